Context: an optimization exercise on an open-source flow, tuned for small area, a short achievable clock period and few clock cycles. The choices shown serve that exercise and are no tape-out recipe. In this exercise RTL edits were held to simulation tests only and were not proved equivalent to the original. The runs stand in the order in which they began. Some may have run side by side, so a run need not build on the results above it, and the first need not be the original design. Some runs may be left out. An edit can pass the tests and still lose a function that they never use.

==> design/flow/design.v <==
`timescale 1ns / 1ps
module stack
(
	data_in,  
	data_out,  
	sp,  
	reset,  
	clk,  
	push,  
	pop,  
	full  
);
parameter CPU_BIT_WIDTH = 32;
input[CPU_BIT_WIDTH-1:0] data_in;
output[CPU_BIT_WIDTH-1:0] data_out;
output[CPU_BIT_WIDTH-1:0] sp;
output full;
input reset;
input clk;
input push;
input pop;
reg[CPU_BIT_WIDTH-1:0] data_out;
reg[CPU_BIT_WIDTH-1:0] sp;
reg full;
parameter stack_addr_bits=4;
parameter stack_addr_max=15;
reg[CPU_BIT_WIDTH-1:0] mem[stack_addr_max:0];
always @ (posedge clk) begin
	if(reset == 1) begin
		data_out <= 0;
		sp <= -1;
		full <= 0;
	end
	else if( (pop==1) && (push==1) ) begin
		data_out <= data_in;
	end
	else if( pop==1) begin
		if(sp > stack_addr_max) begin
			sp <= -1;
			data_out <= mem[0];
		end
		else begin
			sp <= sp -1;
			data_out <= mem[sp[stack_addr_bits-1:0]];
		end
		full <= 0;
	end
	else if( push==1) begin
		if(sp==stack_addr_max) begin
			mem[stack_addr_max] <= data_in;
			full <= 1;
		end
		else begin
			sp <= sp +1;
			full <= 0;
			mem[sp[stack_addr_bits-1:0]+1'b1] <= data_in;
		end
	end
end
endmodule
`timescale 1ns / 1ps
module stack_cpu
(
	clk,  
	rst,  
	inst,  
	inst_ready,  
	inst_complete,  
	pc_next,  
	mem_we,  
	mem_addr,  
	mem_wdata,  
	mem_rdata  
);
parameter CPU_BIT_WIDTH = 32;
parameter OP_CODE_BITS = 5;  
parameter CONST_INST_BITS = CPU_BIT_WIDTH - OP_CODE_BITS;  
input clk;
input rst;
input [CPU_BIT_WIDTH-1:0] inst;
input inst_ready;
output reg inst_complete;
output reg [CPU_BIT_WIDTH-1:0] pc_next;
output reg mem_we;
output reg [7:0] mem_addr;
output reg [CPU_BIT_WIDTH-1:0] mem_wdata;
input [CPU_BIT_WIDTH-1:0] mem_rdata;
reg [CPU_BIT_WIDTH-1:0] pc_current;
reg COMPARE;  
reg [CPU_BIT_WIDTH-1:0] next_open_mem;  
reg [CPU_BIT_WIDTH-1:0] current_sframe_addr;
localparam FETCH_STATE = 1'b0;
localparam EXECUTE_STATE = 1'b1;
reg current_state;
reg [OP_CODE_BITS-1:0] current_op_code;
reg [CONST_INST_BITS-1:0] current_constant;
reg [3:0] step;
reg [1:0] sub;
reg [CPU_BIT_WIDTH-1:0] tmp0, tmp1, tmp2, tmp3;
reg [CPU_BIT_WIDTH-1:0] arg_i;
localparam U_END  = 3'd0;  
localparam U_POP  = 3'd1;  
localparam U_PUSH = 3'd2;  
localparam U_RD   = 3'd3;  
localparam U_WR   = 3'd4;  
localparam U_SET  = 3'd5;  
localparam U_LOOP = 3'd6;  
reg [2:0] u_op;
reg [1:0] u_dst;
reg [CPU_BIT_WIDTH-1:0] u_val;
reg [CPU_BIT_WIDTH-1:0] u_addr;
reg [3:0] u_next;
wire [CPU_BIT_WIDTH-1:0] stack_data_out;
wire [CPU_BIT_WIDTH-1:0] stack_sp;
wire stack_full;
wire stack_push = (current_state == EXECUTE_STATE) && (u_op == U_PUSH);
wire stack_pop = (current_state == EXECUTE_STATE) && (u_op == U_POP) && (sub == 2'd0);
stack cpu_stack(
	.data_in(u_val),
	.data_out(stack_data_out),
	.sp(stack_sp),
	.full(stack_full),
	.reset(rst),
	.clk(clk),
	.push(stack_push),
	.pop(stack_pop)
);
always @(*) begin
	u_op = U_END;
	u_dst = 2'd0;
	u_val = 0;
	u_addr = 0;
	u_next = step + 4'd1;
	case (current_op_code)
	5'd1: begin  
		if (step == 0) begin u_op = U_PUSH; u_val = {{OP_CODE_BITS{1'b0}}, current_constant}; end
	end
	5'd2: begin  
		case (step)
		4'd0: begin u_op = U_POP; u_dst = 2'd0; end
		4'd1: begin u_op = U_RD; u_addr = tmp0; u_dst = 2'd1; end
		4'd2: begin u_op = U_PUSH; u_val = tmp1; end
		default: ;
		endcase
	end
	5'd3: begin  
		case (step)
		4'd0: begin u_op = U_POP; u_dst = 2'd0; end
		4'd1: begin u_op = U_POP; u_dst = 2'd1; end
		4'd2: begin u_op = U_WR; u_addr = tmp0; u_val = tmp1; end
		default: ;
		endcase
	end
	5'd4, 5'd5, 5'd15, 5'd16, 5'd17: begin  
		case (step)
		4'd0: begin u_op = U_POP; u_dst = 2'd0; end
		4'd1: begin u_op = U_POP; u_dst = 2'd1; end
		4'd2: begin
			if (current_op_code == 5'd15) begin u_op = U_PUSH; u_val = tmp0 + tmp1; end
			else if (current_op_code == 5'd16) begin u_op = U_PUSH; u_val = tmp0 - tmp1; end
			else if (current_op_code == 5'd17) begin u_op = U_PUSH; u_val = tmp0 * tmp1; end
		end
		default: ;
		endcase
	end
	5'd6, 5'd7, 5'd8, 5'd13: begin  
		if (step == 0) begin u_op = U_POP; u_dst = 2'd0; end
	end
	5'd9: begin  
		case (step)
		4'd0: begin u_op = U_POP; u_dst = 2'd0; end  
		4'd1: begin u_op = U_POP; u_dst = 2'd1; end  
		4'd2: begin u_op = U_SET; end
		4'd3: begin u_op = U_WR; u_addr = tmp2; u_val = pc_current + 1; end
		4'd4: begin u_op = U_WR; u_addr = tmp2 + 1; u_val = tmp1; end
		4'd5: begin u_op = U_LOOP; u_next = (arg_i < tmp1) ? 4'd6 : 4'd8; end
		4'd6: begin u_op = U_POP; u_dst = 2'd3; end
		4'd7: begin u_op = U_WR; u_addr = tmp2 + 2 + arg_i; u_val = tmp3; u_next = 4'd5; end
		4'd8: begin u_op = U_PUSH; u_val = tmp2; end
		default: ;
		endcase
	end
	5'd10: begin  
		case (step)
		4'd0: begin u_op = U_POP; u_dst = 2'd3; end  
		4'd1: begin u_op = U_POP; u_dst = 2'd0; end  
		4'd2: begin u_op = U_RD; u_addr = tmp0; u_dst = 2'd1; end  
		4'd3: begin u_op = U_RD; u_addr = tmp0 + 1; u_dst = 2'd2; end  
		4'd4: begin u_op = U_POP; u_dst = 2'd3; end  
		default: ;
		endcase
	end
	5'd11: begin  
		if (step == 0) begin u_op = U_PUSH; u_val = current_sframe_addr + 2 + {{OP_CODE_BITS{1'b0}}, current_constant}; end
	end
	5'd12: begin  
		if (step == 0) begin u_op = U_PUSH; u_val = 0; end
	end
	default: ;  
	endcase
end
always @(posedge clk) begin
	mem_we <= 1'b0;
	if (rst) begin
		current_state <= FETCH_STATE;
		inst_complete <= 1'b1;
		pc_next <= 0;
		pc_current <= 0;
		next_open_mem <= 0;
		current_sframe_addr <= 0;
		COMPARE <= 1'b0;
		mem_addr <= 8'd0;
		step <= 0;
		sub <= 0;
	end
	else if (current_state == FETCH_STATE) begin
		if (inst_ready) begin
			current_op_code <= inst[CPU_BIT_WIDTH-1:CPU_BIT_WIDTH-OP_CODE_BITS];
			current_constant <= inst[CONST_INST_BITS-1:0];
			pc_current <= pc_next;
			inst_complete <= 1'b0;
			current_state <= EXECUTE_STATE;
			step <= 0;
			sub <= 0;
		end
	end
	else begin
		case (u_op)
		U_POP: begin
			if (sub == 2'd0) sub <= 2'd1;
			else begin
				sub <= 2'd0;
				step <= u_next;
				case (u_dst)
				2'd0: tmp0 <= stack_data_out;
				2'd1: tmp1 <= stack_data_out;
				2'd2: tmp2 <= stack_data_out;
				default: tmp3 <= stack_data_out;
				endcase
			end
		end
		U_PUSH: step <= u_next;
		U_RD: begin
			if (sub == 2'd0) begin
				mem_addr <= u_addr[7:0];
				sub <= 2'd1;
			end
			else if (sub == 2'd1) sub <= 2'd2;
			else begin
				sub <= 2'd0;
				step <= u_next;
				case (u_dst)
				2'd0: tmp0 <= mem_rdata;
				2'd1: tmp1 <= mem_rdata;
				2'd2: tmp2 <= mem_rdata;
				default: tmp3 <= mem_rdata;
				endcase
			end
		end
		U_WR: begin
			mem_we <= 1'b1;
			mem_addr <= u_addr[7:0];
			mem_wdata <= u_val;
			if (u_addr >= next_open_mem) next_open_mem <= u_addr + 1;
			if (current_op_code == 5'd9 && step == 4'd7) arg_i <= arg_i + 1;
			step <= u_next;
		end
		U_SET: begin
			tmp2 <= next_open_mem;
			arg_i <= 0;
			step <= u_next;
		end
		U_LOOP: step <= u_next;
		default: begin  
			current_state <= FETCH_STATE;
			inst_complete <= 1'b1;
			pc_next <= pc_current + 1;
			case (current_op_code)
			5'd4: COMPARE <= (tmp0 == tmp1);
			5'd5: COMPARE <= (tmp0 < tmp1);
			5'd6: pc_next <= tmp0;
			5'd7: if (COMPARE == 1'b0) pc_next <= tmp0;
			5'd8: if (COMPARE != 1'b0) pc_next <= tmp0;
			5'd9: begin
				current_sframe_addr <= tmp2;
				pc_next <= tmp0;
			end
			5'd10: begin
				next_open_mem <= tmp0;
				pc_next <= tmp1;
				current_sframe_addr <= tmp3;
			end
			default: ;
			endcase
		end
		endcase
	end
end
endmodule
==> design/flow/run.sh <==
#!/bin/bash
# synth_recipe.tcl (not shown) runs the flow's synth.tcl, then flattens the netlist and writes it again
# the make line also repeats each setting of config.mk as NAME=value (left out here)
make -C /OpenROAD-flow-scripts/flow DESIGN_CONFIG=/design/flow/config.mk WORK_HOME=/design/flow/orfs CLKGATE_MAP_FILE= SYNTH_SCRIPT=/design/flow/synth_recipe.tcl finish
==> design/flow/config.mk <==
export PLATFORM = sky130hd
export DESIGN_NAME = stack_cpu
export DESIGN_NICKNAME = stack_cpu
export VERILOG_FILES = /design/flow/design.v
export SDC_FILE = /design/flow/constraint.sdc
export NUM_CORES = 4
export LEC_CHECK = 0
export CAP_MARGIN = 20
export CORE_MARGIN = 2
export CORE_UTILIZATION = 40
export PLACE_DENSITY = 0.6
export SLEW_MARGIN = 20
==> design/flow/constraint.sdc <==
create_clock -name core_clock -period 12.0 [get_ports {clk}]
set_input_delay 2.4000 -clock core_clock [delete_from_list [all_inputs] [get_ports {clk}]]
set_output_delay 2.4000 -clock core_clock [all_outputs]
set_load 0.01 [all_outputs]
==> results of run 1 <==
-- routing by layer --
| metal | vias up | share of wire | global-route usage |
|---|---|---|---|
| met5 | - | 0.00050 | 0.00389 |
| met4 | 8 | 0.065 | 0.171 |
| met3 | 607 | 0.093 | 0.0529 |
| met2 | 2981 | 0.44 | 0.469 |
| met1 | 27400 | 0.40 | 0.409 |
| li1 | 23200 | - | - |
-- cells in the mapped netlist, types with 21 or more instances --
cell	count
a211oi_1	66
a21o_1	58
a21oi_1	366
a221o_1	24
a221oi_1	35
a222oi_1	48
a22oi_1	56
a311oi_1	51
a31oi_1	45
and2_1	272
and3_1	42
and4_1	21
buf_1	22
clkbuf_1	349
dfxtp_1	214
edfxtp_1	736
fa_1	412
ha_1	376
inv_1	543
mux2_2	32
mux2i_1	50
mux4_2	160
nand2_1	705
nand2b_1	39
nand3_1	122
nand4_1	57
nor2_1	464
nor2b_1	36
nor3_1	107
nor4_1	23
o211ai_1	38
o21a_1	28
o21ai_0	196
o21bai_1	28
o22ai_1	40
or3_1	33
xnor2_1	160
xor2_1	91
-- worst paths after layout --
path	start	to	slack, ps	cells past startpoint
worst max-delay path	tmp1[3]	cpu_stack.mem[6][28]	2850	26
worst min register to register	inst_complete	inst_complete	470	1
worst min-delay path	inst_complete	inst_complete	470	1
worst max register to register	tmp1[3]	cpu_stack.mem[6][28]	2850	26
-- through the flow --
step / hold slack [ps] / utilization / std cells / area, um2 / setup WS, ps
2_1_floorplan: 443 / - / 6471 / 68000 / 4350
3_3_place_gp: 447 / 0.427 / 8595 / 72200 / 3240
3_5_place_dp: 454 / 0.427 / 8596 / 72200 / 3030
4_1_cts: 469 / 0.447 / 8779 / 75600 / 3020
5_1_grt: 504 / 0.447 / 8781 / 75700 / 2610
6_report: 466 / 0.448 / 8791 / 75700 / 2850
-- worst max-delay path, delay by kind of cell, from the launching register on --
family / cells / cell delay (ps)
flops: 1 / 760
compound gates: 8 / 2570
buf+inv: 6 / 850
mux: 1 / 120
simple gates: 2 / 810
fa+ha+maj: 9 / 3530
-- cells by family after synthesis --
kind of cell,Yosys count,share of synthesized area
DFF,950,0.388
xor gates and xnor gates,251,0.0323
muxes,242,0.0656
adders and majority gates,788,0.190
AOI/OAI and AO/OA,1283,0.128
and+or+nand+nor,2012,0.142
buffers and inverters,945,0.0533
-- sequential cells by signal, indices dropped and copies added, names as in the netlist, 27 cells and up, named ones only --
| signal | flops |
|---|---|
| cpu_stack.data_out | 32 |
| arg_i | 32 |
| tmp2 | 32 |
| tmp3 | 32 |
| tmp1 | 32 |
| current_constant | 27 |
| tmp0 | 32 |
| cpu_stack.sp | 32 |
| mem_wdata | 32 |
| pc_current | 32 |
| current_sframe_addr | 32 |
| pc_next | 32 |
| cpu_stack.mem | 512 |
| next_open_mem | 32 |
-- final cells by class --
class / count / share of cell area
multi-input cells: 4576 / 0.506
flip-flops and latches: 950 / 0.349
well taps: 2218 / 0.0367
repair buffers: 308 / 0.0352
clock buffers: 111 / 0.0342
inverters: 545 / 0.0270
clock inverters: 72 / 0.0114
diodes: 11 / 0.000364
==> results.txt, run 1 <==
Fin Clk Skew: 85.4 ps
DR iter-0 viols: 6838
asr flop ratio synth: 0
Netlist cell types: 115
via count: 54200
final wirelength: 269000 um
DP Wirelength: 194000 um
final net count: 7336
Vias/cell: 6.17
top-area cell type share of the netlist area: 0.325
Slew Viols, Final: 0
Slew headroom: 0.214
CTS Buf Count: 100
GRT Util Overall: 0.305
cell area after synthesis: 68000 um2
CTS root buf: clkbuf_16
remaining antenna violation count after routing: 0
Syn Inst Count: 6471
EDFF count, synth: 736
Initial Util: 0.402
die area: 173000 um2
most common cell after layout, fill and taps aside: edfxtp_1
drt pass-1 iters: 9
most frequent CP cell: fa_1
yosys warns: 2
endpoint class of the critical path: flip-flop
Die W: 416 um
setup TNS: 0 ps
Syn-to-layout area delta: 11.3%
Hold Vio Cnt, Final: 0
Setup violations, final: 0
layout cells sized above 1: 0.0975
commonest non-fill, non-tap cells in the layout: edfxtp_1 (736), nand2_1 (705), inv_1 (543)
worst hold path class: flip-flop to flip-flop
Skew-Pair Late Insertion Delay: 790 ps
area leader, netlist: edfxtp_1
filler cell count: 15800
Core ar.: 169000 um2
FF/Latch Area: 26400 um2
post-layout minimum cycle time: 9150 ps
CTS H-tree depth: 3
max-cap viol count: 0
main flop type after synthesis: edfxtp_1
hold_buf cts: 0
Die H: 416 um
max frequency: 0.109 GHz
CTS tree: done
Seq/Total Area, Yosys: 0.388
IO Port Bufs: 140
Critical Path Max Stage Delay: 760 ps
CP arrival: 9390 ps
GRT Residual Overflow: 0
CP Data Required Time: 12250 ps
Mean Syn Cell Area: 10.5 um2
setup repair bufs after CTS: 0
drc violations: 0
initial antenna violation count: 20
Reg clk slew, reported paths: 70 ps
I/O Pins: 141
number of global-route vias before repair: 52300
ranking of synthesized cells by area: edfxtp_1 (33%), fa_1 (12%), ha_1 (6.9%)
Multi-input gate area: 38300 um2
Wirelength per Cell: 30.6 um
num rows: 151
largest net degree at the start of global routing: 75
post-synthesis net count: 7326
part of the cycle the worst path needs: 0.762
Critical Setup Path Class: flip-flop to flip-flop
post-CTS sizing: 0
slowest cell on the critical path: edfxtp_1
startpoint types: flip-flop
RSZ-0062 raised after global routing: false
Slew @ Worst Pin: 1180 ps
GPL Wtd Cong: 1.04
first-pass GRT wire length: 382000 um
Max clock buf depth: 3
Sink Count: 950
worst-path fanout max: 19
post-synthesis register bit count: 950
outcome: complete, no violations
Testbench counts, summed over its fixed seeds: cycles 93,686.
Power of run 1 is not shown: the default activity estimate is doubtful for this run.
==> inputs of run 2 (changes only) <==
==> design/flow/design.v (replaced) <==
`timescale 1ns / 1ps
module stack
(
	clk,
	we,      
	waddr,
	wdata,
	raddr,
	rdata
);
parameter CPU_BIT_WIDTH = 32;
parameter DEPTH = 14;
input clk;
input we;
input [3:0] waddr;
input [CPU_BIT_WIDTH-1:0] wdata;
input [3:0] raddr;
output [CPU_BIT_WIDTH-1:0] rdata;
reg [CPU_BIT_WIDTH-1:0] mem [0:DEPTH-1];
integer i;
always @(posedge clk) begin
	for (i = 0; i < DEPTH; i = i + 1)
		if (we && waddr == i) mem[i] <= wdata;
end
assign rdata = (raddr < DEPTH) ? mem[raddr] : {CPU_BIT_WIDTH{1'b0}};
endmodule
`timescale 1ns / 1ps
module stack_cpu
(
	clk,  
	rst,  
	inst,  
	inst_ready,  
	inst_complete,  
	pc_next,  
	mem_we,  
	mem_addr,  
	mem_wdata,  
	mem_rdata  
);
input clk;
input rst;
input [31:0] inst;
input inst_ready;
output inst_complete;
output reg [31:0] pc_next;
output mem_we;
output [7:0] mem_addr;
output [31:0] mem_wdata;
input [31:0] mem_rdata;
localparam OP_SC = 5'd1, OP_SL = 5'd2, OP_SS = 5'd3, OP_SCMP = 5'd4,
           OP_SSLT = 5'd5, OP_JMP = 5'd6, OP_JZ = 5'd7, OP_JNZ = 5'd8,
           OP_SCALL = 5'd9, OP_SRTN = 5'd10, OP_SLAA = 5'd11, OP_ALLOC = 5'd12,
           OP_DEALLOC = 5'd13, OP_SADD = 5'd15, OP_SSUB = 5'd16, OP_SMULT = 5'd17;
reg COMPARE;
reg [31:0] next_open_mem;
reg [31:0] sframe;  
reg [4:0] op;
reg [26:0] cst;
reg [1:0] st;  
reg [3:0] argc;  
reg [31:0] T, N;
reg tv, nv;
reg [3:0] top;  
wire arr_empty = (top == 4'd15);
wire [31:0] R;
reg [31:0] P;
wire is_sc = (op == OP_SC);
wire is_sl = (op == OP_SL);
wire is_ss = (op == OP_SS);
wire is_scmp = (op == OP_SCMP);
wire is_sslt = (op == OP_SSLT);
wire is_j = (op == OP_JMP) || (op == OP_JZ) || (op == OP_JNZ) || (op == OP_DEALLOC);
wire is_scall = (op == OP_SCALL);
wire is_srtn = (op == OP_SRTN);
wire is_slaa = (op == OP_SLAA);
wire is_alloc = (op == OP_ALLOC);
wire is_sadd = (op == OP_SADD);
wire is_ssub = (op == OP_SSUB);
wire is_smult = (op == OP_SMULT);
wire needs_n = is_ss || is_scmp || is_sslt || is_sadd || is_ssub || is_smult || (is_srtn && st == 2'd0);
wire use_sub = is_ssub || is_sslt;
wire [32:0] alu = {1'b0, T} + {1'b0, N ^ {32{use_sub}}} + {32'd0, use_sub};
wire t_lt_n = ~alu[32];
wire t_eq_n = (T == N);
wire [31:0] msum = P + (T & {32{N[0]}}) + ({T[30:0], 1'b0} & {32{N[1]}})
                 + ({T[29:0], 2'b0} & {32{N[2]}}) + ({T[28:0], 3'b0} & {32{N[3]}});
wire mlast = (N[31:4] == 28'd0);
reg fin;
always @(*) begin
	fin = 1'b1;
	if (is_sl) fin = (st == 2'd1);
	else if (is_ss || is_scmp || is_sslt || is_sadd || is_ssub) fin = nv;
	else if (is_smult) fin = (st == 2'd1);
	else if (is_scall) fin = (st == 2'd1) ? (T[3:0] == 4'd0) : (st == 2'd2) ? (argc == 4'd0) : 1'b0;
	else if (is_srtn) fin = (st == 2'd2);
end
assign inst_complete = fin;
wire take = fin && inst_ready;
wire wr_ss = is_ss && nv;
assign mem_we = wr_ss || is_scall;
assign mem_addr = is_scall ? next_open_mem[7:0] : (is_srtn && st == 2'd0) ? N[7:0] : T[7:0];
assign mem_wdata = wr_ss ? N : (is_scall && st == 2'd0) ? sframe : T;
reg s_push, s_pop1, s_pop2, s_pop1_keep, s_refill, s_set;
reg [31:0] s_val;
reg mstep;
always @(*) begin
	s_push = 1'b0; s_pop1 = 1'b0; s_pop2 = 1'b0; s_pop1_keep = 1'b0;
	s_refill = 1'b0; s_set = 1'b0; s_val = 32'd0; mstep = 1'b0;
	if (needs_n && !nv) s_refill = 1'b1;
	else case (op)
	OP_SC: begin s_push = 1'b1; s_val = {5'd0, cst}; end
	OP_SLAA: begin s_push = 1'b1; s_val = sframe + 32'd2 + {5'd0, cst}; end
	OP_ALLOC: begin s_push = 1'b1; s_val = 32'd0; end
	OP_SL: begin
		if (st == 2'd1) begin s_set = 1'b1; s_val = mem_rdata; end
	end
	OP_SS, OP_SCMP, OP_SSLT: s_pop2 = 1'b1;
	OP_SADD, OP_SSUB: begin s_pop1_keep = 1'b1; s_val = alu[31:0]; end
	OP_SMULT: begin
		if (st == 2'd0) mstep = 1'b1;
		else begin s_pop1_keep = 1'b1; s_val = P; end
	end
	OP_JMP, OP_JZ, OP_JNZ, OP_DEALLOC: s_pop1 = 1'b1;
	OP_SCALL: begin
		if (st == 2'd0) s_pop1 = 1'b1;
		else if (fin) begin s_set = 1'b1; s_val = sframe; end
		else s_pop1 = 1'b1;
	end
	OP_SRTN: begin
		if (st == 2'd0) s_pop2 = 1'b1;
		else if (st == 2'd1) s_pop1 = 1'b1;
	end
	default: ;
	endcase
end
wire arr_we = s_push && tv && nv && !rst;
wire [3:0] arr_waddr = top + 4'd1;
stack cpu_stack(
	.clk(clk),
	.we(arr_we),
	.waddr(arr_waddr),
	.wdata(N),
	.raddr(top),
	.rdata(R)
);
reg [31:0] t_next;
always @(*) begin
	t_next = T;
	if (s_push || s_set) t_next = s_val;
	else if (s_pop1_keep) t_next = s_val;
	else if (s_pop1) t_next = nv ? N : R;
	else if (s_pop2) t_next = R;
	else if (mstep) t_next = {T[27:0], 4'd0};
end
wire c_next = is_scmp && nv ? t_eq_n : is_sslt && nv ? t_lt_n : COMPARE;
wire [4:0] iop = inst[31:27];
wire jump = (iop == OP_JMP) || (iop == OP_SCALL) || (iop == OP_JZ && !c_next) || (iop == OP_JNZ && c_next);
wire [31:0] pc_inc = pc_next + 32'd1;
always @(posedge clk) begin
	if (rst) begin
		pc_next <= 32'd0;
		op <= 5'd0;
		st <= 2'd0;
		COMPARE <= 1'b0;
		next_open_mem <= 32'd0;
		sframe <= 32'd0;
		tv <= 1'b0;
		nv <= 1'b0;
		top <= 4'd15;
	end
	else begin
		if (take) begin
			op <= iop;
			cst <= inst[26:0];
			pc_next <= jump ? t_next : pc_inc;
			if (iop == OP_SCALL) sframe <= pc_inc;
		end
		else if (fin) op <= 5'd0;
		if (fin) st <= 2'd0;
		else if (!(needs_n && !nv) && !(is_smult && st == 2'd0 && !mlast)) st <= st + ((st == 2'd2) ? 2'd0 : 2'd1);
		COMPARE <= c_next;
		T <= t_next;
		if (s_push) begin
			tv <= 1'b1;
			if (tv) begin
				N <= T;
				nv <= 1'b1;
				if (nv) top <= top + 4'd1;
			end
		end
		else if (s_pop1) begin
			if (nv) begin
				if (!arr_empty) begin N <= R; top <= top - 4'd1; end
				else nv <= 1'b0;
			end
			else if (!arr_empty) top <= top - 4'd1;
			else tv <= 1'b0;
		end
		else if (s_pop1_keep) begin
			if (!arr_empty) begin N <= R; top <= top - 4'd1; end
			else nv <= 1'b0;
		end
		else if (s_pop2) begin
			nv <= 1'b0;
			if (!arr_empty) top <= top - 4'd1;
			else tv <= 1'b0;
		end
		else if (s_refill) begin
			N <= R;
			nv <= 1'b1;
			if (!arr_empty) top <= top - 4'd1;
		end
		else if (mstep && !mlast) N <= {4'd0, N[31:4]};
		if (wr_ss && (T >= next_open_mem)) next_open_mem <= T + 32'd1;
		if (is_scall) begin
			next_open_mem <= next_open_mem + 32'd1;
			if (st == 2'd0) sframe <= next_open_mem;
			if (st == 2'd1) argc <= T[3:0] - 4'd1;
			else argc <= argc - 4'd1;
		end
		if (is_srtn && st == 2'd0 && nv) next_open_mem <= N;
		if (is_srtn && st == 2'd1) begin
			pc_next <= mem_rdata;
			sframe <= T;
		end
	end
end
always @(posedge clk) begin
	if (rst) P <= 32'd0;
	else if (mstep) P <= msum;
	else P <= 32'd0;
end
endmodule
==> results.txt, run 2 <==
outcome: complete, no violations
post-synthesis register bit count: 685 (-28%)
hold depth: 2 (+1)
asr flop ratio synth: 0 (unchanged)
worst path buffer plus inverter count: 3 (-3)
Critical Setup Path Class: flip-flop to output port
CTS H-tree depth: 3 (unchanged)
Vias/cell: 6.30 (+2.3%)
setup repair bufs after CTS: 0 (unchanged)
CP arrival: 4480 ps (-4910 ps)
most common cell after layout, fill and taps aside: edfxtp_1
FF-to-FF Start: op[4]
largest net degree at the start of global routing: 67 (-11%)
final cell area excluding filler cells: 47500 um2 (-37%)
CTS root buf: clkbuf_16
reg2reg path depth: 17 (-35%)
drt pass-1 iters: 8 (-1)
part of the cycle the worst path needs: 0.573 (-0.189)
cell area after synthesis: 41800 um2 (-39%)
GPL Wtd Cong: 0.964 (-7.3%)
Reg clk slew, reported paths: 60 ps (about the same)
endpoint class of the critical path: output port
Hold Vio Cnt, Final: 0 (unchanged)
Max clock buf depth: 3 (unchanged)
number of global-route vias before repair: 33300 (-36%)
Initial Util: 0.403 (+0.00121)
post-synthesis net count: 4353 (-41%)
CP Data Required Time: 9600 ps (-2650 ps)
GRT Util Overall: 0.290 (-0.0148)
most frequent CP cell: buf_4
setup TNS: 0 ps (unchanged)
max-cap viol count: 0 (unchanged)
CTS Buf Count: 79 (-21%)
Wirelength per Cell: 28.9 um (-5.4%)
area leader, netlist: edfxtp_1
Netlist cell types: 100 (-13%)
drc violations: 0 (unchanged)
Mean Syn Cell Area: 10.4 um2 (-1.1%)
top-area cell type share of the netlist area: 0.390 (+0.0650)
CP cell instances: nor2b_1, nand2_2, nor2_4, buf_4, buf_4, mux2i_1, o21ai_0, clkdlybuf4s50_1
post-layout minimum cycle time: 6880 ps (-2270 ps)
Slew Viols, Final: 0 (unchanged)
Worst path depth: 8 (-69%)
Skew-Pair Late Insertion Delay: 660 ps (-130 ps)
Largest Register: cpu_stack.mem
most common cell in the netlist: edfxtp_1
num rows: 118 (-22%)
first-pass GRT wire length: 230000 um (-40%)
flop-to-flop setup slack: 5640 ps (+2790 ps)
final wirelength: 159000 um (-41%)
remaining antenna violation count after routing: 0 (unchanged)
CTS tree: done
Die W: 327 um (-21%)
Critical Path End: mem_wdata[2]
hold_buf cts: 0 (unchanged)
Slew headroom: 0.207 (-0.00718)
layout cells sized above 1: 0.0853 (-0.0122)
DP Wirelength: 107000 um (-45%)
worst flop-to-flop path endpoint: pc_next[26]
Largest register FFs: 448 (-13%)
worst hold path class: flip-flop to flip-flop
Fin Clk Skew: 29.6 ps (-55.8 ps)
critical path's top delay family: buffers and inverters
max frequency: 0.145 GHz (+33%)
Syn-to-layout area delta: 13.5%
Slew @ Worst Pin: 1190 ps (+10.8 ps)
worst-path fanout max: 50 (+31)
DR iter-0 viols: 4102 (-40%)
startpoint types: flip-flop
Seq/Total Area, Yosys: 0.458 (+0.0700)
I/O Pins: 141 (unchanged)
Setup violations, final: 0 (unchanged)
Core ar.: 104000 um2 (-39%)
die area: 107000 um2 (-38%)
Placement Cell Area: 44800 um2 (-38%)
RSZ-0062 raised after global routing: false
final net count: 4379 (-40%)
placed cell count: 5349 (-38%)
via count: 34600 (-36%)
commonest non-fill, non-tap cells in the layout: edfxtp_1 (543), nand2_1 (396), a21oi_1 (232)
Syn Inst Count: 4024 (-38%)
yosys warns: 3 (+1)
GRT Residual Overflow: 0 (unchanged)
EDFF count, synth: 543 (-26%)
ranking of synthesized cells by area: edfxtp_1 (39%), dfxtp_1 (6.8%), ha_1 (5.1%)
Sink Count: 685 (-28%)
synth cell count leaders: edfxtp_1 (543), nand2_1 (397), clkbuf_1 (247), nor2_1 (245), a21oi_1 (233)
worst hold margin: 539 ps (+72.6 ps)
post-CTS sizing: 0 (unchanged)
slowest cell on the critical path: buf_4
initial antenna violation count: 3 (-85%)
Critical Path Max Stage Delay: 700 ps (-60 ps)
Post-Layout Cell Count: 5495 (-37%)
Setup crit start: op[0]
main flop type after synthesis: edfxtp_1
IO Port Bufs: 140 (unchanged)
Die H: 327 um (-21%)
-- run 2: changes by cell type in the layout (fill, tap and decap cells not counted), sizes merged, moves of 132 or more --
cell    delta
and2     -141
edfxtp   -193
fa       -322
a21oi    -132
inv      -456
nor2     -222
ha       -204
mux4     -159
nand2    -311
-- run 2: worst min-delay path by stage --
| stage | start | end | slack [ps] |
|---|---|---|---|
| 3_3_place_gp | st[1] | st[1] | 500 |
| 4_1_cts | next_open_mem[28] | next_open_mem[28] | 530 |
| 3_5_place_dp | st[1] | st[1] | 520 |
| 2_1_floorplan | next_open_mem[23] | next_open_mem[23] | 470 |
| 6_report | next_open_mem[28] | next_open_mem[28] | 540 |
| 5_1_grt | next_open_mem[30] | next_open_mem[30] | 570 |
-- run 2: metal layers --
layer,GRT usage,vias up,share of wire
met5,0,-,0.00014
met1,0.398,17200,0.41
met2,0.460,1886,0.45
li1,-,15200,-
met4,0.113,4,0.043
met3,0.0474,331,0.096
-- run 2: metrics by stage --
step | setup slack, ps | utilization
after CTS | 5130 | 0.458
after detailed placement | 5810 | 0.432
after floorplan | 6850 | -
after global routing | 4820 | 0.458
final | 5120 | 0.458
after global placement | 5860 | 0.432
-- run 2: cell families after synthesis --
| group | Yosys count | share of synthesized area |
|---|---|---|
| compound gates | 1144 | 0.190 |
| xor+xnor | 201 | 0.0421 |
| fa+ha+maj | 262 | 0.0946 |
| buf+inv | 409 | 0.0399 |
| flops | 685 | 0.458 |
| mux | 159 | 0.0390 |
| simple gates | 1164 | 0.136 |
-- run 2: cell type report --
cell class,count,area (um2)
fillers,9711,56200
clock inverters,53,602
flip-flops and latches,685,19200
diodes,1,2.50
multi-input cells,2930,21200
clock buffers,92,2080
repair buffers,263,2320
well taps,1380,1730
inverters,91,342
-- run 2: worst min-delay path: cells and delay by family (launching register included) --
kind	cells	cell delay, ps
buf+inv	1	100
flops	1	320
compound gates	1	70
Testbench counts for the RTL of run 2, summed over its fixed seeds: cycles 23,973.
Power of run 2 is not shown: the default activity estimate is doubtful for this run.
==> inputs of run 3 (changes only) <==
==> design/flow/design.v (replaced) <==
`timescale 1ns / 1ps
module stack
(
	clk,
	we,      
	waddr,
	wdata,
	raddr,
	rdata
);
parameter CPU_BIT_WIDTH = 32;
parameter DEPTH = 14;
input clk;
input we;
input [3:0] waddr;
input [CPU_BIT_WIDTH-1:0] wdata;
input [3:0] raddr;
output [CPU_BIT_WIDTH-1:0] rdata;
reg [CPU_BIT_WIDTH-1:0] mem [0:DEPTH-1];
integer i;
always @(posedge clk) begin
	for (i = 0; i < DEPTH; i = i + 1)
		if (we && waddr == i) mem[i] <= wdata;
end
assign rdata = (raddr < DEPTH) ? mem[raddr] : {CPU_BIT_WIDTH{1'b0}};
endmodule
`timescale 1ns / 1ps
module stack_cpu
(
	clk,  
	rst,  
	inst,  
	inst_ready,  
	inst_complete,  
	pc_next,  
	mem_we,  
	mem_addr,  
	mem_wdata,  
	mem_rdata  
);
input clk;
input rst;
input [31:0] inst;
input inst_ready;
output reg inst_complete;
output reg [31:0] pc_next;
output reg mem_we;
output reg [7:0] mem_addr;
output reg [31:0] mem_wdata;
input [31:0] mem_rdata;
localparam OP_SC = 5'd1, OP_SL = 5'd2, OP_SS = 5'd3, OP_SCMP = 5'd4,
           OP_SSLT = 5'd5, OP_JMP = 5'd6, OP_JZ = 5'd7, OP_JNZ = 5'd8,
           OP_SCALL = 5'd9, OP_SRTN = 5'd10, OP_SLAA = 5'd11, OP_ALLOC = 5'd12,
           OP_DEALLOC = 5'd13, OP_SADD = 5'd15, OP_SSUB = 5'd16, OP_SMULT = 5'd17;
reg COMPARE;
reg [31:0] next_open_mem;
reg [31:0] sframe;  
reg x_push, x_slaa, x_sl, x_ss, x_cmp, x_lt, x_add, x_sub, x_mul, x_pop1, x_scall, x_srtn;
reg [1:0] st;  
reg [3:0] argc;  
reg hit;  
reg [31:0] T, N;
reg tv, nv;
reg [3:0] top;  
wire arr_empty = (top == 4'd15);
wire [31:0] R;
wire two = x_ss || x_cmp || x_add || x_sub || x_mul || (x_srtn && st == 2'd0);
wire refill = two && !nv;
wire use_sub = x_sub || x_lt || x_mul;
wire [31:0] alu_a = x_slaa ? sframe : T;
wire [31:0] alu_b = x_slaa ? mem_wdata : (N ^ {32{use_sub}});
wire [32:0] alu = {1'b0, alu_a} + {1'b0, alu_b} + {32'd0, use_sub || x_slaa};
wire t_lt_n = ~alu[32];
wire t_eq_n = (T == N);
wire mswap = x_mul && nv && st == 2'd0 && t_lt_n;
wire mstep = x_mul && st != 2'd0;
wire [31:0] msum = mem_wdata + (T & {32{N[0]}}) + ({T[30:0], 1'b0} & {32{N[1]}});
wire mlast = (N[31:2] == 30'd0);
wire fin = inst_complete;
wire take = fin && inst_ready;
wire s_push = x_push;
wire s_setl = x_sl && fin;
wire s_keep = (x_add || x_sub) && nv || x_mul && mstep && mlast;
wire s_pop2 = (x_ss || x_cmp) && nv || x_srtn && st == 2'd0 && nv;
wire s_pop1 = x_pop1 || x_scall && !fin || x_srtn && st == 2'd1;
wire s_setf = x_scall && fin;
wire s_shift = mstep && !mlast;
wire arr_we = s_push && tv && nv && !rst;
wire [3:0] arr_waddr = top + 4'd1;
stack cpu_stack(
	.clk(clk),
	.we(arr_we),
	.waddr(arr_waddr),
	.wdata(N),
	.raddr(top),
	.rdata(R)
);
reg [31:0] t_next;
always @(*) begin
	t_next = T;
	if (s_push) t_next = x_slaa ? alu[31:0] : mem_wdata;
	else if (s_setl) t_next = mem_rdata;
	else if (s_keep) t_next = (x_mul ? msum : alu[31:0]);
	else if (s_pop1) t_next = nv ? N : R;
	else if (s_pop2) t_next = R;
	else if (s_setf) t_next = sframe;
	else if (mswap) t_next = N;
	else if (s_shift) t_next = {T[29:0], 2'b0};
end
reg [31:0] n_next;
always @(*) begin
	n_next = N;
	if (s_push || mswap) n_next = T;
	else if (s_pop1 && nv || s_keep || refill) n_next = R;
	else if (s_shift) n_next = {2'b0, N[31:2]};
end
wire c_next = (x_cmp && nv) ? (x_lt ? t_lt_n : t_eq_n) : COMPARE;
wire [31:0] no_inc = next_open_mem + 32'd1;
reg [31:0] no_next;
always @(*) begin
	no_next = next_open_mem;
	if (x_ss && nv && (T >= next_open_mem)) no_next = T + 32'd1;
	else if (x_scall) no_next = no_inc;
	else if (x_srtn && st == 2'd0 && nv) no_next = N;
end
wire [4:0] iop = inst[31:27];
wire i_push = (iop == OP_SC) || (iop == OP_SLAA) || (iop == OP_ALLOC);
wire jump = (iop == OP_JMP) || (iop == OP_SCALL) || (iop == OP_JZ && !c_next) || (iop == OP_JNZ && c_next);
wire [31:0] pc_inc = pc_next + 32'd1;
wire i_slaa = (iop == OP_SLAA);
wire [31:0] i_val = i_slaa ? {5'd0, inst[26:0]} + 32'd1 : (iop == OP_ALLOC) ? 32'd0 : {5'd0, inst[26:0]};
wire [7:0] i_addr = i_slaa ? sframe[7:0] + 8'd2 + inst[7:0] : (iop == OP_ALLOC) ? 8'd0 : inst[7:0];
reg m_we;
reg [7:0] m_addr;
reg [31:0] m_wdata;
always @(*) begin
	m_we = 1'b0;
	m_addr = t_next[7:0];
	m_wdata = t_next;
	if (take) begin
		if (iop == OP_SS && nv_next) begin m_we = 1'b1; m_wdata = n_next; end
		else if (iop == OP_SCALL) begin m_we = 1'b1; m_addr = no_next[7:0]; m_wdata = pc_inc; end
		else if (i_push) begin m_addr = i_addr; m_wdata = i_val; end
		else if ((iop == OP_JMP) || (iop == OP_JZ) || (iop == OP_JNZ) || (iop == OP_DEALLOC) || (iop == OP_SRTN)) m_addr = n_next[7:0];
	end
	else if (!fin) begin
		if (x_ss) begin m_we = 1'b1; m_wdata = n_next; end
		else if (x_scall) begin
			m_we = 1'b1; m_addr = no_next[7:0];
		end
		else if (x_srtn) m_addr = n_next[7:0];
		else if (x_mul) m_wdata = (st == 2'd0) ? 32'd0 : msum;
	end
end
reg tv_next, nv_next;
reg [3:0] top_next;
always @(*) begin
	tv_next = tv; nv_next = nv; top_next = top;
	if (s_push) begin
		tv_next = 1'b1;
		if (tv) begin
			nv_next = 1'b1;
			if (nv) top_next = top + 4'd1;
		end
	end
	else if (s_pop1) begin
		if (!arr_empty) top_next = top - 4'd1;
		else if (nv) nv_next = 1'b0;
		else tv_next = 1'b0;
	end
	else if (s_keep) begin
		if (!arr_empty) top_next = top - 4'd1;
		else nv_next = 1'b0;
	end
	else if (s_pop2) begin
		nv_next = 1'b0;
		if (!arr_empty) top_next = top - 4'd1;
		else tv_next = 1'b0;
	end
	else if (refill) begin
		nv_next = 1'b1;
		if (!arr_empty) top_next = top - 4'd1;
	end
end
wire hit_next = !mem_we && (mem_addr == t_next[7:0]);
wire [1:0] st_next = fin ? 2'd0 : refill ? st : (st == 2'd2) ? 2'd2 : st + 2'd1;
wire [3:0] argc_next = (x_scall && st == 2'd1) ? T[3:0] - 4'd1 : argc - 4'd1;
reg n_push, n_slaa, n_sl, n_ss, n_cmp, n_lt, n_add, n_sub, n_mul, n_pop1, n_scall, n_srtn;
always @(*) begin
	{n_push, n_slaa, n_sl, n_ss, n_cmp, n_lt, n_add, n_sub, n_mul, n_pop1, n_scall, n_srtn} = 12'd0;
	if (take) begin
		n_push = i_push;
		n_slaa = i_slaa;
		n_sl = (iop == OP_SL);
		n_ss = (iop == OP_SS);
		n_cmp = (iop == OP_SCMP) || (iop == OP_SSLT);
		n_lt = (iop == OP_SSLT);
		n_add = (iop == OP_SADD);
		n_sub = (iop == OP_SSUB);
		n_mul = (iop == OP_SMULT);
		n_pop1 = (iop == OP_JMP) || (iop == OP_JZ) || (iop == OP_JNZ) || (iop == OP_DEALLOC);
		n_scall = (iop == OP_SCALL);
		n_srtn = (iop == OP_SRTN);
	end
	else if (!fin) {n_push, n_slaa, n_sl, n_ss, n_cmp, n_lt, n_add, n_sub, n_mul, n_pop1, n_scall, n_srtn} =
		{x_push, x_slaa, x_sl, x_ss, x_cmp, x_lt, x_add, x_sub, x_mul, x_pop1, x_scall, x_srtn};
end
wire fin_next = n_sl ? (hit_next || st_next == 2'd1) :
                (n_ss || n_cmp || n_add || n_sub) ? nv_next :
                n_mul ? (st_next != 2'd0 && n_next[31:2] == 30'd0) :
                n_scall ? ((st_next == 2'd1) ? (t_next[3:0] == 4'd0) : (st_next == 2'd2) ? (argc_next == 4'd0) : 1'b0) :
                n_srtn ? (st_next == 2'd2) : 1'b1;
always @(posedge clk) begin
	if (rst) begin
		pc_next <= 32'd0;
		{x_push, x_slaa, x_sl, x_ss, x_cmp, x_lt, x_add, x_sub, x_mul, x_pop1, x_scall, x_srtn} <= 12'd0;
		st <= 2'd0;
		COMPARE <= 1'b0;
		next_open_mem <= 32'd0;
		sframe <= 32'd0;
		tv <= 1'b0;
		nv <= 1'b0;
		top <= 4'd15;
		mem_we <= 1'b0;
		hit <= 1'b0;
		inst_complete <= 1'b1;
	end
	else begin
		if (take) begin
			pc_next <= jump ? t_next : pc_inc;
		end
		{x_push, x_slaa, x_sl, x_ss, x_cmp, x_lt, x_add, x_sub, x_mul, x_pop1, x_scall, x_srtn} <=
			{n_push, n_slaa, n_sl, n_ss, n_cmp, n_lt, n_add, n_sub, n_mul, n_pop1, n_scall, n_srtn};
		st <= st_next;
		inst_complete <= fin_next;
		argc <= argc_next;
		COMPARE <= c_next;
		T <= t_next;
		N <= n_next;
		tv <= tv_next;
		nv <= nv_next;
		top <= top_next;
		next_open_mem <= no_next;
		if (x_scall && st == 2'd0) sframe <= next_open_mem;
		if (x_srtn && st == 2'd1) begin
			pc_next <= mem_rdata;
			sframe <= T;
		end
		hit <= hit_next;
		mem_we <= m_we;
		mem_addr <= m_addr;
		mem_wdata <= m_wdata;
	end
end
endmodule
==> design/flow/flow/run.sh (new file) <==
#!/bin/bash
set -euo pipefail
bash standard.sh SETUP_SLACK_MARGIN=8 TNS_END_PERCENT=100 finish > standard.log 2>&1
==> design/flow/standard.sh (new file) <==
#!/bin/bash
# synth_recipe.tcl (not shown) runs the flow's synth.tcl, then flattens the netlist and writes it again
# the make line also repeats each setting of config.mk as NAME=value (left out here)
make -C /OpenROAD-flow-scripts/flow DESIGN_CONFIG=/design/flow/config.mk WORK_HOME=/design/flow/orfs CLKGATE_MAP_FILE= SYNTH_SCRIPT=/design/flow/synth_recipe.tcl "${@:-finish}"
--- a/design/flow/config.mk
+++ b/design/flow/config.mk
@@ -7,6 +7,7 @@
 export LEC_CHECK = 0
+export ABC_CLOCK_PERIOD_IN_PS = 3500
 export CAP_MARGIN = 20
 export CORE_MARGIN = 2
-export CORE_UTILIZATION = 40
-export PLACE_DENSITY = 0.6
+export CORE_UTILIZATION = 50
+export PLACE_DENSITY = 0.65
 export SLEW_MARGIN = 20
removed: design/flow/run.sh
==> results.txt, run 3 <==
most common cell after layout, fill and taps aside: edfxtp_1
Largest register FFs: 448 (unchanged)
Largest Register: cpu_stack.mem
filler cell count: 6998 (-28%)
Die W: 298 um (-8.8%)
Critical Path Max Stage Delay: 730 ps (+30 ps)
Syn-to-layout area delta: 27.2%
post-synthesis net count: 4801 (+10%)
Seq/Total Area, Yosys: 0.440 (-0.0180)
Max clock buf depth: 3 (unchanged)
CTS H-tree depth: 3 (unchanged)
Critical Setup Path Class: input port to flip-flop
ranking of synthesized cells by area: edfxtp_1 (39%), dfxtp_1 (5.5%), nand2_1 (4.4%)
Slew Viols, Final: 0 (unchanged)
remaining antenna violation count after routing: 0 (unchanged)
startpoint types: input port
hold depth: 2 (unchanged)
asr flop ratio synth: 0 (unchanged)
Core ar.: 86300 um2 (-17%)
main flop type after synthesis: edfxtp_1
CTS Buf Count: 75 (-5.1%)
Setup violations, final: 0 (unchanged)
Die H: 298 um (-8.8%)
top-area cell type share of the netlist area: 0.385 (-0.00499)
initial antenna violation count: 6 (+3)
Skew-Pair Late Insertion Delay: 690 ps (+30 ps)
Initial Util: 0.502 (+0.0988)
part of the cycle the worst path needs: 0.415 (-0.158)
final net count: 5132 (+17%)
area leader, netlist: edfxtp_1
Slew headroom: 0.179 (-0.0281)
reg2reg path depth: 15 (-2)
commonest non-fill, non-tap cells in the layout: edfxtp_1 (556), nand2_1 (481), nor2_1 (324), buf_4 (324), a21oi_1 (215)
largest net degree at the start of global routing: 65 (-3.0%)
worst hold path class: flip-flop to flip-flop
cell area after synthesis: 43400 um2 (+3.7%)
CP arrival: 5590 ps (+1110 ps)
Fin Clk Skew: 39.5 ps (+9.82 ps)
hold path endpoint: sframe[17]
GRT Util Overall: 0.427 (+0.137)
num rows: 108 (-8.5%)
synth cell count leaders: edfxtp_1 (556), nand2_1 (512), nor2_1 (374), o21ai_0 (277)
CTS root buf: clkbuf_16
drt pass-1 iters: 10 (+2)
CP Data Required Time: 12610 ps (+3010 ps)
hold_buf cts: 0 (unchanged)
number of global-route vias before repair: 40300 (+21%)
DP Wirelength: 126000 um (+17%)
max frequency: 0.201 GHz (+38%)
endpoint class of the critical path: flip-flop
worst-path fanout max: 3 (-94%)
max-cap viol count: 0 (unchanged)
drc violations: 0 (unchanged)
FF-to-FF Start: st[0]
worst flop-to-flop path endpoint: inst_complete
slowest cell on the critical path: clkdlybuf4s50_1
layout cells sized above 1: 0.232 (+0.147)
post-synthesis register bit count: 675 (-1.5%)
CP cell instances: clkdlybuf4s50_1, xnor2_1, a31oi_1, a211oi_1, o2111ai_1, a211o_1, nor4_1, nand4_1, nor4_4, a31oi_1, a311oi_2
hold_sp: next_open_mem[17]
most common cell in the netlist: edfxtp_1
yosys warns: 3 (unchanged)
setup TNS: 0 ps (unchanged)
IO Port Bufs: 140 (unchanged)
critical path's top delay family: compound AO/OA/AOI/OAI gates
post-layout minimum cycle time: 4980 ps (-1900 ps)
Vias/cell: 7.11 (+13%)
die area: 89100 um2 (-17%)
final wirelength: 201000 um (+26%)
DR iter-0 viols: 7002 (+71%)
CTS tree: done
most frequent CP cell: a31oi_1
worst path buffer plus inverter count: 1 (-2)
Hold Vio Cnt, Final: 0 (unchanged)
Syn Inst Count: 4577 (+14%)
via count: 43600 (+26%)
RSZ-0062 raised after global routing: true
Netlist cell types: 97 (-3.0%)
I/O Pins: 141 (unchanged)
GRT Residual Overflow: 0 (unchanged)
Mean Syn Cell Area: 9.47 um2 (-8.8%)
Sink Count: 675 (-1.5%)
Reg clk slew, reported paths: 70 ps (about the same)
first-pass GRT wire length: 280000 um (+21%)
GPL Wtd Cong: 1.02 (+5.8%)
EDFF count, synth: 556 (+2.4%)
outcome: complete, no violations
Wirelength per Cell: 32.8 um (+13%)
flop-to-flop setup slack: 7050 ps (+1410 ps)
Slew @ Worst Pin: 1230 ps (+37.7 ps)
[run 3: cell count changes in the layout (fill, tap and decap cells not counted), moves of 61 or more]
cell | before | now
nand2_1 | 396 | 481
ha_1 | 172 | 98
clkdlybuf4s50_1 | 139 | 56
fa_1 | 90 | 29
dlygate4sd2_1 | 0 | 72
buf_4 | 124 | 324
nor2_1 | 226 | 324
buf_6 | 0 | 92
[run 3: worst max-delay path by stage]
stage | start | end | cells after the start
detailed placement | x_slaa | inst_complete | 13
floorplan | x_mul | inst_complete | 21
finish | mem_rdata[4] | inst_complete | 11
global placement | inst[27] | mem_addr[4] | 11
CTS | x_mul | inst_complete | 20
global route | x_mul | pc_next[1] | 26
[run 3: through the flow]
stage	cells	hold slack [ps]	worst slack (ps)	instance area (um2)	util
6_report	6126	498	7020	55200	0.639
4_1_cts	6017	491	7130	53200	0.616
2_1_floorplan	4577	458	7040	44400	-
3_5_place_dp	5639	485	5720	46600	0.540
3_3_place_gp	5639	478	5680	46600	0.540
5_1_grt	6124	498	6940	55200	0.639
[run 3: what timing repair did]
item                       CTS  global route
pin swaps                  135           122
gates resized for setup    520           214
setup endpoints to repair  535           174
buffers inserted           222           103
gates cloned                18             3
[run 3: layout make-up]
type                            instances  area [um2]  area share
Clock inverter                         38         380     0.00689
Tap cell                             1155        1450      0.0262
Clock buffer                          100        2040      0.0370
Sequential cell                       675       19100       0.347
Multi-Input combinational cell       3422       25500       0.462
Antenna cell                            2        5.00   0.0000907
Timing Repair Buffer                  622        6230       0.113
Inverter                              112         433     0.00785
[run 3: layer usage]
metal  track usage  part of all wire
met5             0                 0
met4         0.280             0.086
met3         0.122              0.14
met2         0.630              0.42
met1         0.549              0.36
[run 3: worst register-to-register path, cell delays in order, from the launching register on]
cell	delay, ps
dfxtp_1	400
inv_1	80
ha_1	350
buf_4	320
a211oi_2	440
nor2_1	110
buf_4	240
nor2_2	670
nand2_2	470
nor4_2	320
a311o_1	230
nor3_1	70
or4_1	600
nor4_4	250
a31oi_1	150
a311oi_2	180
[run 3: logic make-up (layout without fill, tap and decap cells)]
logic type               count (synthesis)  after routing  synth area share
adder cells (fa/ha/maj)                157            157            0.0512
buffers and inverters                  482            872            0.0440
XOR/XNOR                               195            195            0.0394
AND/OR/NAND/NOR                       1499           1501             0.162
flip-flops                             675            675             0.440
other                                    0              2                 0
AO/OA/AOI/OAI                         1414           1414             0.226
multiplexers                           155            155            0.0374
Testbench counts for the RTL of run 3, summed over its fixed seeds: cycles 22,535.
Power of run 3 is not shown: the default activity estimate is doubtful for this run.
==> inputs of run 4 (changes only) <==
--- a/design/flow/design.v
+++ b/design/flow/design.v
@@ -58,2 +58,4 @@
 reg x_push, x_slaa, x_sl, x_ss, x_cmp, x_lt, x_add, x_sub, x_mul, x_pop1, x_scall, x_srtn;
+reg x_jmp, x_jz, x_jnz;  
+reg x_jlate;  
 reg [1:0] st;  
@@ -68,3 +70,3 @@
 wire refill = two && !nv;
-wire use_sub = x_sub || x_lt || x_mul;
+wire use_sub = x_sub || x_lt;
 wire [31:0] alu_a = x_slaa ? sframe : T;
@@ -74,3 +76,5 @@
 wire t_eq_n = (T == N);
-wire mswap = x_mul && nv && st == 2'd0 && t_lt_n;
+wire t_fewer = (T[31:8] == 24'd0 && N[31:8] != 24'd0) || (T[31:16] == 16'd0 && N[31:16] != 16'd0) ||
+               (T[31:24] == 8'd0 && N[31:24] != 8'd0);
+wire mswap = x_mul && nv && st == 2'd0 && t_fewer;
 wire mstep = x_mul && st != 2'd0;
@@ -84,3 +88,3 @@
 wire s_pop2 = (x_ss || x_cmp) && nv || x_srtn && st == 2'd0 && nv;
-wire s_pop1 = x_pop1 || x_scall && !fin || x_srtn && st == 2'd1;
+wire s_pop1 = x_pop1 && st == 2'd0 || x_scall && !fin || x_srtn && st == 2'd1;
 wire s_setf = x_scall && fin;
@@ -109,2 +113,3 @@
 end
+wire late = !(x_push && !x_slaa);
 reg [31:0] n_next;
@@ -127,3 +132,5 @@
 wire i_push = (iop == OP_SC) || (iop == OP_SLAA) || (iop == OP_ALLOC);
-wire jump = (iop == OP_JMP) || (iop == OP_SCALL) || (iop == OP_JZ && !c_next) || (iop == OP_JNZ && c_next);
+wire i_jump = (iop == OP_JMP) || (iop == OP_JZ) || (iop == OP_JNZ);
+wire jump = (iop == OP_JMP) || (iop == OP_JZ && !COMPARE) || (iop == OP_JNZ && COMPARE);
+wire jtaken = x_jmp || x_jz && !COMPARE || x_jnz && COMPARE;
 wire [31:0] pc_inc = pc_next + 32'd1;
@@ -187,5 +194,5 @@
 wire [3:0] argc_next = (x_scall && st == 2'd1) ? T[3:0] - 4'd1 : argc - 4'd1;
-reg n_push, n_slaa, n_sl, n_ss, n_cmp, n_lt, n_add, n_sub, n_mul, n_pop1, n_scall, n_srtn;
-always @(*) begin
-	{n_push, n_slaa, n_sl, n_ss, n_cmp, n_lt, n_add, n_sub, n_mul, n_pop1, n_scall, n_srtn} = 12'd0;
+reg n_push, n_slaa, n_sl, n_ss, n_cmp, n_lt, n_add, n_sub, n_mul, n_pop1, n_scall, n_srtn, n_jmp, n_jz, n_jnz, n_jlate;
+always @(*) begin
+	{n_push, n_slaa, n_sl, n_ss, n_cmp, n_lt, n_add, n_sub, n_mul, n_pop1, n_scall, n_srtn, n_jmp, n_jz, n_jnz, n_jlate} = 16'd0;
 	if (take) begin
@@ -203,5 +210,9 @@
 		n_srtn = (iop == OP_SRTN);
-	end
-	else if (!fin) {n_push, n_slaa, n_sl, n_ss, n_cmp, n_lt, n_add, n_sub, n_mul, n_pop1, n_scall, n_srtn} =
-		{x_push, x_slaa, x_sl, x_ss, x_cmp, x_lt, x_add, x_sub, x_mul, x_pop1, x_scall, x_srtn};
+		n_jmp = (iop == OP_JMP);
+		n_jz = (iop == OP_JZ);
+		n_jnz = (iop == OP_JNZ);
+		n_jlate = i_jump && late;
+	end
+	else if (!fin) {n_push, n_slaa, n_sl, n_ss, n_cmp, n_lt, n_add, n_sub, n_mul, n_pop1, n_scall, n_srtn, n_jmp, n_jz, n_jnz, n_jlate} =
+		{x_push, x_slaa, x_sl, x_ss, x_cmp, x_lt, x_add, x_sub, x_mul, x_pop1, x_scall, x_srtn, x_jmp, x_jz, x_jnz, x_jlate};
 end
@@ -211,3 +222,4 @@
                 n_scall ? ((st_next == 2'd1) ? (t_next[3:0] == 4'd0) : (st_next == 2'd2) ? (argc_next == 4'd0) : 1'b0) :
-                n_srtn ? (st_next == 2'd2) : 1'b1;
+                n_srtn ? (st_next == 2'd2) :
+                n_jlate ? (st_next != 2'd0) : 1'b1;
 always @(posedge clk) begin
@@ -215,3 +227,3 @@
 		pc_next <= 32'd0;
-		{x_push, x_slaa, x_sl, x_ss, x_cmp, x_lt, x_add, x_sub, x_mul, x_pop1, x_scall, x_srtn} <= 12'd0;
+		{x_push, x_slaa, x_sl, x_ss, x_cmp, x_lt, x_add, x_sub, x_mul, x_pop1, x_scall, x_srtn, x_jmp, x_jz, x_jnz, x_jlate} <= 16'd0;
 		st <= 2'd0;
@@ -229,6 +241,8 @@
 		if (take) begin
-			pc_next <= jump ? t_next : pc_inc;
-		end
-		{x_push, x_slaa, x_sl, x_ss, x_cmp, x_lt, x_add, x_sub, x_mul, x_pop1, x_scall, x_srtn} <=
-			{n_push, n_slaa, n_sl, n_ss, n_cmp, n_lt, n_add, n_sub, n_mul, n_pop1, n_scall, n_srtn};
+			if (!(i_jump && late) && iop != OP_SCALL) pc_next <= jump ? mem_wdata : pc_inc;
+		end
+		else if (x_jlate && st == 2'd0) pc_next <= jtaken ? T : pc_inc;
+		else if (x_scall && st == 2'd0) pc_next <= T;
+		{x_push, x_slaa, x_sl, x_ss, x_cmp, x_lt, x_add, x_sub, x_mul, x_pop1, x_scall, x_srtn, x_jmp, x_jz, x_jnz, x_jlate} <=
+			{n_push, n_slaa, n_sl, n_ss, n_cmp, n_lt, n_add, n_sub, n_mul, n_pop1, n_scall, n_srtn, n_jmp, n_jz, n_jnz, n_jlate};
 		st <= st_next;
==> design/flow/flow/run.sh (replaced) <==
#!/bin/bash
set -euo pipefail
bash standard.sh SETUP_SLACK_MARGIN=8 TNS_END_PERCENT=100 MATCH_CELL_FOOTPRINT=0 \
  'BUFFER_PORTS_ARGS=-buffer_cell sky130_fd_sc_hd__buf_4' finish > standard.log 2>&1
==> results.txt, run 4 <==
outcome: complete, no violations
hold depth: 2 (unchanged)
GRT Util Overall: 0.425 (-0.00170)
worst slack at placement: 6650 ps (+933 ps)
Core ar.: 86300 um2 (unchanged)
Critical Path Max Stage Delay: 580 ps (-150 ps)
worst flop-to-flop path endpoint: mem_wdata[29]
min setup slack post-route: 7670 ps (+654 ps)
Slew Viols, Final: 0 (unchanged)
hold_buf cts: 0 (unchanged)
Skew-Pair Late Insertion Delay: 680 ps (about the same)
yosys warns: 3 (unchanged)
worst-path fanout max: 26 (+23)
EDFF count, synth: 556 (unchanged)
via count: 41900 (-3.7%)
CTS Buf Count: 77 (+2.7%)
drt pass-1 iters: 9 (-1)
Vias/cell: 7.02 (-1.3%)
Setup violations, final: 0 (unchanged)
main flop type after synthesis: edfxtp_1
DP Wirelength: 129000 um (+2.8%)
CP arrival: 4850 ps (-740 ps)
CTS root buf: clkbuf_16
most common cell in the netlist: edfxtp_1
Syn-to-layout area delta: 19.6%
IO Port Bufs: 140 (unchanged)
final core utilization: 0.601 (-0.0379)
CTS tree: done
flop-to-flop setup slack: 7670 ps (+620 ps)
Largest Register: cpu_stack.mem
I/O Pins: 141 (unchanged)
Mean Syn Cell Area: 9.44 um2 (-0.41%)
FF-to-FF Start: N[1]
CP cell instances: buf_12, ha_1, fa_1, inv_1, fa_2, nor2b_4, o31ai_4, a211o_4, a21oi_4, o211ai_1, a31o_4, o21ai_4, xnor2_2, o221a_2, a211oi_2, a21o_1
largest net degree at the start of global routing: 72 (+11%)
part of the cycle the worst path needs: 0.361 (-0.0545)
layout cells sized above 1: 0.197 (-0.0351)
synth cell count leaders: edfxtp_1 (556), nand2_1 (483), nor2_1 (436), a21oi_1 (291), o21ai_0 (265)
post-layout minimum cycle time: 4330 ps (-654 ps)
setup TNS: 0 ps (unchanged)
most common cell after layout, fill and taps aside: edfxtp_1
Placement Cell Area: 46100 um2 (-1.1%)
post-synthesis register bit count: 679 (+0.59%)
cell area after synthesis: 43400 um2 (about the same)
num rows: 108 (unchanged)
final wirelength: 196000 um (-2.5%)
worst path buffer plus inverter count: 2 (+1)
compound-cell area share of the yosys netlist: 0.234 (+0.00793)
drc violations: 0 (unchanged)
hold_sp: pc_next[1]
Max clock buf depth: 3 (unchanged)
max frequency: 0.231 GHz (+15%)
Seq/Total Area, Yosys: 0.441 (+0.00145)
Wirelength per Cell: 32.7 um (-0.10%)
Syn Inst Count: 4600 (+0.50%)
initial antenna violation count: 14 (+8)
simple-gate area share of the yosys netlist: 0.161 (-0.00115)
startpoint types: flip-flop
Synth Area in Adders: 0.0509 (-0.000334)
Hold Vio Cnt, Final: 0 (unchanged)
Critical Setup Path Class: flip-flop to flip-flop
DR iter-0 viols: 6320 (-9.7%)
Die W: 299 um (about the same)
hold path endpoint: pc_next[1]
asr flop ratio synth: 0 (unchanged)
critical path's top delay family: compound AO/OA/AOI/OAI gates
final cell area excluding filler cells: 51900 um2 (-5.9%)
GPL Wtd Cong: 1.02 (-0.25%)
CP Data Required Time: 12520 ps (-90 ps)
Initial Util: 0.503 (about the same)
endpoint class of the critical path: flip-flop
GRT Residual Overflow: 0 (unchanged)
first-pass GRT wire length: 277000 um (-1.2%)
reg2reg path depth: 16 (+1)
Largest register FFs: 448 (unchanged)
ranking of synthesized cells by area: edfxtp_1 (38%), dfxtp_1 (5.7%), nand2_1 (4.2%)
slowest cell on the critical path: fa_1
Slew headroom: 0.209 (+0.0304)
XOR/XNOR Fraction of Synth Area: 0.0407 (+0.00135)
final net count: 4978 (-3.0%)
Reg clk slew, reported paths: 60 ps (about the same)
Netlist cell types: 108 (+11%)
max-cap viol count: 0 (unchanged)
post-synthesis mux area share: 0.0273 (-0.0102)
worst hold path class: flip-flop to flip-flop
Slew @ Worst Pin: 1180 ps (-50.2 ps)
post-synthesis net count: 4823 (+0.46%)
CTS H-tree depth: 3 (unchanged)
area leader, netlist: edfxtp_1
Sink Count: 679 (+0.59%)
top-area cell type share of the netlist area: 0.385 (about the same)
Fin Clk Skew: 32.2 ps (-7.23 ps)
Die H: 299 um (about the same)
commonest non-fill, non-tap cells in the layout: edfxtp_1 (556), nand2_1 (467), nor2_1 (402)
largest family of logic cells by synthesized area: compound AO/OA/AOI/OAI gates
die area: 89200 um2 (about the same)
remaining antenna violation count after routing: 0 (unchanged)
RSZ-0062 raised after global routing: true
number of global-route vias before repair: 38700 (-4.2%)
filler cell count: 7354 (+5.1%)
## run 4: changes by cell type in the layout (fill, tap and decap cells not counted), sizes merged, moves of 15 or more
cell           delta
a311oi           +22
xor2             +15
a22oi            +27
nor2             +61
mux2i            -36
o211ai           +33
dlygate4sd2      -72
nand2            -31
clkdlybuf4s50    -56
nand3            +20
a21oi            +22
buf              -38
## run 4: cell families after synthesis
family                     after synthesis
AOI/OAI and AO/OA                     1465
xor gates and xnor gates               201
adders and majority gates              156
buffers and inverters                  486
DFF                                    679
muxes                                  113
and+or+nand+nor                       1500
## run 4: final cells by class
class | instances | area [um2] | area share
Multi-Input combinational cell | 3437 | 24300 | 0.468
Sequential cell | 679 | 19200 | 0.370
Timing Repair Buffer | 448 | 3900 | 0.0752
Clock buffer | 98 | 2040 | 0.0392
Tap cell | 1155 | 1450 | 0.0278
Clock inverter | 45 | 563 | 0.0108
Inverter | 112 | 454 | 0.00875
Antenna cell | 4 | 10.0 | 0.000193
## run 4: worst max-delay path by stage
stage,from,end,slack [ps],cells past startpoint
2_1_floorplan,inst[1],mem_addr[7],7410,17
3_3_place_gp,inst[31],mem_wdata[23],6660,12
3_5_place_dp,inst[31],mem_wdata[23],6650,12
4_1_cts,N[1],mem_wdata[26],7730,15
5_1_grt,N[1],mem_wdata[29],7580,17
6_report,N[1],mem_wdata[29],7670,16
## run 4: through the flow
step / hold WS (ps) / std cells
2_1_floorplan: 458 / 4600
3_3_place_gp: 479 / 5674
3_5_place_dp: 481 / 5674
4_1_cts: 491 / 5938
5_1_grt: 506 / 5976
6_report: 493 / 5978
## run 4: routing by layer
layer	global-route usage	share of wire
met3	0.0976	0.13
met5	0	0.00022
met1	0.551	0.36
met2	0.656	0.44
met4	0.244	0.071
## run 4: repair_timing
item / CTS / global route
pin swaps: 62 / 49
cloned: 6 / 1
gates resized for setup: 242 / 130
setup endpoints to repair: 382 / 147
buffers inserted: 115 / 35
## run 4: worst min-delay path: stages, from the launching register on
cell and delay, ps:
dfxtp_1 330, nand2_1 60, a21oi_1 50
Testbench counts for the RTL of run 4, summed over its fixed seeds: cycles 22,589.
Power of run 4 is not shown: the default activity estimate is doubtful for this run.
==> inputs of run 5 (changes only) <==
==> design/flow/flow/run.sh (replaced) <==
#!/bin/bash
set -euo pipefail
bash standard.sh SETUP_SLACK_MARGIN=7 TNS_END_PERCENT=100 MATCH_CELL_FOOTPRINT=0 \
  'BUFFER_PORTS_ARGS=-buffer_cell sky130_fd_sc_hd__buf_4' finish > standard.log 2>&1
==> results.txt, run 5 <==
outcome: complete, no violations
initial antenna violation count: 14 (unchanged)
worst slack at placement: 6440 ps (-208 ps)
endpoint class of the critical path: flip-flop
Post-Layout Cell Count: 5835 (-2.4%)
largest family of logic cells by synthesized area: compound AO/OA/AOI/OAI gates
Skew-Pair Late Insertion Delay: 680 ps (about the same)
top-area cell type share of the netlist area: 0.385 (unchanged)
main flop type after synthesis: edfxtp_1
Critical Path Max Stage Delay: 540 ps (-40 ps)
GR Util met1: 0.521 (-0.0302)
Mean Syn Cell Area: 9.44 um2 (unchanged)
asr flop ratio synth: 0 (unchanged)
num rows: 108 (unchanged)
via count: 40600 (-3.3%)
post-synthesis net count: 4823 (unchanged)
Netlist cell types: 108 (unchanged)
Die W: 299 um (unchanged)
cell area after synthesis: 43400 um2 (unchanged)
XOR/XNOR Fraction of Synth Area: 0.0407 (unchanged)
drt pass-1 iters: 7 (-2)
CTS tree: done
startpoint types: flip-flop
GRT Residual Overflow: 0 (unchanged)
number of global-route vias before repair: 37900 (-1.9%)
max frequency: 0.202 GHz (-13%)
layout cells sized above 1: 0.124 (-0.0731)
Vias/cell: 6.95 (-0.93%)
CP Data Required Time: 12520 ps (about the same)
I/O Pins: 141 (unchanged)
Reg clk slew, reported paths: 60 ps (about the same)
Sink Count: 679 (unchanged)
Syn-to-layout area delta: 12.0%
ranking of synthesized cells by area: edfxtp_1 (38%), dfxtp_1 (5.7%), nand2_1 (4.2%)
most common cell in the netlist: edfxtp_1
Core ar.: 86300 um2 (unchanged)
Initial Util: 0.503 (unchanged)
GPL Wtd Cong: 1.03 (+1.0%)
CP arrival: 5470 ps (+620 ps)
CTS root buf: clkbuf_16
DP Wirelength: 126000 um (-2.3%)
min setup slack post-route: 7050 ps (-623 ps)
yosys warns: 3 (unchanged)
Max clock buf depth: 3 (unchanged)
post-synthesis mux area share: 0.0273 (unchanged)
Seq/Total Area, Yosys: 0.441 (unchanged)
worst hold margin: 489 ps (-4.05 ps)
setup TNS: 0 ps (unchanged)
simple-gate area share of the yosys netlist: 0.161 (unchanged)
Syn Inst Count: 4600 (unchanged)
Synth Area in Adders: 0.0509 (unchanged)
DR iter-0 viols: 6118 (-3.2%)
Setup violations, final: 0 (unchanged)
worst-path fanout max: 70 (+170%)
post-layout minimum cycle time: 4950 ps (+623 ps)
commonest non-fill, non-tap cells in the layout: edfxtp_1 (556), nand2_1 (480), nor2_1 (413)
drc violations: 0 (unchanged)
hold_buf cts: 0 (unchanged)
Global Route met3 Usage: 0.0774 (-0.0202)
placed cell count: 5682 (+0.14%)
IO Port Bufs: 140 (unchanged)
Largest Register: cpu_stack.mem
GRT Util Overall: 0.394 (-0.0311)
final net count: 4838 (-2.8%)
compound-cell area share of the yosys netlist: 0.234 (unchanged)
Slew Viols, Final: 0 (unchanged)
GR Layer Usage met2: 0.613 (-0.0439)
CTS H-tree depth: 3 (unchanged)
Slew @ Worst Pin: 1260 ps (+80.0 ps)
most common cell after layout, fill and taps aside: edfxtp_1
RSZ-0062 raised after global routing: false
slowest cell on the critical path: a2111oi_2
remaining antenna violation count after routing: 0 (unchanged)
first-pass GRT wire length: 260000 um (-6.0%)
Critical Setup Path Class: flip-flop to flip-flop
Most Used Layer, Global Route: met2
largest net degree at the start of global routing: 97 (+35%)
Wirelength per Cell: 31.0 um (-5.3%)
post-synthesis register bit count: 679 (unchanged)
Die H: 299 um (unchanged)
CP cell instances: inv_1, ha_1, buf_4, nand2_8, buf_12, and3_1, buf_4, a21oi_1, nor2_1, buf_4, o211ai_1, o31a_1, o21ai_2, nor3_1, a2111oi_2, nor2_1, o21ai_1
area leader, netlist: edfxtp_1
Hold Vio Cnt, Final: 0 (unchanged)
EDFF count, synth: 556 (unchanged)
Slew headroom: 0.157 (-0.0523)
CTS Buf Count: 78 (+1.3%)
die area: 89200 um2 (unchanged)
Fin Clk Skew: 39.5 ps (+7.28 ps)
worst hold path class: flip-flop to flip-flop
max-cap viol count: 0 (unchanged)
most frequent CP cell: buf_4
synth cell count leaders: edfxtp_1 (556), nand2_1 (483), nor2_1 (436), a21oi_1 (291), o21ai_0 (265)
part of the cycle the worst path needs: 0.413 (+0.0519)
Largest register FFs: 448 (unchanged)
final wirelength: 181000 um (-7.5%)
==> run 5: final timing paths <==
path | startpoint | to | slack [ps] | cells past startpoint
setup / recovery | st[1] | mem_addr[0] | 7050 | 17
setup reg to reg | st[1] | mem_addr[0] | 7050 | 17
hold reg to reg | pc_next[31] | pc_next[31] | 490 | 2
hold / removal | pc_next[31] | pc_next[31] | 490 | 2
==> run 5: stage by stage <==
stage,utilization,area [um2]
2_1_floorplan,-,43400
3_3_place_gp,0.531,45800
3_5_place_dp,0.531,45800
4_1_cts,0.561,48400
5_1_grt,0.563,48600
6_report,0.563,48600
==> run 5: cells by family after synthesis <==
logic type | count (synthesis)
AOI/OAI and AO/OA | 1465
buffers and inverters | 486
muxes | 113
xor gates and xnor gates | 201
adders and majority gates | 156
DFF | 679
and+or+nand+nor | 1500
==> run 5: area by class of cell <==
class | count | area [um2]
fillers | 7729 | 37800
clock inverters | 33 | 368
well taps | 1155 | 1450
inverters | 112 | 424
clock buffers | 109 | 2120
flip-flops and latches | 679 | 19200
diodes | 3 | 7.51
repair buffers | 309 | 2370
multi-input cells | 3435 | 22700
==> run 5: layer usage <==
layer | up-vias | share of wire
met5 | - | 0.00020
met4 | 6 | 0.066
met3 | 648 | 0.12
met2 | 2905 | 0.44
met1 | 19500 | 0.38
li1 | 17500 | -
==> run 5: what timing repair did <==
| item | CTS | global route |
|---|---|---|
| buffers inserted | 5 | 3 |
| endpoints found under the setup margin | 23 | 32 |
| pin swaps | 1 | 0 |
| gates resized for setup | 9 | 40 |
==> run 5: critical path, delay by kind of cell, from the launching register on <==
| family | cells | cell delay [ps] |
|---|---|---|
| AOI/OAI and AO/OA | 6 | 1700 |
| buffers and inverters | 5 | 1210 |
| and+or+nand+nor | 5 | 1200 |
| DFF | 1 | 330 |
| adders and majority gates | 1 | 170 |
Power of run 5 is not shown: the default activity estimate is doubtful for this run.
==> inputs of run 6 (changes only) <==
--- a/design/flow/design.v
+++ b/design/flow/design.v
@@ -56,3 +56,3 @@
 reg [31:0] next_open_mem;
-reg [31:0] sframe;  
+reg [31:0] sframe1;  
 reg x_push, x_slaa, x_sl, x_ss, x_cmp, x_lt, x_add, x_sub, x_mul, x_pop1, x_scall, x_srtn;
@@ -71,4 +71,4 @@
 wire use_sub = x_sub || x_lt;
-wire [31:0] alu_a = x_slaa ? sframe : T;
-wire [31:0] alu_b = x_slaa ? mem_wdata : (N ^ {32{use_sub}});
+wire [31:0] alu_a = (x_slaa || x_scall) ? sframe1 : T;
+wire [31:0] alu_b = x_slaa ? mem_wdata : x_scall ? 32'hffffffff : (N ^ {32{use_sub}});
 wire [32:0] alu = {1'b0, alu_a} + {1'b0, alu_b} + {32'd0, use_sub || x_slaa};
@@ -109,3 +109,3 @@
 	else if (s_pop2) t_next = R;
-	else if (s_setf) t_next = sframe;
+	else if (s_setf) t_next = alu[31:0];
 	else if (mswap) t_next = N;
@@ -137,4 +137,4 @@
 wire i_slaa = (iop == OP_SLAA);
-wire [31:0] i_val = i_slaa ? {5'd0, inst[26:0]} + 32'd1 : (iop == OP_ALLOC) ? 32'd0 : {5'd0, inst[26:0]};
-wire [7:0] i_addr = i_slaa ? sframe[7:0] + 8'd2 + inst[7:0] : (iop == OP_ALLOC) ? 8'd0 : inst[7:0];
+wire [31:0] i_val = (iop == OP_ALLOC) ? 32'd0 : {5'd0, inst[26:0]};
+wire [7:0] i_addr = i_slaa ? sframe1[7:0] + inst[7:0] + 8'd1 : (iop == OP_ALLOC) ? 8'd0 : inst[7:0];
 reg m_we;
@@ -191,3 +191,14 @@
 end
-wire hit_next = !mem_we && (mem_addr == t_next[7:0]);
+reg [7:0] t_lo;
+always @(*) begin
+	t_lo = T[7:0];
+	if (s_push) t_lo = x_slaa ? alu[7:0] : mem_wdata[7:0];
+	else if (s_keep) t_lo = (x_mul ? msum[7:0] : alu[7:0]);
+	else if (s_pop1) t_lo = nv ? N[7:0] : R[7:0];
+	else if (s_pop2) t_lo = R[7:0];
+	else if (s_setf) t_lo = alu[7:0];
+	else if (mswap) t_lo = N[7:0];
+	else if (s_shift) t_lo = {T[5:0], 2'b0};
+end
+wire hit_next = !mem_we && !s_setl && (mem_addr == t_lo);
 wire [1:0] st_next = fin ? 2'd0 : refill ? st : (st == 2'd2) ? 2'd2 : st + 2'd1;
@@ -221,3 +232,3 @@
                 n_mul ? (st_next != 2'd0 && n_next[31:2] == 30'd0) :
-                n_scall ? ((st_next == 2'd1) ? (t_next[3:0] == 4'd0) : (st_next == 2'd2) ? (argc_next == 4'd0) : 1'b0) :
+                n_scall ? ((st_next == 2'd1) ? ((nv ? N[3:0] : R[3:0]) == 4'd0) : (st_next == 2'd2) ? (argc_next == 4'd0) : 1'b0) :
                 n_srtn ? (st_next == 2'd2) :
@@ -231,3 +242,3 @@
 		next_open_mem <= 32'd0;
-		sframe <= 32'd0;
+		sframe1 <= 32'd1;
 		tv <= 1'b0;
@@ -257,6 +268,6 @@
 		next_open_mem <= no_next;
-		if (x_scall && st == 2'd0) sframe <= next_open_mem;
+		if (x_scall && st == 2'd0) sframe1 <= no_inc;
 		if (x_srtn && st == 2'd1) begin
 			pc_next <= mem_rdata;
-			sframe <= T;
+			sframe1 <= T + 32'd1;
 		end
==> design/flow/flow/run.sh (replaced) <==
#!/bin/bash
set -euo pipefail
bash standard.sh SETUP_SLACK_MARGIN=8 TNS_END_PERCENT=100 MATCH_CELL_FOOTPRINT=0 \
  'BUFFER_PORTS_ARGS=-buffer_cell sky130_fd_sc_hd__buf_4' finish > standard.log 2>&1
==> results.txt, run 6 <==
outcome: complete, no violations
worst-path fanout max: 10 (-86%)
most common cell in the netlist: edfxtp_1
GRT Util Overall: 0.486 (+0.0918)
post-synthesis net count: 4681 (-2.9%)
IO Port Bufs: 140 (unchanged)
Skew-Pair Late Insertion Delay: 710 ps (+30 ps)
Critical Setup Path Class: flip-flop to flip-flop
CTS Buf Count: 77 (-1.3%)
Die H: 296 um (-0.82%)
num rows: 107 (-0.93%)
asr flop ratio synth: 0 (unchanged)
GRT Residual Overflow: 0 (unchanged)
Core ar.: 84900 um2 (-1.7%)
CP Data Required Time: 12500 ps (-20 ps)
FF-to-FF Start: N[0]
first-pass GRT wire length: 300000 um (+15%)
XOR/XNOR Fraction of Synth Area: 0.0474 (+0.00666)
endpoint class of the critical path: flip-flop
Syn-to-layout area delta: 24.6%
drt pass-1 iters: 12 (+5)
Netlist cell types: 85 (-21%)
compound-cell area share of the yosys netlist: 0.230 (-0.00338)
Setup violations, final: 0 (unchanged)
hold path endpoint: x_jnz
Fin Clk Skew: 75.9 ps (+36.4 ps)
post-layout minimum cycle time: 4450 ps (-504 ps)
post-synthesis mux area share: 0.0388 (+0.0116)
CP arrival: 4950 ps (-520 ps)
CTS H-tree depth: 3 (unchanged)
CTS root buf: clkbuf_16
yosys warns: 3 (unchanged)
Mean Syn Cell Area: 9.56 um2 (+1.3%)
startpoint types: flip-flop
Wirelength per Cell: 36.8 um (+19%)
largest net degree at the start of global routing: 75 (-23%)
part of the cycle the worst path needs: 0.370 (-0.0420)
Synth Area in Adders: 0.0499 (-0.000906)
hold_sp: x_jnz
Hold Vio Cnt, Final: 0 (unchanged)
Max clock buf depth: 3 (unchanged)
Vias/cell: 7.30 (+5.0%)
worst hold path class: flip-flop to flip-flop
EDFF count, synth: 556 (unchanged)
synth cell count leaders: edfxtp_1 (556), nor2_1 (437), nand2_1 (422), a21oi_1 (382), clkbuf_1 (272)
Slew @ Worst Pin: 1340 ps (+85.4 ps)
cell area after synthesis: 42700 um2 (-1.6%)
layout cells sized above 1: 0.246 (+0.122)
via count: 43600 (+7.4%)
Slew headroom: 0.0958 (-0.0613)
hold_buf cts: 0 (unchanged)
Initial Util: 0.503 (about the same)
Sink Count: 679 (unchanged)
Largest Register: cpu_stack.mem
flop-to-flop setup slack: 7550 ps (+500 ps)
DR iter-0 viols: 7578 (+24%)
top-area cell type share of the netlist area: 0.391 (+0.00645)
CTS tree: done
setup TNS: 0 ps (unchanged)
Slew Viols, Final: 0 (unchanged)
hold depth: 2 (unchanged)
post-synthesis register bit count: 679 (unchanged)
Syn Inst Count: 4464 (-3.0%)
DP Wirelength: 145000 um (+15%)
max-cap viol count: 0 (unchanged)
die area: 87700 um2 (-1.6%)
final net count: 4961 (+2.5%)
most common cell after layout, fill and taps aside: edfxtp_1
area leader, netlist: edfxtp_1
max frequency: 0.225 GHz (+11%)
initial antenna violation count: 29 (+15)
Seq/Total Area, Yosys: 0.449 (+0.00740)
reg2reg path depth: 17 (unchanged)
main flop type after synthesis: edfxtp_1
I/O Pins: 141 (unchanged)
largest family of logic cells by synthesized area: compound AO/OA/AOI/OAI gates
Largest register FFs: 448 (unchanged)
ranking of synthesized cells by area: edfxtp_1 (39%), dfxtp_1 (5.8%), a21oi_1 (4.5%)
GPL Wtd Cong: 1.08 (+5.3%)
simple-gate area share of the yosys netlist: 0.145 (-0.0157)
remaining antenna violation count after routing: 0 (unchanged)
commonest non-fill, non-tap cells in the layout: edfxtp_1 (556), buf_4 (474), nand2_1 (404)
drc violations: 0 (unchanged)
worst flop-to-flop path endpoint: mem_wdata[29]
Die W: 296 um (-0.82%)
RSZ-0062 raised after global routing: true
Reg clk slew, reported paths: 60 ps (about the same)
final wirelength: 220000 um (+21%)
number of global-route vias before repair: 38800 (+2.3%)
[run 6: cell count changes after synthesis, sizes merged, moves of 25 or more]
cell / delta
o21ai: -35
a311oi: -60
inv: -26
o211ai: -29
a2bb2oi: +29
nand3: -38
o22ai: -25
a21oi: +88
a22oi: -25
nand2: -61
buf: -45
mux2: +25
clkbuf: +26
[run 6: timing repair]
action                                  4_1_cts  5_1_grt
endpoints found under the setup margin      588      161
endpoints found under the hold margin         0        0
gates resized for setup                     339      231
pin swaps                                   111      121
setup buffers                               162       63
gates cloned                                 15        0
[run 6: per-layer routing]
metal  routed length, um  track usage  vias to the layer above
li1                    -            -                    17500
met1               79400        0.637                    21000
met2               85100        0.656                     3968
met3               37000        0.214                     1099
met4               17800        0.288                       26
met5                 403       0.0150                        -
[run 6: kinds of logic (layout without fill, tap and decap cells)]
group | after synthesis | in the layout
AO/OA/AOI/OAI | 1453 | 1453
buffers and inverters | 437 | 780
flip-flops | 679 | 679
other | 0 | 19
XOR/XNOR | 231 | 231
adder cells (fa/ha/maj) | 150 | 150
AND/OR/NAND/NOR | 1358 | 1359
multiplexers | 156 | 156
[run 6: metrics by stage]
stage	setup WS, ps	utilization	hold slack, ps	std cells	cell area [um2]
global placement	6460	0.539	467	5569	45800
floorplan	7700	-	444	4464	43400
global route	7570	0.626	522	5957	53100
finish	7550	0.627	490	5971	53200
detailed placement	6480	0.539	478	5569	45800
CTS	7550	0.608	493	5889	51600
[run 6: worst max-delay path, cell delays in order, from the launching register on]
cell and delay [ps]:
edfxtp_1 450, buf_6 190, clkbuf_16 190, and2_1 180
fa_1 480, ha_4 320, nand4_1 110, o221ai_2 240
o21ai_2 120, a211o_4 410, a21oi_4 220, o21bai_4 120
buf_6 130, nand2_4 40, nor2_1 40, nand3b_1 400
a32o_1 390, o31ai_1 240
[run 6: area by class of cell]
cell class / count / area [um2]
multi-input cells: 3349 / 24800
diodes: 19 / 47.5
clock buffers: 101 / 2110
clock inverters: 42 / 432
repair buffers: 555 / 4860
flip-flops and latches: 679 / 19200
fillers: 7071 / 31700
well taps: 1144 / 1430
inverters: 82 / 343
[run 6: worst max-delay path by stage]
| stage | startpoint | slack (ps) | end |
|---|---|---|---|
| 5_1_grt | N[0] | 7570 | mem_wdata[30] |
| 3_3_place_gp | x_slaa | 6460 | mem_wdata[14] |
| 4_1_cts | top[0] | 7550 | inst_complete |
| 6_report | N[0] | 7550 | mem_wdata[29] |
| 3_5_place_dp | x_slaa | 6480 | mem_wdata[14] |
| 2_1_floorplan | inst[1] | 7700 | mem_addr[7] |
Testbench counts for the RTL of run 6, summed over its fixed seeds: cycles 22,589.
Power of run 6 is not shown: the default activity estimate is doubtful for this run.
==> inputs of run 7 (changes only) <==
--- a/design/flow/design.v
+++ b/design/flow/design.v
@@ -145,5 +145,5 @@
 	m_addr = t_next[7:0];
-	m_wdata = t_next;
+	m_wdata = n_next;
 	if (take) begin
-		if (iop == OP_SS && nv_next) begin m_we = 1'b1; m_wdata = n_next; end
+		if (iop == OP_SS && nv_next) m_we = 1'b1;
 		else if (iop == OP_SCALL) begin m_we = 1'b1; m_addr = no_next[7:0]; m_wdata = pc_inc; end
@@ -153,5 +153,5 @@
 	else if (!fin) begin
-		if (x_ss) begin m_we = 1'b1; m_wdata = n_next; end
+		if (x_ss) m_we = 1'b1;
 		else if (x_scall) begin
-			m_we = 1'b1; m_addr = no_next[7:0];
+			m_we = 1'b1; m_addr = no_next[7:0]; m_wdata = nv ? N : R;
 		end
==> design/flow/flow/run.sh (replaced) <==
#!/bin/bash
set -euo pipefail
bash standard.sh SETUP_SLACK_MARGIN=9 TNS_END_PERCENT=0 MATCH_CELL_FOOTPRINT=0 \
  'BUFFER_PORTS_ARGS=-buffer_cell sky130_fd_sc_hd__buf_4' finish > standard.log 2>&1
==> results.txt, run 7 <==
outcome: complete, no violations
post-synthesis register bit count: 679 (unchanged)
area leader, netlist: edfxtp_1
number of global-route vias before repair: 36700 (-5.5%)
FF/Latch Area: 19200 um2 (about the same)
DR iter-0 viols: 7206 (-4.9%)
Critical Setup Path Class: flip-flop to flip-flop
CTS tree: done
setup TNS: 0 ps (unchanged)
cell area after synthesis: 42600 um2 (-0.16%)
Seq/Total Area, Yosys: 0.450 (+0.000725)
worst-path fanout max: 56 (+46)
top-area cell type share of the netlist area: 0.392 (+0.000632)
final net count: 4649 (-6.3%)
Mean Syn Cell Area: 9.87 um2 (+3.2%)
Skew-Pair Late Insertion Delay: 670 ps (-40 ps)
commonest non-fill, non-tap cells in the layout: edfxtp_1 (556), nand2_1 (394), nor2_1 (355)
die area: 87600 um2 (-0.16%)
CTS root buf: clkbuf_16
GRT Util Overall: 0.424 (-0.0618)
DP Wirelength: 125000 um (-14%)
synth cell count leaders: edfxtp_1 (556), nand2_1 (401), nor2_1 (377), a21oi_1 (341), clkbuf_1 (255)
GRT Residual Overflow: 0 (unchanged)
Vias/cell: 7.13 (-2.3%)
startpoint types: flip-flop
Largest Register: cpu_stack.mem
Die W: 296 um (about the same)
EDFF count, synth: 556 (unchanged)
num rows: 107 (unchanged)
slowest cell on the critical path: nor3_1
initial antenna violation count: 13 (-55%)
RSZ-0062 raised after global routing: true
Core ar.: 84900 um2 (unchanged)
Fin Clk Skew: 40.5 ps (-35.4 ps)
CP Data Required Time: 12540 ps (+40 ps)
max frequency: 0.227 GHz (+0.71%)
Initial Util: 0.502 (-0.000811)
Sink Count: 679 (unchanged)
Netlist cell types: 99 (+16%)
CTS H-tree depth: 3 (unchanged)
most common cell in the netlist: edfxtp_1
Syn-to-layout area delta: 16.0%
endpoint class of the critical path: flip-flop
final wirelength: 189000 um (-14%)
Max clock buf depth: 3 (unchanged)
Largest register FFs: 448 (unchanged)
Critical Path Max Stage Delay: 1030 ps (+550 ps)
worst hold path class: flip-flop to flip-flop
drt pass-1 iters: 12 (unchanged)
Slew headroom: 0.167 (+0.0713)
most common cell after layout, fill and taps aside: edfxtp_1
CP arrival: 4960 ps (about the same)
Multi-input gate area: 22700 um2 (-8.4%)
Syn Inst Count: 4319 (-3.2%)
post-synthesis net count: 4535 (-3.1%)
drc violations: 0 (unchanged)
I/O Pins: 141 (unchanged)
remaining antenna violation count after routing: 0 (unchanged)
yosys warns: 3 (unchanged)
part of the cycle the worst path needs: 0.368 (-0.00259)
IO Port Bufs: 140 (unchanged)
Slew Viols, Final: 0 (unchanged)
max-cap viol count: 0 (unchanged)
Reg clk slew, reported paths: 60 ps (about the same)
GPL Wtd Cong: 1.04 (-3.7%)
Setup violations, final: 0 (unchanged)
largest net degree at the start of global routing: 65 (-13%)
asr flop ratio synth: 0 (unchanged)
ranking of synthesized cells by area: edfxtp_1 (39%), dfxtp_1 (5.8%), a21oi_1 (4.0%)
layout cells sized above 1: 0.175 (-0.0707)
via count: 40300 (-7.6%)
Wirelength per Cell: 33.5 um (-8.9%)
filler cell count: 7347 (+3.9%)
Die H: 296 um (about the same)
Hold Vio Cnt, Final: 0 (unchanged)
post-layout minimum cycle time: 4410 ps (-31.1 ps)
first-pass GRT wire length: 267000 um (-11%)
Slew @ Worst Pin: 1240 ps (-104 ps)
CTS Buf Count: 77 (unchanged)
CP cell instances: buf_6, nand2_1, nor3_1, o31ai_1, buf_4, nand2_1, buf_4, a21oi_1, a221oi_1, or2_1
main flop type after synthesis: edfxtp_1
-- run 7: cell count changes in the layout (fill, tap and decap cells not counted), moves of 19 or more --
| cell | change |
|---|---|
| buf_4 | -140 |
| nor2_1 | -38 |
| a21oi_2 | -33 |
| ha_1 | +33 |
| buf_6 | -28 |
| mux2i_1 | +28 |
| ha_4 | -27 |
| a22o_1 | +26 |
| o21ai_1 | -23 |
| nor3_1 | +22 |
| mux2_2 | +21 |
| a211o_1 | -20 |
| a21oi_4 | -20 |
| o211ai_1 | +19 |
-- run 7: kinds of logic after synthesis --
| logic type | after synthesis | synth area share |
|---|---|---|
| AOI/OAI and AO/OA | 1366 | 0.222 |
| xor gates and xnor gates | 230 | 0.0473 |
| adders and majority gates | 149 | 0.0497 |
| buffers and inverters | 427 | 0.0412 |
| DFF | 679 | 0.450 |
| muxes | 198 | 0.0490 |
| and+or+nand+nor | 1270 | 0.141 |
-- run 7: worst max-delay path: cells and delay by family (launching register included) --
family	cells	cell delay [ps]
compound gates	3	890
buf+inv	3	1140
flops	1	430
simple gates	4	1810
-- run 7: through the flow --
step | setup WS (ps) | util | cell area, um2 | std cells | hold slack [ps]
4_1_cts | 7780 | 0.580 | 49200 | 5635 | 467
3_3_place_gp | 6540 | 0.531 | 45000 | 5399 | 461
5_1_grt | 7530 | 0.582 | 49400 | 5638 | 492
2_1_floorplan | 7650 | - | 42900 | 4319 | 441
6_report | 7590 | 0.583 | 49400 | 5647 | 461
3_5_place_dp | 6490 | 0.531 | 45000 | 5399 | 459
-- run 7: layout make-up --
cell class | count | area share
sequential | 679 | 0.388
tap | 1144 | 0.0289
antenna | 9 | 0.000455
timing repair buffer | 376 | 0.0661
multi-input combinational | 3213 | 0.459
clock inverter | 36 | 0.00833
clock buffer | 104 | 0.0417
inverter | 86 | 0.00741
-- run 7: final timing paths --
path	to	slack [ps]	from	cells after the start
worst min register to register	x_jnz	460	x_jnz	2
worst max register to register	mem_addr[7]	7590	nv	10
worst max-delay path	mem_addr[7]	7590	nv	10
worst min-delay path	x_jnz	460	x_jnz	2
-- run 7: timing repair --
action                     CTS  global route
buffers inserted            86             3
gates cloned                10             0
pin swaps                   35            15
gates resized for setup    171            41
hold buffers                 0             0
setup endpoints to repair  799           802
-- run 7: routing by layer --
metal  vias up  wire length (um)  track usage
met4        12             14700        0.262
met2      3295             76400        0.588
met3       768             27400        0.130
met5         -                92            0
met1     19500             70700        0.577
li1      16700                 -            -
Testbench counts for the RTL of run 7, summed over its fixed seeds: cycles 22,589.
Power of run 7 is not shown: the default activity estimate is doubtful for this run.
==> inputs of run 8 (changes only) <==
--- a/design/flow/design.v
+++ b/design/flow/design.v
@@ -24,3 +24,3 @@
 end
-assign rdata = (raddr < DEPTH) ? mem[raddr] : {CPU_BIT_WIDTH{1'b0}};
+assign rdata = mem[raddr];
 endmodule
@@ -158,3 +158,3 @@
 		else if (x_srtn) m_addr = n_next[7:0];
-		else if (x_mul) m_wdata = (st == 2'd0) ? 32'd0 : msum;
+		else if (x_mul) m_wdata = 32'd0;
 	end
@@ -276,3 +276,3 @@
 		mem_addr <= m_addr;
-		mem_wdata <= m_wdata;
+		mem_wdata <= (x_mul && st != 2'd0 && !fin) ? msum : m_wdata;
 	end
--- a/design/flow/config.mk
+++ b/design/flow/config.mk
@@ -10,4 +10,4 @@
 export CORE_MARGIN = 2
-export CORE_UTILIZATION = 50
-export PLACE_DENSITY = 0.65
+export CORE_UTILIZATION = 40
+export PLACE_DENSITY = 0.6
 export SLEW_MARGIN = 20
==> results.txt, run 8 <==
Hold Vio Cnt, Final: 0 (unchanged)
FF-to-FF Start: T[17]
Initial Util: 0.405 (-0.0974)
GRT Residual Overflow: 0 (unchanged)
RSZ-0062 raised after global routing: true
Die H: 331 um (+12%)
Seq/Total Area, Yosys: 0.448 (-0.00175)
Sink Count: 679 (unchanged)
remaining antenna violation count after routing: 0 (unchanged)
max-cap viol count: 0 (unchanged)
worst slack at placement: 6210 ps (-285 ps)
number of global-route vias before repair: 36500 (-0.51%)
Largest register FFs: 448 (unchanged)
I/O Pins: 141 (unchanged)
Die W: 331 um (+12%)
CTS Buf Count: 78 (+1.3%)
Critical Setup Path Class: flip-flop to flip-flop
reg2reg path depth: 11 (+1)
post-layout minimum cycle time: 4430 ps (+12.9 ps)
part of the cycle the worst path needs: 0.369 (+0.00108)
worst path buffer plus inverter count: 1 (-2)
area leader, netlist: edfxtp_1
Slew headroom: 0.190 (+0.0225)
compound-cell area share of the yosys netlist: 0.227 (+0.00493)
post-synthesis net count: 4578 (+0.95%)
outcome: complete, no violations
Mean Syn Cell Area: 9.81 um2 (-0.55%)
hold_sp: x_jnz
XOR/XNOR Fraction of Synth Area: 0.0469 (-0.000389)
initial antenna violation count: 5 (-8)
yosys warns: 3 (unchanged)
top-area cell type share of the netlist area: 0.390 (-0.00152)
via count: 39100 (-2.8%)
EDFF count, synth: 556 (unchanged)
largest net degree at the start of global routing: 77 (+18%)
GRT Util Overall: 0.332 (-0.0926)
Largest Register: cpu_stack.mem
main flop type after synthesis: edfxtp_1
drc violations: 0 (unchanged)
GPL Wtd Cong: 1.02 (-2.2%)
DP Wirelength: 123000 um (-1.1%)
CP cell instances: buf_4, or4_1, o211ai_2, o211a_4, nand2_1, o32ai_1, a2111oi_0, nor4_1, o31ai_1, xor2_1, o31ai_1
Critical Path Max Stage Delay: 770 ps (-260 ps)
CP Data Required Time: 12590 ps (+50 ps)
flop-to-flop setup slack: 7570 ps (about the same)
IO Port Bufs: 140 (unchanged)
commonest non-fill, non-tap cells in the layout: edfxtp_1 (556), nor2_1 (398), nand2_1 (342)
Fin Clk Skew: 44.0 ps (+3.45 ps)
Syn-to-layout area delta: 17.1%
CTS H-tree depth: 3 (unchanged)
DR iter-0 viols: 5236 (-27%)
endpoint class of the critical path: flip-flop
asr flop ratio synth: 0 (unchanged)
Syn Inst Count: 4360 (+0.95%)
worst flop-to-flop path endpoint: inst_complete
first-pass GRT wire length: 264000 um (-0.97%)
Max clock buf depth: 3 (unchanged)
max frequency: 0.226 GHz (-0.29%)
critical path's top delay family: compound AO/OA/AOI/OAI gates
post-synthesis register bit count: 679 (unchanged)
hold depth: 2 (unchanged)
Slew Viols, Final: 0 (unchanged)
most common cell in the netlist: edfxtp_1
largest family of logic cells by synthesized area: compound AO/OA/AOI/OAI gates
Slew @ Worst Pin: 1200 ps (-33.5 ps)
min setup slack post-route: 7570 ps (-12.9 ps)
startpoint types: flip-flop
CP arrival: 5020 ps (+60 ps)
Core ar.: 106000 um2 (+25%)
die area: 110000 um2 (+25%)
setup TNS: 0 ps (unchanged)
slowest cell on the critical path: nor4_1
hold path endpoint: x_jnz
Skew-Pair Late Insertion Delay: 700 ps (+30 ps)
hold_buf cts: 0 (unchanged)
ranking of synthesized cells by area: edfxtp_1 (39%), dfxtp_1 (5.8%), a21oi_1 (3.8%)
Vias/cell: 6.61 (-7.2%)
Wirelength per Cell: 31.7 um (-5.5%)
simple-gate area share of the yosys netlist: 0.138 (-0.00306)
num rows: 119 (+11%)
worst hold path class: flip-flop to flip-flop
Setup violations, final: 0 (unchanged)
Synth Area in Adders: 0.0501 (+0.000391)
CTS root buf: clkbuf_16
cell area after synthesis: 42800 um2 (+0.39%)
final wirelength: 187000 um (-1.0%)
most common cell after layout, fill and taps aside: edfxtp_1
Netlist cell types: 102 (+3.0%)
Reg clk slew, reported paths: 70 ps (about the same)
synth cell count leaders: edfxtp_1 (556), nor2_1 (417), nand2_1 (344), a21oi_1 (324), o21ai_0 (220)
drt pass-1 iters: 8 (-4)
post-synthesis mux area share: 0.0447 (-0.00426)
worst-path fanout max: 18 (-68%)
final net count: 4674 (+0.54%)
most frequent CP cell: o31ai_1
layout cells sized above 1: 0.176 (+0.000502)
CTS tree: done
run 8: cell families after synthesis:
| logic type | Yosys count |
|---|---|
| buffers and inverters | 455 |
| muxes | 182 |
| DFF | 679 |
| and+or+nand+nor | 1245 |
| xor gates and xnor gates | 229 |
| adders and majority gates | 151 |
| AOI/OAI and AO/OA | 1419 |
run 8: area by class of cell:
class | instances | area, um2
clock inverters | 40 | 494
clock buffers | 105 | 2260
fillers | 9894 | 55600
multi-input cells | 3229 | 22800
well taps | 1391 | 1740
diodes | 3 | 7.51
inverters | 96 | 379
repair buffers | 372 | 3250
flip-flops and latches | 679 | 19200
run 8: metrics by stage:
stage | utilization | hold slack (ps) | std cells | cell area, um2
floorplan | - | 444 | 4360 | 43000
global placement | 0.428 | 501 | 5658 | 45300
detailed placement | 0.428 | 499 | 5658 | 45300
CTS | 0.468 | 516 | 5876 | 49400
global route | 0.474 | 547 | 5912 | 50100
finish | 0.474 | 506 | 5915 | 50100
run 8: worst min-delay path: stages, from the launching register on:
cell,delay (ps)
dfxtp_1,340
a32oi_1,60
nor2_1,70
run 8: worst max-delay path by stage:
stage,from,endpoint,slack (ps),cells after the start
after floorplan,inst[0],mem_addr[6],7620,15
after global placement,inst_ready,inst_complete,6200,13
after detailed placement,inst_ready,inst_complete,6210,13
after CTS,x_slaa,T[28],7720,18
after global routing,x_lt,T[31],7570,18
final,T[17],inst_complete,7570,11
run 8: per-layer routing:
metal | wire length [um] | global-route usage | vias to the layer above
met5 | 18 | 0 | -
met4 | 12000 | 0.175 | 4
met3 | 21600 | 0.0791 | 610
met2 | 81400 | 0.502 | 2677
met1 | 72300 | 0.440 | 19100
li1 | - | - | 16800
run 8: timing repair:
item,CTS,global route
resized for setup,153,53
buffers inserted,60,35
cloned,13,1
pin swaps,40,19
setup endpoints to repair,813,840
Testbench counts for the RTL of run 8, summed over its fixed seeds: cycles 22,589.
Power of run 8 is not shown: the default activity estimate is doubtful for this run.
==> inputs of run 9 (changes only) <==
--- a/design/flow/design.v
+++ b/design/flow/design.v
@@ -158,3 +158,3 @@
 		else if (x_srtn) m_addr = n_next[7:0];
-		else if (x_mul) m_wdata = 32'd0;
+		else if (x_mul) m_wdata = (st == 2'd0) ? 32'd0 : msum;
 	end
@@ -276,3 +276,3 @@
 		mem_addr <= m_addr;
-		mem_wdata <= (x_mul && st != 2'd0 && !fin) ? msum : m_wdata;
+		mem_wdata <= m_wdata;
 	end
==> design/flow/flow/run.sh (replaced) <==
#!/bin/bash
set -euo pipefail
bash standard.sh SETUP_SLACK_MARGIN=8.5 TNS_END_PERCENT=0 MATCH_CELL_FOOTPRINT=0 \
  'BUFFER_PORTS_ARGS=-buffer_cell sky130_fd_sc_hd__buf_4' finish > standard.log 2>&1
==> results.txt, run 9 <==
outcome: complete, no violations
FF-to-FF Start: N[17]
post-synthesis net count: 4572 (-0.13%)
initial antenna violation count: 7 (+2)
first-pass GRT wire length: 270000 um (+2.3%)
yosys warns: 3 (unchanged)
Fin Clk Skew: 29.0 ps (-14.9 ps)
FF/Latch Area: 19200 um2 (about the same)
remaining antenna violation count after routing: 0 (unchanged)
max frequency: 0.220 GHz (-2.5%)
Slew Viols, Final: 0 (unchanged)
GR Util met1: 0.452 (+0.0120)
final net count: 4733 (+1.3%)
most common cell in the netlist: edfxtp_1
largest net degree at the start of global routing: 63 (-18%)
endpoint class of the critical path: flip-flop
Setup crit start: N[17]
Netlist cell types: 97 (-4.9%)
Setup violations, final: 0 (unchanged)
drc violations: 0 (unchanged)
num rows: 119 (unchanged)
Syn-to-layout area delta: 18.7%
Critical Setup Path Class: flip-flop to flip-flop
CTS tree: done
Global Route met3 Usage: 0.0898 (+0.0107)
IO Port Bufs: 140 (unchanged)
worst hold path class: flip-flop to flip-flop
max-cap viol count: 0 (unchanged)
Hold Vio Cnt, Final: 0 (unchanged)
Slew headroom: 0.159 (-0.0303)
setup TNS: 0 ps (unchanged)
Slew @ Worst Pin: 1250 ps (+48.1 ps)
Initial Util: 0.403 (-0.00216)
main flop type after synthesis: edfxtp_1
GRT Util Overall: 0.345 (+0.0135)
layout cells sized above 1: 0.182 (+0.00677)
CTS H-tree depth: 3 (unchanged)
Wirelength per Cell: 32.1 um (+1.5%)
Reg clk slew, reported paths: 60 ps (about the same)
Largest Register: cpu_stack.mem
Die H: 329 um (-0.54%)
GR Layer Usage met2: 0.519 (+0.0170)
die area: 108000 um2 (-1.1%)
Max clock buf depth: 3 (unchanged)
CTS Buf Count: 78 (unchanged)
CP arrival: 4980 ps (-40 ps)
DR iter-0 viols: 5897 (+13%)
post-synthesis register bit count: 679 (unchanged)
asr flop ratio synth: 0 (unchanged)
DP Wirelength: 127000 um (+3.3%)
most common cell after layout, fill and taps aside: edfxtp_1
reg2reg path depth: 13 (+2)
I/O Pins: 141 (unchanged)
ranking of synthesized cells by area: edfxtp_1 (39%), dfxtp_1 (5.8%), nor2_1 (3.8%)
GPL Wtd Cong: 1.02 (-0.34%)
CP Data Required Time: 12440 ps (-150 ps)
Critical Path End: mem_addr[5]
Core ar.: 105000 um2 (-0.56%)
filler cell count: 9867 (-0.27%)
worst flop-to-flop path endpoint: mem_addr[5]
Most Used Layer, Global Route: met2
number of global-route vias before repair: 37000 (+1.5%)
Syn Inst Count: 4355 (-0.11%)
Vias/cell: 6.62 (about the same)
Seq/Total Area, Yosys: 0.453 (+0.00495)
Largest register FFs: 448 (unchanged)
cell area after synthesis: 42300 um2 (-1.1%)
final wirelength: 192000 um (+2.5%)
commonest non-fill, non-tap cells in the layout: edfxtp_1 (556), nor2_1 (399), buf_4 (388)
area leader, netlist: edfxtp_1
drt pass-1 iters: 6 (-2)
CTS root buf: clkbuf_16
worst hold margin: 475 ps (-30.6 ps)
Multi-input gate area: 22600 um2 (-0.74%)
via count: 39500 (+1.0%)
EDFF count, synth: 556 (unchanged)
top-area cell type share of the netlist area: 0.395 (+0.00432)
Die W: 329 um (-0.54%)
Sink Count: 679 (unchanged)
RSZ-0062 raised after global routing: true
post-layout minimum cycle time: 4540 ps (+112 ps)
startpoint types: flip-flop
synth cell count leaders: edfxtp_1 (556), nor2_1 (425), nand2_1 (381), a21oi_1 (309), clkbuf_1 (261)
Skew-Pair Late Insertion Delay: 680 ps (-20 ps)
flop-to-flop setup slack: 7460 ps (-110 ps)
GRT Residual Overflow: 0 (unchanged)
part of the cycle the worst path needs: 0.378 (+0.00936)
worst-path fanout max: 27 (+9)
Mean Syn Cell Area: 9.72 um2 (-0.98%)
[run 9: cell types whose count changed in the layout (fill, tap and decap cells not counted), sizes merged, moves of 22 or more]
cell    change
o211ai     -62
buf        +57
o21ai      +42
nand2      +39
xor2       -29
xnor2      +27
nor3       +22
[run 9: stage by stage]
step	cell area (um2)	worst slack, ps	util	instances
finish	50200	7460	0.478	5972
global route	50200	7490	0.478	5969
CTS	49900	7710	0.475	5955
detailed placement	45300	6240	0.431	5706
global placement	45300	6300	0.431	5706
floorplan	42500	7570	-	4355
[run 9: cell families (layout without fill, tap and decap cells)]
| logic type | count (synthesis) | count (layout) | share of synthesized area |
|---|---|---|---|
| compound gates | 1391 | 1391 | 0.225 |
| xor+xnor | 227 | 227 | 0.0470 |
| mux | 156 | 156 | 0.0388 |
| fa+ha+maj | 150 | 150 | 0.0504 |
| other cells | 0 | 3 | 0 |
| flops | 679 | 679 | 0.453 |
| buf+inv | 436 | 658 | 0.0409 |
| simple gates | 1316 | 1317 | 0.146 |
[run 9: how the worst min path moves through the flow]
| stage | depth (start not counted) | endpoint | slack [ps] | startpoint |
|---|---|---|---|---|
| 3_5_place_dp | 2 | x_jz | 470 | x_jz |
| 2_1_floorplan | 2 | x_jz | 440 | x_jz |
| 6_report | 2 | x_jz | 480 | x_jz |
| 3_3_place_gp | 2 | x_jz | 460 | x_jz |
| 4_1_cts | 2 | x_jz | 470 | x_jz |
| 5_1_grt | 2 | x_jmp | 530 | x_jmp |
[run 9: per-layer routing]
| layer | vias to the layer above | part of all wire |
|---|---|---|
| met5 | - | 0 |
| met3 | 648 | 0.12 |
| met1 | 19200 | 0.38 |
| li1 | 16800 | - |
| met4 | 0 | 0.069 |
| met2 | 2846 | 0.43 |
[run 9: worst max-delay path, cell delays in order, from the launching register on]
cell      delay, ps
edfxtp_1        360
buf_4           270
nor4_2          450
nand4_1         460
o32ai_4         420
buf_4           480
nor2_1          330
o21ai_0         200
a31oi_1         180
o31ai_1         540
a21o_1          200
a221oi_1        100
a22oi_1         230
nand2_1          60
[run 9: final cells by class]
cell class                      count  area share
Timing Repair Buffer              428      0.0728
Inverter                           88     0.00695
Clock inverter                     43      0.0105
Multi-Input combinational cell   3241       0.450
Clock buffer                       99      0.0429
Sequential cell                   679       0.382
Antenna cell                        3    0.000149
Tap cell                         1391      0.0347
[run 9: what timing repair did]
item / in CTS / in global routing
hold buffers: 0 / 0
buffers inserted: 96 / 13
setup endpoints to repair: 775 / 731
gates cloned: 11 / 1
resized for setup: 193 / 31
pin swaps: 49 / 15
Testbench counts for the RTL of run 9, summed over its fixed seeds: cycles 22,589.
Power of run 9 is not shown: the default activity estimate is doubtful for this run.
==> inputs of run 10 (changes only) <==
--- a/design/flow/design.v
+++ b/design/flow/design.v
@@ -158,3 +158,3 @@
 		else if (x_srtn) m_addr = n_next[7:0];
-		else if (x_mul) m_wdata = (st == 2'd0) ? 32'd0 : msum;
+		else if (x_mul) m_wdata = 32'd0;
 	end
@@ -276,3 +276,3 @@
 		mem_addr <= m_addr;
-		mem_wdata <= m_wdata;
+		mem_wdata <= (x_mul && st != 2'd0 && !fin) ? msum : m_wdata;
 	end
==> design/flow/flow/run.sh (replaced) <==
#!/bin/bash
set -euo pipefail
bash standard.sh SETUP_SLACK_MARGIN=9 TNS_END_PERCENT=0 MATCH_CELL_FOOTPRINT=0 \
  'BUFFER_PORTS_ARGS=-buffer_cell sky130_fd_sc_hd__buf_4' finish > standard.log 2>&1
--- a/design/flow/config.mk
+++ b/design/flow/config.mk
@@ -10,4 +10,4 @@
 export CORE_MARGIN = 2
-export CORE_UTILIZATION = 40
-export PLACE_DENSITY = 0.6
+export CORE_UTILIZATION = 45
+export PLACE_DENSITY = 0.62
 export SLEW_MARGIN = 20
==> results.txt, run 10 <==
GRT Residual Overflow: 0 (unchanged)
Max clock buf depth: 3 (unchanged)
worst-path fanout max: 6 (-78%)
CTS root buf: clkbuf_16
setup TNS: 0 ps (unchanged)
Multi-input gate area: 22900 um2 (+1.5%)
slowest cell on the critical path: nor4_4
Die W: 312 um (-5.1%)
worst path buffer plus inverter count: 2 (unchanged)
number of global-route vias before repair: 37400 (+0.88%)
commonest non-fill, non-tap cells in the layout: edfxtp_1 (556), nor2_1 (394), buf_4 (351)
Syn Inst Count: 4360 (+0.11%)
ranking of synthesized cells by area: edfxtp_1 (39%), dfxtp_1 (5.8%), a21oi_1 (3.8%)
largest net degree at the start of global routing: 77 (+22%)
Critical Setup Path Class: input port to flip-flop
Fin Clk Skew: 26.8 ps (-2.18 ps)
synth cell count leaders: edfxtp_1 (556), nor2_1 (417), nand2_1 (344), a21oi_1 (324), o21ai_0 (220)
remaining antenna violation count after routing: 0 (unchanged)
critical path's top delay family: simple AND/OR/NAND/NOR gates
Setup violations, final: 0 (unchanged)
area leader, netlist: edfxtp_1
CTS tree: done
CTS Buf Count: 78 (unchanged)
max frequency: 0.232 GHz (+5.3%)
drt pass-1 iters: 8 (+2)
IO Port Bufs: 140 (unchanged)
post-synthesis net count: 4578 (+0.13%)
RSZ-0062 raised after global routing: true
layout cells sized above 1: 0.181 (-0.00146)
Critical Path Max Stage Delay: 440 ps (-100 ps)
I/O Pins: 141 (unchanged)
drc violations: 0 (unchanged)
main flop type after synthesis: edfxtp_1
Die H: 312 um (-5.1%)
Syn-to-layout area delta: 16.9%
asr flop ratio synth: 0 (unchanged)
post-layout minimum cycle time: 4310 ps (-230 ps)
Sink Count: 679 (unchanged)
Slew Viols, Final: 0 (unchanged)
most common cell in the netlist: edfxtp_1
cell area after synthesis: 42800 um2 (+1.1%)
Initial Util: 0.452 (+0.0498)
Wirelength per Cell: 31.9 um (-0.63%)
DP Wirelength: 122000 um (-4.4%)
Seq/Total Area, Yosys: 0.448 (-0.00495)
max-cap viol count: 0 (unchanged)
post-synthesis register bit count: 679 (unchanged)
via count: 39400 (-0.33%)
yosys warns: 3 (unchanged)
worst hold path class: flip-flop to flip-flop
endpoint class of the critical path: flip-flop
hold_buf cts: 0 (unchanged)
GPL Wtd Cong: 1.04 (+2.4%)
Reg clk slew, reported paths: 60 ps (about the same)
most frequent CP cell: and4_4
top-area cell type share of the netlist area: 0.390 (-0.00432)
num rows: 113 (-5.0%)
Hold Vio Cnt, Final: 0 (unchanged)
final wirelength: 185000 um (-3.5%)
Core ar.: 94600 um2 (-10%)
die area: 97600 um2 (-10%)
Skew-Pair Late Insertion Delay: 670 ps (about the same)
outcome: complete, no violations
FF/Latch Area: 19200 um2 (about the same)
first-pass GRT wire length: 263000 um (-2.7%)
initial antenna violation count: 7 (unchanged)
final net count: 4687 (-0.97%)
CTS H-tree depth: 3 (unchanged)
part of the cycle the worst path needs: 0.359 (-0.0191)
CP arrival: 4890 ps (-90 ps)
Netlist cell types: 102 (+5.2%)
GRT Util Overall: 0.368 (+0.0229)
Slew @ Worst Pin: 1140 ps (-112 ps)
Slew headroom: 0.238 (+0.0784)
EDFF count, synth: 556 (unchanged)
Largest register FFs: 448 (unchanged)
Largest Register: cpu_stack.mem
CP cell instances: buf_4, and2_4, buf_12, and3_4, nor2b_1, a21oi_1, and4_4, nand3_4, nor4_4, and3_1, and4_4, o41ai_2, o31ai_2
startpoint types: input port
filler cell count: 8509 (-14%)
Mean Syn Cell Area: 9.81 um2 (+0.99%)
most common cell after layout, fill and taps aside: edfxtp_1
Vias/cell: 6.79 (+2.6%)
CP Data Required Time: 12580 ps (+140 ps)
DR iter-0 viols: 5868 (-0.49%)
[run 10: cell types whose count changed in the layout (fill, tap and decap cells not counted), sizes merged, moves of 17 or more]
cell | previous run | this run
a211oi | 128 | 111
nor3 | 85 | 63
a21oi | 310 | 327
o211ai | 35 | 97
o21ai | 270 | 228
a21o | 42 | 62
xor2 | 81 | 110
a211o | 27 | 10
xnor2 | 146 | 119
nand2 | 384 | 345
buf | 415 | 376
[run 10: per-layer routing]
layer	up-vias	global-route usage	wire, um
met5	-	0	38
met4	6	0.195	11500
met3	623	0.0989	23800
met2	2848	0.554	79500
met1	19100	0.485	70300
li1	16800	-	-
[run 10: cells by family after synthesis]
kind of cell             after synthesis  share of synthesized area
buffers and inverters                455                     0.0454
AND/OR/NAND/NOR                     1245                      0.138
multiplexers                         182                     0.0447
AO/OA/AOI/OAI                       1419                      0.227
XOR/XNOR                             229                     0.0469
flip-flops                           679                      0.448
adder cells (fa/ha/maj)              151                     0.0501
[run 10: worst min-delay path: cells and delay by family (launching register included)]
| family | cells | cell delay (ps) |
|---|---|---|
| simple gates | 1 | 70 |
| compound gates | 1 | 50 |
| flops | 1 | 330 |
[run 10: worst paths after layout]
check | depth (start not counted) | slack (ps) | from | end
worst min-delay path | 2 | 490 | x_jnz | x_jnz
worst max register to register | 18 | 7740 | N[0] | T[31]
worst min register to register | 2 | 490 | x_jnz | x_jnz
worst max-delay path | 13 | 7690 | inst_ready | inst_complete
[run 10: layout make-up]
cell class                 instances  share of cell area
antenna                            3            0.000150
clock buffer                     102              0.0431
clock inverter                    41             0.00911
inverter                          96             0.00766
multi-input combinational       3228               0.459
sequential                       679               0.384
tap                             1265              0.0317
timing repair buffer             385              0.0658
timing repair inverter             1            0.000150
[run 10: stage by stage]
stage	hold slack, ps	utilization	setup slack [ps]	instance area, um2	instances
floorplan	444	-	7620	43000	4360
global placement	477	0.478	6210	45200	5546
global route	532	0.529	7640	50000	5797
finish	491	0.529	7690	50000	5800
detailed placement	479	0.478	6210	45200	5546
CTS	492	0.523	7800	49500	5774
[run 10: repair_timing]
action	CTS	global route
setup endpoints to repair	846	848
resized for setup	186	62
gates cloned	10	1
buffers inserted	75	22
pin swaps	46	27
Testbench counts for the RTL of run 10, summed over its fixed seeds: cycles 22,589.
Power of run 10 is not shown: the default activity estimate is doubtful for this run.

[afterwards: timing with drivers on the ports]
In the flow no input, the clock included, has a driving cell. The finished layouts below were timed again as built, in two steps. Step 1: set_driving_cell puts a clkbuf_16 on clk and a buf_2 on each other input, an assumption about the parent block. Step 2 times the ports against the registers' clock, not the clock port: input delays grow and output delays shrink by t, the midpoint of the rising clock arrivals with the driver on. Slacks: ideal ports / drivers / drivers and shift; pairs: ideal ports / drivers.
run | t, ns | setup WS [ns] | worst setup path at the end | worst register clock-pin slew, ns | pins driven straight from the clock port
run 1 | 0.827 | 2.854 / 2.854 / 2.854 | register to register | 0.08 / 0.08 | 1
run 2 | 0.721 | 5.121 / 5.049 / 5.642 | register to register | 0.07 / 0.07 | 1
run 3 | 0.746 | 7.019 / 7.047 / 6.318 | input to register | 0.09 / 0.09 | 1
run 4 | 0.740 | 7.673 / 7.673 / 6.992 | input to register | 0.08 / 0.08 | 1
run 5 | 0.734 | 7.050 / 7.050 / 6.508 | input to register | 0.07 / 0.07 | 1
run 6 | 0.757 | 7.554 / 7.554 / 6.965 | input to register | 0.08 / 0.08 | 1
run 7 | 0.726 | 7.586 / 7.586 / 7.009 | input to register | 0.07 / 0.07 | 1
run 8 | 0.750 | 7.573 / 7.573 / 7.014 | input to register | 0.07 / 0.07 | 1
run 9 | 0.750 | 7.460 / 7.460 / 6.886 | input to register | 0.07 / 0.07 | 1
run 10 | 0.734 | 7.690 / 7.743 / 7.010 | input to register | 0.07 / 0.07 | 1
After both steps every run listed still meets setup and hold. For run 3, which loses most, drivers alone change the setup slack by +0.028 ns; drivers and shift together by -0.701 ns.
